What follows belongs to an exercise in optimizing a design on an open flow for small area; a production flow would make more cautious choices. RTL that was checked went through simulation tests only; none was proved equivalent to the original. Runs are listed by start time; runs that overlapped did not see each other's results, and the first one shown may already differ from the original design. Some runs may be left out. An edit can pass the tests and still lose a function that they never use. The RTL of runs 3 and 4 was laid out without a check of its function. Power is estimated from default activity; no workload was simulated.

==> design.v <==
`timescale 1ns / 1ps
module CPU_Set(
    input CLK,
	 input reset,
	 input [15:0]camera,
	 input [15:0] move_command,
	 input [15:0] data_out,
	 output reg [23:0] memory_location,
	 output reg [15:0] memory_input,
	 output reg [127:0] display,
	 output reg write_memory
    );
    parameter [14:0] termination_line = 15'd22;
	 parameter [4:0] stall = 5'd0;
    parameter [4:0] store = 5'd1;
    parameter [4:0] add = 5'd2;
    parameter [4:0] sub = 5'd3;
    parameter [4:0] move = 5'd4;
    parameter [4:0] sll = 5'd5;
    parameter [4:0] srl = 5'd6;
    parameter [4:0] load_hi_reg = 5'd7;
    parameter [4:0] load_lo_reg = 5'd8;
    parameter [4:0] jump = 5'd9;
    parameter [4:0] set_servo = 5'd10;
    parameter [4:0] load_cam = 5'd11;
    parameter [4:0] move_buffer = 5'd12;
    parameter [4:0] bne = 5'd13;
    parameter [4:0] beq = 5'd14;
    parameter [4:0] slt = 5'd15;
    parameter [4:0] AND = 5'd16;
    parameter [4:0] OR = 5'd17;
    parameter [4:0] NOT = 5'd18;
    parameter [4:0] load = 5'd19;
    parameter [4:0] loadl = 5'd20;
    parameter [4:0] storel = 5'd21;
    parameter [1:0] phase0 = 2'b00;
    parameter [1:0] phase1 = 2'b01;
    parameter [1:0] phase2 = 2'b10;
    parameter [2:0] reg0 = 3'b000;
    parameter [2:0] reg1 = 3'b001;
    parameter [2:0] reg2 = 3'b010;
    parameter [2:0] reg3 = 3'b011;
    parameter [2:0] reg4 = 3'b100;
    parameter [2:0] reg5 = 3'b101;
    parameter [2:0] reg6 = 3'b110;    
	 reg [15:0] word;
	 reg [14:0] pc_counter;
	 reg [7:0] right_servo;  
	 reg [7:0] left_servo;
	 reg [7:0] hi_part;
	 reg [2:0] reg_to_store;
	 reg [1:0] phase;
	 reg memory_flag;
	 reg memory_ready;
	 reg load_store;  
	 reg [15:0] r0;
	 reg [15:0] r1;
	 reg [15:0] r2;
	 reg [15:0] r3;
	 reg [15:0] r4;
	 reg [15:0] r5;
	 reg [15:0] r6;
	 reg [15:0] r7;
	 reg [15:0] tempA;
	 reg [15:0] tempB;
	 reg [10:0] jump_amount;  
	 always@(posedge CLK)
	 begin 
		if(reset)
		begin
			word <= 16'b0;
			pc_counter <= 15'b0;
			right_servo <= 8'b0;
			left_servo <= 8'b0;
			hi_part <= 8'b0;
			reg_to_store <= 3'b0;
			phase <= 2'b11;
			memory_flag <= 1'b0;
			memory_ready <= 1'b0;
			write_memory <= 1'b0;
			load_store <= 1'b1;
			r0 <= 16'b0;
			r1 <= 16'b0;
			r2 <= 16'b0;
			r3 <= 16'b0;
			r4 <= 16'b0;
			r5 <= 16'b0;
			r6 <= 16'b0;
			r7 <= 16'b0;
			jump_amount <= 11'b0;
			memory_location <= 24'b0;
			memory_input <= 16'b0;
			display <= 128'b0;
		end
		else
		begin
		if(pc_counter > termination_line )
            phase <= phase0;
		else
			phase <= phase + 1'b1;	
        case(phase) 
            phase0:
            begin 
					word <= data_out;
					if(memory_flag)
					begin
					  case(reg_to_store)
							reg0: memory_input <= r0;
							reg1:	memory_input <= r1;
							reg2:	memory_input <= r2;
							reg3:	memory_input <= r3;
							reg4:	memory_input <= r4;
							reg5:	memory_input <= r5;
							reg6:	memory_input <= r6;
							default: memory_input <= r7;
					  endcase	
					  memory_ready <= 1'b1;
					end
					else if(data_out[15:11] == loadl)
					begin
						memory_location <= {16'b0, data_out[7:0]};
						memory_ready <= 1'b1;
						reg_to_store <= data_out[10:8];
						load_store <= 1'b1;
					end
					else if(data_out[15:11] == storel)
					begin
						memory_location <= {16'b0, data_out[7:0]};
						memory_ready <= 1'b1;
						load_store <= 1'b0;
						write_memory <= 1'b1;
						case(data_out[10:8])
							reg0: memory_input <= r0;
							reg1:	memory_input <= r1;
							reg2:	memory_input <= r2;
							reg3:	memory_input <= r3;
							reg4:	memory_input <= r4;
							reg5:	memory_input <= r5;
							reg6:	memory_input <= r6;
							default: memory_input <= r7;
					  endcase	
					end
            end
            phase1:
            begin
                if(memory_flag)
                begin
                  write_memory <= ~(load_store);
						memory_location <= {hi_part,word};
						hi_part <= 1'b0;
						memory_flag <= 1'b0;
                end
                else 
                begin
						case(word[15:11])  
							load:
							begin
								 memory_flag <= 1'b1;
								 load_store <= 1'b1;
								 reg_to_store <= word[10:8];
								 hi_part <= word[7:0];
							end
							store:
							begin
								 memory_flag <= 1'b1;
								 load_store <= 1'b0;
								 reg_to_store <= word[10:8];
								 hi_part <= word[7:0];
							end
							add:
							begin
								 case(word[7:5]) 
									  reg0: tempA = r0; 
									  reg1: tempA = r1; 
									  reg2: tempA = r2; 
									  reg3: tempA = r3; 
									  reg4: tempA = r4; 
									  reg5: tempA = r5; 
									  reg6: tempA = r6; 
									  default: tempA = r7;
								 endcase					
								 case(word[4:2]) 
									  reg0: tempB = r0; 
									  reg1: tempB = r1; 
									  reg2: tempB = r2; 
									  reg3: tempB = r3; 
									  reg4: tempB = r4; 
									  reg5: tempB = r5; 
									  reg6: tempB = r6; 
									  default: tempB = r7;
								 endcase					
								 case(word[10:8]) 
									  reg0: r0 <= tempA + tempB;  
									  reg1: r1 <= tempA + tempB;
									  reg2: r2 <= tempA + tempB;
									  reg3: r3 <= tempA + tempB;
									  reg4: r4 <= tempA + tempB;
									  reg5: r5 <= tempA + tempB;
									  reg6: r6 <= tempA + tempB;
									  default: r7 <= tempA + tempB;
								 endcase					
							end
							sub:
							begin
								 case(word[7:5]) 
									  reg0: tempA = r0; 
									  reg1: tempA = r1; 
									  reg2: tempA = r2; 
									  reg3: tempA = r3; 
									  reg4: tempA = r4; 
									  reg5: tempA = r5; 
									  reg6: tempA = r6; 
									  default: tempA = r7;
								 endcase					
								 case(word[4:2]) 
									  reg0: tempB= r0; 
									  reg1: tempB = r1; 
									  reg2: tempB = r2; 
									  reg3: tempB = r3; 
									  reg4: tempB = r4; 
									  reg5: tempB = r5; 
									  reg6: tempB = r6; 
									  default: tempB = r7;
								 endcase					
								 case(word[10:8]) 
									  reg0: r0 <= tempA - tempB;  
									  reg1: r1 <= tempA - tempB;
									  reg2: r2 <= tempA - tempB;
									  reg3: r3 <= tempA - tempB;
									  reg4: r4 <= tempA - tempB;
									  reg5: r5 <= tempA - tempB;
									  reg6: r6 <= tempA - tempB;
									  default: r7 <= tempA - tempB;
								 endcase
							end
							move:
							begin
								 case(word[7:5]) 
									  reg0: tempA = r0; 
									  reg1: tempA = r1; 
									  reg2: tempA = r2; 
									  reg3: tempA = r3; 
									  reg4: tempA = r4; 
									  reg5: tempA = r5; 
									  reg6: tempA = r6; 
									  default: tempA = r7;
								 endcase					
								 case(word[10:8]) 
									  reg0: r0 <= tempA;
									  reg1: r1 <= tempA;
									  reg2: r2 <= tempA;
									  reg3: r3 <= tempA;
									  reg4: r4 <= tempA;
									  reg5: r5 <= tempA;
									  reg6: r6 <= tempA;
									  default: r7 <= tempA;
								 endcase
							end
							sll:
							begin
								 case(word[7:5]) 
									  reg0: tempA = r0 << word[4:1]; 
									  reg1: tempA = r1 << word[4:1]; 
									  reg2: tempA = r2 << word[4:1]; 
									  reg3: tempA = r3 << word[4:1]; 
									  reg4: tempA = r4 << word[4:1]; 
									  reg5: tempA = r5 << word[4:1]; 
									  reg6: tempA = r6 << word[4:1]; 
									  default: tempA = r7 << word[4:1];
								 endcase					
								 case(word[10:8]) 
									  reg0: r0 <= tempA;
									  reg1: r1 <= tempA;
									  reg2: r2 <= tempA;
									  reg3: r3 <= tempA;
									  reg4: r4 <= tempA;
									  reg5: r5 <= tempA;
									  reg6: r6 <= tempA;
									  default: r7 <= tempA;
								 endcase
							end
							srl:
							begin
								 case(word[7:5]) 
									  reg0: tempA = r0 >> word[4:1]; 
									  reg1: tempA = r1 >> word[4:1]; 
									  reg2: tempA = r2 >> word[4:1]; 
									  reg3: tempA = r3 >> word[4:1]; 
									  reg4: tempA = r4 >> word[4:1]; 
									  reg5: tempA = r5 >> word[4:1]; 
									  reg6: tempA = r6 >> word[4:1]; 
									  default: tempA = r7 >> word[4:1];
								 endcase					
								 case(word[10:8]) 
									  reg0: r0 <= tempA;
									  reg1: r1 <= tempA;
									  reg2: r2 <= tempA;
									  reg3: r3 <= tempA;
									  reg4: r4 <= tempA;
									  reg5: r5 <= tempA;
									  reg6: r6 <= tempA;
									  default: r7 <= tempA;
								 endcase
							end
							load_hi_reg:
							begin
								 case(word[10:8]) 
									  reg0: r0[15:8] <= word[7:0];
									  reg1: r1[15:8] <= word[7:0];
									  reg2: r2[15:8] <= word[7:0];
									  reg3: r3[15:8] <= word[7:0];
									  reg4: r4[15:8] <= word[7:0];
									  reg5: r5[15:8] <= word[7:0];
									  reg6: r6[15:8] <= word[7:0];
									  default: r7[15:8] <= word[7:0];
								 endcase
							end
							load_lo_reg:
							begin
								 case(word[10:8]) 
									  reg0: r0[7:0] <= word[7:0];
									  reg1: r1[7:0] <= word[7:0];
									  reg2: r2[7:0] <= word[7:0];
									  reg3: r3[7:0] <= word[7:0];
									  reg4: r4[7:0] <= word[7:0];
									  reg5: r5[7:0] <= word[7:0];
									  reg6: r6[7:0] <= word[7:0];
									  default: r7[7:0] <= word[7:0];
								 endcase
							end
							jump:
							begin
								 jump_amount <= word[10:0];
							end
							set_servo:
							begin
								 case(word[10:8]) 
									  reg0:
									  begin
											right_servo <= r0[7:0];
											left_servo <= r0[15:8];
									  end
									  reg1:
									  begin
											right_servo <= r1[7:0];
											left_servo <= r1[15:8];
									  end
									  reg2:
									  begin
											right_servo <= r2[7:0];
											left_servo <= r2[15:8];
									  end
									  reg3:
									  begin
											right_servo <= r3[7:0];
											left_servo <= r3[15:8];
									  end
									  reg4:
									  begin
											right_servo <= r4[7:0];
											left_servo <= r4[15:8];
									  end
									  reg5:
									  begin
											right_servo <= r5[7:0];
											left_servo <= r5[15:8];
									  end
									  reg6:
									  begin
											right_servo <= r6[7:0];
											left_servo <= r6[15:8];
									  end
									  default:
									  begin
											right_servo <= r7[7:0];
											left_servo <= r7[15:8];
									  end
								 endcase
							end
							load_cam:
							begin
								 case(word[10:8]) 
									  reg0: r0 <= camera;
									  reg1: r1 <= camera;
									  reg2: r2 <= camera;
									  reg3: r3 <= camera;
									  reg4: r4 <= camera;
									  reg5: r5 <= camera;
									  reg6: r6 <= camera;
									  default: r7 <= camera;
								 endcase
							end
							move_buffer:
							begin
								 case(word[10:8]) 
									  reg0: r0 <= move_command;
									  reg1: r1 <= move_command;
									  reg2: r2 <= move_command;
									  reg3: r3 <= move_command;
									  reg4: r4 <= move_command;
									  reg5: r5 <= move_command;
									  reg6: r6 <= move_command;
									  default: r7 <= move_command;
								 endcase
							end
							bne:
							begin
								 case(word[10:8]) 
									  reg0: tempA = r0; 
									  reg1: tempA = r1; 
									  reg2: tempA = r2; 
									  reg3: tempA = r3; 
									  reg4: tempA = r4; 
									  reg5: tempA = r5; 
									  reg6: tempA = r6; 
									  default: tempA = r7;
								 endcase					
								 case(word[7:5]) 
									  reg0: tempB= r0; 
									  reg1: tempB = r1; 
									  reg2: tempB = r2; 
									  reg3: tempB = r3; 
									  reg4: tempB = r4; 
									  reg5: tempB = r5; 
									  reg6: tempB = r6; 
									  default: tempB = r7;
								 endcase		
								 if(tempA != tempB)
								 begin
									  jump_amount <= {6'b0, word[4:0]};
								 end
								 else
								 begin
									  jump_amount <= 11'b0;
								 end
							end
							beq:
							begin
								 case(word[10:8]) 
									  reg0: tempA = r0; 
									  reg1: tempA = r1; 
									  reg2: tempA = r2; 
									  reg3: tempA = r3; 
									  reg4: tempA = r4; 
									  reg5: tempA = r5; 
									  reg6: tempA = r6; 
									  default: tempA = r7;
								 endcase					
								 case(word[7:5]) 
									  reg0: tempB = r0; 
									  reg1: tempB = r1; 
									  reg2: tempB = r2; 
									  reg3: tempB = r3; 
									  reg4: tempB = r4; 
									  reg5: tempB = r5; 
									  reg6: tempB = r6; 
									  default: tempB = r7;
								 endcase		
								 if(tempA == tempB)
								 begin
									  jump_amount <= {6'b0 , word[4:0]};
								 end
								 else
								 begin
									  jump_amount <= 11'b0;
								 end
							end
							slt:
							begin
								 case(word[7:5]) 
									  reg0: tempA = r0; 
									  reg1: tempA = r1; 
									  reg2: tempA = r2; 
									  reg3: tempA = r3; 
									  reg4: tempA = r4; 
									  reg5: tempA = r5; 
									  reg6: tempA = r6; 
									  default: tempA = r7;
								 endcase					
								 case(word[4:2]) 
									  reg0: tempB = r0; 
									  reg1: tempB = r1; 
									  reg2: tempB = r2; 
									  reg3: tempB = r3; 
									  reg4: tempB = r4; 
									  reg5: tempB = r5; 
									  reg6: tempB = r6; 
									  default: tempB = r7;
								 endcase		
								 case(word[10:8]) 
									  reg0: r0 <= tempA < tempB;
									  reg1: r1 <= tempA < tempB;
									  reg2: r2 <= tempA < tempB;
									  reg3: r3 <= tempA < tempB;
									  reg4: r4 <= tempA < tempB;
									  reg5: r5 <= tempA < tempB;
									  reg6: r6 <= tempA < tempB;
									  default: r7 <= tempA < tempB;
								 endcase
							end
							AND:
							begin
								 case(word[7:5]) 
									  reg0: tempA = r0; 
									  reg1: tempA = r1; 
									  reg2: tempA = r2; 
									  reg3: tempA = r3; 
									  reg4: tempA = r4; 
									  reg5: tempA = r5; 
									  reg6: tempA = r6; 
									  default: tempA = r7;
								 endcase					
								 case(word[4:2]) 
									  reg0: tempB = r0; 
									  reg1: tempB = r1; 
									  reg2: tempB = r2; 
									  reg3: tempB = r3; 
									  reg4: tempB = r4; 
									  reg5: tempB = r5; 
									  reg6: tempB = r6; 
									  default: tempB = r7;
								 endcase		
								 case(word[10:8]) 
									  reg0: r0 <= tempA & tempB;
									  reg1: r1 <= tempA & tempB;
									  reg2: r2 <= tempA & tempB;
									  reg3: r3 <= tempA & tempB;
									  reg4: r4 <= tempA & tempB;
									  reg5: r5 <= tempA & tempB;
									  reg6: r6 <= tempA & tempB;
									  default: r7 <= tempA & tempB;
								 endcase
							end
							OR:
							begin
								 case(word[7:5]) 
									  reg0: tempA = r0; 
									  reg1: tempA = r1; 
									  reg2: tempA = r2; 
									  reg3: tempA = r3; 
									  reg4: tempA = r4; 
									  reg5: tempA = r5; 
									  reg6: tempA = r6; 
									  default: tempA = r7;
								 endcase					
								 case(word[4:2]) 
									  reg0: tempB = r0; 
									  reg1: tempB = r1; 
									  reg2: tempB = r2; 
									  reg3: tempB = r3; 
									  reg4: tempB = r4; 
									  reg5: tempB = r5; 
									  reg6: tempB = r6; 
									  default: tempB = r7;
								 endcase		
								 case(word[10:8]) 
									  reg0: r0 <= tempA | tempB;
									  reg1: r1 <= tempA | tempB;
									  reg2: r2 <= tempA | tempB;
									  reg3: r3 <= tempA | tempB;
									  reg4: r4 <= tempA | tempB;
									  reg5: r5 <= tempA | tempB;
									  reg6: r6 <= tempA | tempB;
									  default: r7 <= tempA | tempB;
								 endcase
							end
							NOT:
							begin
								 case(word[7:5]) 
									  reg0: tempA = r0; 
									  reg1: tempA = r1; 
									  reg2: tempA = r2; 
									  reg3: tempA = r3; 
									  reg4: tempA = r4; 
									  reg5: tempA = r5; 
									  reg6: tempA = r6; 
									  default: tempA = r7;
								 endcase
								 case(word[10:8]) 
									  reg0: r0 <= ~(tempA);
									  reg1: r1 <= ~(tempA);
									  reg2: r2 <= ~(tempA);
									  reg3: r3 <= ~(tempA);
									  reg4: r4 <= ~(tempA);
									  reg5: r5 <= ~(tempA);
									  reg6: r6 <= ~(tempA);
									  default: r7 <= ~(tempA);
								 endcase
							end
							storel:
							begin
								write_memory <= 1'b0;
							end
							default:
							begin
							end
						endcase
               end
            end
            phase2:
				begin
					write_memory <= 1'b0;
					if (memory_ready && load_store)
					begin
						memory_ready <= 1'b0;
						case(reg_to_store)
							reg0: r0 <= data_out;
							reg1:	r1 <= data_out;
							reg2:	r2 <= data_out;
							reg3:	r3 <= data_out;
							reg4:	r4 <= data_out;
							reg5:	r5 <= data_out;
							reg6:	r6 <= data_out;
							default: r7 <= data_out;
						endcase
					end
					if(jump_amount > 1'b0)
					begin
						if(jump_amount[0] == 1'b1)
						begin
							memory_location <= {9'b0,pc_counter - jump_amount[10:1]};
							pc_counter <= pc_counter - jump_amount[10:1];
						end
						else
						begin
							memory_location <= {9'b0,pc_counter + jump_amount[10:1]};
							pc_counter <= pc_counter + jump_amount[10:1];
						end
						jump_amount <= 11'b0;
					end
					else
					begin
						memory_location <= {9'b0,pc_counter + 1'b1};
						pc_counter <= pc_counter + 1'b1;
					end
				end
            default:  
            begin
					display <= {r7,r6,r5,r4,r3,r2,r1,r0};
            end				
        endcase
	 end
		end
endmodule
==> run.sh <==
#!/bin/bash
# synth_recipe.tcl (not shown) runs the flow's synth.tcl, then flattens the netlist and writes it again
# the make line also repeats each setting of config.mk as NAME=value (left out here)
make -C /OpenROAD-flow-scripts/flow DESIGN_CONFIG=/design/flow/config.mk WORK_HOME=/design/flow/orfs CLKGATE_MAP_FILE= SYNTH_SCRIPT=/design/flow/synth_recipe.tcl finish
==> config.mk <==
export PLATFORM = sky130hd
export DESIGN_NAME = CPU_Set
export DESIGN_NICKNAME = CPU_Set
export VERILOG_FILES = /design/flow/design.v
export SDC_FILE = /design/flow/constraint.sdc
export NUM_CORES = 4
export LEC_CHECK = 0
export CAP_MARGIN = 20
export CORE_MARGIN = 2
export CORE_UTILIZATION = 40
export SLEW_MARGIN = 20
==> constraint.sdc <==
create_clock -name core_clock -period 10.0 [get_ports {CLK}]
set_input_delay 2.0000 -clock core_clock [delete_from_list [all_inputs] [get_ports {CLK}]]
set_output_delay 2.0000 -clock core_clock [all_outputs]
set_load 0.01 [all_outputs]
==> impl_metrics.csv, run 1 <==
group,metric,value,unit
power_and_ir_drop,total_power,10.4,mW
place,io_buffer_count,218,
setup_path,end_kind,"register",
layout,layout_commonest_cell,"nor2_1",
global_routing,antenna_found_initial,6,
clock_tree,cts_buffers,42,
synth,synth.cell_area,0.0254,mm^2
power_and_ir_drop,ir_drop,0.160,mV
layout,largestRegisters,"display: 128 flops, memory_location: 24 flops",
place,dpl_worst_slack,4.14,ns
timing,fin_crit_sh,60.7,%
detailed_routing,drt_wl_total,121,mm
clock_tree,cts.reportedPaths.clkPinSlew,0.06,ns
synth,async_flop_share,0,%
layout,top_register,"display",
clock_tree,cts_tree,"yes",
detailed_routing,avgViaCountPerCell,6.56,
place,place.gp.congestion,0.989,
floorplanning,die_w,256,um
clock_tree,clk_latency,0.62,ns
timing,slew_headroom,23.6,%
timing,finalWorstSetupSlack,3.93,ns
place,dp.cells,3991,
power_and_ir_drop,power_density,356,mW/mm^2
synth,ys_ff_latch,355,
layout,synthToLayoutAreaGrowth,15.4,%
power_and_ir_drop,p_leak,10.3,nW
layout,largest_register_ff_count,128,
floorplanning,core,0.0630,mm^2
setup_path,r2r_slack,3.93,ns
setup_path,start_kind,"register",
hold_path,hold_end,"memory_location[19]",
power_and_ir_drop,p_clk_share,15.0,%
synth,synth_edf_count,0,
clock_tree,cts_sinks,355,
floorplanning,rows,92,
global_routing,grt_pass1_wl,174,mm
layout,layout-drive-gt1-share,9.17,%
synth,synth.net_count,3269,
hold_path,hold_path.startpoint,"memory_location[19]",
clock_tree,root_buffer,"clkbuf_16",
clock_tree,cts_max_level,2,
timing,rsz0062_at_grt,"false",
detailed_routing,vias,26700,
floorplanning,start_util,40.4,%
floorplanning,die_y,256,um
synth,avgSynthCellArea,8.07,um^2
outcome,status,"finished clean",
layout,postLayoutCoreUtil,46.6,%
timing,worstMarginPinSlew,1.14,ns
floorplanning,die_area,0.0656,mm^2
power_and_ir_drop,p_comb_share,57.3,%
detailed_routing,final_antenna_net_count,0,
place,hpwlAfterDp,88.6,mm
setup_path,r2r-start,"word[6]",
timing,fin_setup_tns,0,ns
setup_path,crit_arrival,6.54,ns
power_and_ir_drop,p_int,4.91,mW
synth,ys.flop_type,"dfxtp_1",
layout,finalNetCount,3310,
floorplanning,ios,219,
timing,min_period,6.07,ns
global_routing,overflow,0,
global_routing,grt_usage,35.2,%
clock_tree,cts_hold_buf,0,
layout,final_cell_mix,"nor2_1, dfxtp_1, mux2i_1, nand2_1, clkdlybuf4s50_1",
timing,setup_viol,0,
place,dpl_cell_area,0.0279,mm^2
timing,whs,0.448,ns
setup_path,r2r_end,"r4[14]",
global_routing,grt_max_degree,189,
detailed_routing,drtPass1Iterations,6,
synth,ys_warn_count,1,
setup_path,critPathMaxFanout,35,
detailed_routing,dr.first_iter.drc_count,3609,
setup_path,critPathKind,"register to register",
detailed_routing,drc,0,
detailed_routing,routedWlPerCell,29.7,um
power_and_ir_drop,p_switching,5.52,mW
job,cap_violations,0,
timing,drv_slew,0,
layout,finalNonFillerCells,4065,
clock_tree,cts_buffer_depth,3,
setup_path,critPathRequiredTime,10.48,ns
synth,synth.distinct_cells,115,
setup_path,rr_worst_depth,15,
layout,final_cell_area,0.0293,mm^2
global_routing,first_global_vias,25100,
timing,max_freq,0.165,GHz
timing,hold_viol,0,
timing,finalClockSkew,0.0546,ns
clock_tree,ctsResizeCount,0,
synth,syn_inst,3148,
power_and_ir_drop,p_seq_share,27.7,%
clock_tree,post_cts_buffers,0,
hold_path,hp-class,"register to register",
synth,yosysSeqAreaShare,28.0,%
hold_path,min_path_cells,2,
power_and_ir_drop,swShare,52.9,%
[area by class of cell]
type                    instances  area [um^2]
clock inverters                18          206
flip-flops and latches        355         7120
repair buffers                271         2590
multi-input cells            2420        16800
inverters                      99          375
diodes                          1         2.50
fillers                      6198        33600
well taps                     846         1060
clock buffers                  55         1180
[worst max path at each step]
stage / startpoint / cells past startpoint / slack [ns] / endpoint
6_report: word[6] / 15 / 3.93 / r4[14]
4_1_cts: word[6] / 15 / 4.09 / r4[14]
2_1_floorplan: word[2] / 17 / 5.15 / r4[14]
5_1_grt: word[6] / 15 / 3.62 / r4[14]
3_3_place_gp: word[6] / 15 / 4.35 / r4[14]
3_5_place_dp: word[6] / 15 / 4.14 / r4[14]
[critical path, stage by stage (launching register included)]
cell	delay, ns
dfxtp_2	0.68
buf_4	0.48
nand3_2	0.59
or2_2	0.57
and2_0	0.32
ha_1	0.30
inv_1	0.09
fa_1	0.24
nor2b_1	0.08
o31ai_1	0.58
a211oi_1	0.28
or3_1	0.48
a41oi_1	0.27
mux2i_1	0.61
nor2_1	0.08
a211oi_1	0.25
[logic make-up (layout without fill, tap and decap cells)]
logic type,count (synthesis),after routing,synth area share [%]
xor+xnor,53,53,1.83
mux,351,351,16.5
buf+inv,373,443,6.06
flops,355,355,28.0
compound gates,894,894,24.7
other cells,0,1,0
simple gates,1051,1051,19.4
fa+ha+maj,71,71,3.58
[power groups by stage]
| stage | Clock [mW] | Sequential (mW) | Combinational, mW |
|---|---|---|---|
| after detailed placement | 0 | 2.84 | 5.81 |
| final | 1.56 | 2.89 | 5.98 |
| after global placement | 0 | 2.83 | 5.77 |
| after floorplan | 0 | 2.22 | 4.07 |
| after CTS | 1.57 | 2.81 | 5.84 |
| after global routing | 1.63 | 2.85 | 6.36 |
[cells in the mapped netlist (all sizes together), types with 19 or more instances]
| cell | instances | area (um^2) |
|---|---|---|
| ha | 68 | 851 |
| nand2 | 223 | 837 |
| and3 | 19 | 119 |
| nand2b | 31 | 194 |
| or3 | 27 | 174 |
| dfxtp | 355 | 7110 |
| nand3 | 153 | 771 |
| buf | 103 | 523 |
| inv | 98 | 370 |
| nor3 | 61 | 327 |
| a211oi | 43 | 345 |
| o22ai | 46 | 294 |
| clkbuf | 171 | 644 |
| mux4 | 51 | 1150 |
| a31oi | 41 | 263 |
| o31ai | 30 | 273 |
| o21ai | 208 | 1040 |
| xnor2 | 40 | 350 |
| o41ai | 21 | 221 |
| nor2 | 394 | 1480 |
| a221oi | 30 | 269 |
| a21oi | 170 | 877 |
| a22oi | 42 | 315 |
| o211ai | 34 | 260 |
| o221ai | 33 | 308 |
| mux2i | 267 | 2670 |
| mux2 | 33 | 375 |
| nor2b | 33 | 206 |
[layer usage]
metal  part of all wire [%]  vias to the layer above  track usage (%)
li1                       -                    11700                -
met1                     40                    13000             45.2
met2                     45                     1559             55.8
met3                    9.2                      409             7.31
met4                    5.9                        4             18.1
met5                  0.021                        -                0
==> inputs of run 2 (changes only) <==
==> design.v (replaced) <==
`timescale 1ns / 1ps
module CPU_Set(
    input CLK,
    input reset,
    input [15:0] camera,
    input [15:0] move_command,
    input [15:0] data_out,
    output [23:0] memory_location,
    output reg [15:0] memory_input,
    output reg [127:0] display,
    output reg write_memory
    );
    localparam [4:0] OP_STORE = 5'd1,  OP_ADD = 5'd2,  OP_SUB = 5'd3,  OP_MOVE = 5'd4,
                     OP_SLL = 5'd5,    OP_SRL = 5'd6,  OP_LHI = 5'd7,  OP_LLO = 5'd8,
                     OP_JUMP = 5'd9,   OP_CAM = 5'd11, OP_MVB = 5'd12, OP_BNE = 5'd13,
                     OP_BEQ = 5'd14,   OP_SLT = 5'd15, OP_AND = 5'd16, OP_OR = 5'd17,
                     OP_NOT = 5'd18,   OP_LOAD = 5'd19, OP_LOADL = 5'd20, OP_STOREL = 5'd21;
    reg [15:0] word;
    reg [14:0] pc;
    reg [7:0]  hi;           
    reg [2:0]  rts;          
    reg [1:0]  phase;
    reg        mflag;        
    reg        mready;       
    reg        lstore;       
    reg        addr_word;    
    reg        zero;         
    reg        pload;        
    reg [15:0] P;            
    reg [1:0]  lmode;        
    wire [4:0] op  = word[15:11];
    wire [4:0] dop = data_out[15:11];
    wire ph0 = phase == 2'd0;
    wire ph1 = phase == 2'd1;
    wire ph2 = phase == 2'd2;
    wire ph3 = phase == 2'd3;
    assign memory_location[23:16] = (lmode == 2'd1) ? hi : 8'd0;
    assign memory_location[15:8]  = (lmode == 2'd1) ? word[15:8] :
                                    (lmode == 2'd0) ? {1'b0, pc[14:8]} : 8'd0;
    assign memory_location[7:0]   = (lmode == 2'd1) ? word[7:0] :
                                    (lmode == 2'd0) ? pc[7:0] : hi;
    reg [2:0] ridx;
    always @(*) begin
        case (phase)
            2'd0: ridx = mflag ? rts : data_out[10:8];
            2'd1: ridx = word[7:5];
            default: ridx = word[4:2];
        endcase
    end
    wire [15:0] rdat = display[ridx*16 +: 16];
    wire        inv = op != OP_ADD;
    wire [16:0] sum = {1'b0, P} + {1'b0, rdat ^ {16{inv}}} + {16'd0, inv};
    wire        eq  = sum[15:0] == 16'd0;
    reg [15:0] res;
    always @(*) begin
        case (op)
            OP_ADD, OP_SUB: res = sum[15:0];
            OP_SLT: res = {15'd0, ~sum[16]};
            OP_AND: res = P & rdat;
            OP_OR:  res = P | rdat;
            OP_NOT: res = ~P;
            OP_SLL: res = P << word[4:1];
            OP_SRL: res = P >> word[4:1];
            OP_LHI, OP_LLO: res = {word[7:0], word[7:0]};
            default: res = P;
        endcase
    end
    wire alu_wr = ~addr_word & (op == OP_ADD || op == OP_SUB || op == OP_MOVE || op == OP_SLL ||
                                op == OP_SRL || op == OP_LHI || op == OP_LLO || op == OP_CAM ||
                                op == OP_MVB || op == OP_SLT || op == OP_AND || op == OP_OR ||
                                op == OP_NOT);
    wire [2:0]  wdst = pload ? rts : word[10:8];
    wire [15:0] wdat = pload ? P : res;
    wire wr_hi = ph3 & (pload | (alu_wr & op != OP_LLO));
    wire wr_lo = ph3 & (pload | (alu_wr & op != OP_LHI));
    wire taken_br = ~addr_word & ((op == OP_BNE & ~zero) | (op == OP_BEQ & zero));
    wire is_jump  = ~addr_word & (op == OP_JUMP);
    wire [10:0] ja = is_jump ? word[10:0] : taken_br ? {6'd0, word[4:0]} : 11'd0;
    wire ja_zero = ja == 11'd0;
    wire [9:0] mag = {ja[10:2], ja[1] | ja_zero};
    wire [14:0] pc_next = pc + ({{5{ja[0]}}, mag ^ {10{ja[0]}}}) + {14'd0, ja[0]};
    integer i;
    always @(posedge CLK) begin
        for (i = 0; i < 8; i = i + 1) begin
            if (reset) display[i*16 +: 16] <= 16'd0;
            else begin
                if (wr_hi && wdst == i) display[i*16+8 +: 8] <= wdat[15:8];
                if (wr_lo && wdst == i) display[i*16   +: 8] <= wdat[7:0];
            end
        end
        if (reset) begin
            pc <= 15'd0;
            phase <= 2'd3;
            mflag <= 1'b0;
            mready <= 1'b0;
            lstore <= 1'b1;
            write_memory <= 1'b0;
            memory_input <= 16'd0;
            addr_word <= 1'b1;
            pload <= 1'b0;
            lmode <= 2'd0;
        end else begin
            if (pc > 15'd22) phase <= 2'd0;
            else phase <= phase + 2'd1;
            case (phase)
            2'd0: begin
                word <= data_out;
                P <= rdat;
                if (mflag) begin
                    memory_input <= rdat;
                    mready <= 1'b1;
                end else if (dop == OP_LOADL) begin
                    lmode <= 2'd2;
                    hi <= data_out[7:0];
                    mready <= 1'b1;
                    rts <= data_out[10:8];
                    lstore <= 1'b1;
                end else if (dop == OP_STOREL) begin
                    lmode <= 2'd2;
                    hi <= data_out[7:0];
                    mready <= 1'b1;
                    lstore <= 1'b0;
                    write_memory <= 1'b1;
                    memory_input <= rdat;
                end
            end
            2'd1: begin
                addr_word <= mflag;
                zero <= eq;
                P <= (op == OP_CAM) ? camera : (op == OP_MVB) ? move_command : rdat;
                if (mflag) begin
                    write_memory <= ~lstore;
                    lmode <= 2'd1;
                    mflag <= 1'b0;
                end else begin
                    if (op == OP_LOAD || op == OP_STORE) begin
                        mflag <= 1'b1;
                        lstore <= op == OP_LOAD;
                        rts <= word[10:8];
                        hi <= word[7:0];
                    end
                    if (op == OP_STOREL) write_memory <= 1'b0;
                end
            end
            2'd2: begin
                write_memory <= 1'b0;
                lmode <= 2'd0;
                pc <= pc_next;
                pload <= mready & lstore;
                if (mready & lstore) begin
                    mready <= 1'b0;
                    P <= data_out;
                end
            end
            default: ;
            endcase
        end
    end
endmodule
--- a/config.mk
+++ b/config.mk
@@ -7,5 +7,6 @@
 export LEC_CHECK = 0
+export ABC_AREA = 1
 export CAP_MARGIN = 20
 export CORE_MARGIN = 2
-export CORE_UTILIZATION = 40
+export CORE_UTILIZATION = 55
 export SLEW_MARGIN = 20
==> impl_metrics.csv, run 2 <==
group,metric,value,unit
clock_tree,cts.reportedPaths.clkPinSlew,0.06,ns
detailed_routing,routedWlPerCell,21.5,um
place,place.gp.congestion,0.965,
place,hpwlAfterDp,38.9,mm
detailed_routing,vias,15400,
setup_path,worstSetupEndpoint,"display[96]",
global_routing,overflow,0,
timing,fin_crit_sh,65.0,%
floorplanning,die_w,164,um
layout,n_antenna_cell,0,
setup_path,end_kind,"register",
setup_path,r2r_slack,4.34,ns
global_routing,grt_usage,38.6,%
power_and_ir_drop,p_int,1.97,mW
synth,synth_top_family_by_area,"compound AO/OA/AOI/OAI gates",
place,dp.cells,2423,
synth,syn_inst,1971,
floorplanning,die_y,164,um
clock_tree,root_buffer,"clkbuf_16",
setup_path,critPathRequiredTime,10.49,ns
synth,ys.flop_type,"dfxtp_1",
layout,top_register,"display",
setup_path,critPathMaxFanout,75,
synth,synth-xor-area-share,2.05,%
layout,synthToLayoutAreaGrowth,21.2,%
synth,async_flop_share,0,%
timing,max_freq,0.154,GHz
setup_path,crit_arrival,6.99,ns
floorplanning,start_util,55.9,%
global_routing,antenna_found_initial,0,
floorplanning,core,0.0251,mm^2
synth,netlist.top_cell.by_area,"dfxtp_1",
synth,ys_ff_latch,213,
timing,min_period,6.50,ns
timing,setup_viol,0,
synth,ys_warn_count,1,
global_routing,grt_max_degree,115,
layout,largest_register_ff_count,128,
power_and_ir_drop,power_density,198,mW/mm^2
clock_tree,post_cts_buffers,0,
layout,n_fill_cell,2193,
clock_tree,clk_latency,0.55,ns
floorplanning,die_area,0.0268,mm^2
setup_path,rr_worst_depth,23,
floorplanning,rows,58,
timing,hold_viol,0,
synth,synth.distinct_cells,70,
place,io_buffer_count,218,
detailed_routing,drc,0,
power_and_ir_drop,ir_drop,0.172,mV
layout,layout-drive-gt1-share,10.9,%
detailed_routing,drt_wl_total,53.0,mm
setup_path,r2r_end,"display[96]",
clock_tree,cts_tree,"yes",
power_and_ir_drop,p_switching,1.41,mW
synth,synthMuxAreaShare,0.214,%
synth,synth_edf_count,44,
layout,layout_commonest_cell,"o21ai_0",
outcome,status,"finished clean",
timing,drv_slew,0,
timing,fin_setup_tns,0,ns
clock_tree,cts_buffer_depth,3,
setup_path,start_kind,"primary input",
layout,final_cell_mix,"o21ai_0, nand2_1, nor2_1, clkdlybuf4s50_1, a21oi_1",
global_routing,grt_pass1_wl,80.7,mm
clock_tree,cts_sinks,213,
place,dpl_worst_slack,3.08,ns
hold_path,hold_path.startpoint,"write_memory",
clock_tree,cts_buffers,25,
synth,synth.cell_area,0.0140,mm^2
synth,synth-simple-area-share,20.7,%
detailed_routing,avgViaCountPerCell,6.23,
layout,finalNonFillerCells,2468,
layout,postLayoutCoreUtil,67.8,%
detailed_routing,drtPass1Iterations,6,
timing,finalClockSkew,0.0268,ns
synth,synthMostInstantiatedCell,"o21ai_0",
detailed_routing,final_antenna_net_count,0,
clock_tree,cts_hold_buf,0,
floorplanning,ios,219,
power_and_ir_drop,p_leak,6.74,nW
synth,yosys.area_share.adder,3.49,%
clock_tree,ctsResizeCount,0,
global_routing,first_global_vias,14100,
synth,ys_top_cells_by_count,"o21ai_0, nand2_1, nor2_1, a21oi_1, inv_1",
layout,finalNetCount,2208,
setup_path,startpoint,"data_out[8]",
power_and_ir_drop,total_power,3.38,mW
synth,synth.net_count,2059,
timing,slew_headroom,23.1,%
setup_path,critPathKind,"primary input to register",
detailed_routing,dr.first_iter.drc_count,2280,
setup_path,r2r-start,"word[2]",
hold_path,hp-class,"register to register",
clock_tree,cts_max_level,1,
synth,avgSynthCellArea,7.12,um^2
power_and_ir_drop,swShare,41.7,%
timing,rsz0062_at_grt,"false",
power_and_ir_drop,p_clk_share,28.5,%
power_and_ir_drop,p_seq_share,30.3,%
timing,finalWorstSetupSlack,3.50,ns
synth,netlist.area_leader.share,24.1,%
synth,synth_area_leaders,"dfxtp_1, o21ai_0, edfxtp_1",
job,cap_violations,0,
synth,yosysSeqAreaShare,33.5,%
synth,synth_compound_area_share,30.7,%
power_and_ir_drop,p_comb_share,41.3,%
timing,worstMarginPinSlew,1.15,ns
[run 2: cells by family (layout without fill, tap and decap cells)]
group | after synthesis | after routing
compound gates | 719 | 719
simple gates | 664 | 664
buf+inv | 302 | 469
mux | 3 | 3
flops | 213 | 213
fa+ha+maj | 38 | 38
xor+xnor | 32 | 32
[run 2: worst min-delay path by stage]
stage / depth (start not counted) / slack [ns] / end
global route: 2 / 0.51 / write_memory
detailed placement: 2 / 0.49 / write_memory
floorplan: 2 / 0.46 / pc[14]
global placement: 2 / 0.48 / write_memory
finish: 2 / 0.50 / write_memory
CTS: 2 / 0.49 / write_memory
[run 2: through the flow]
stage / hold WS [ns] / instance area [um^2]
finish: 0.498 / 17000
global route: 0.514 / 17000
CTS: 0.493 / 17000
detailed placement: 0.485 / 16200
global placement: 0.478 / 16200
floorplan: 0.459 / 14000
[run 2: critical path, cell delays in order]
cell	delay (ns)
clkdlybuf4s50_1	0.49
inv_1	0.07
nand2_1	0.06
nand3_1	0.10
nand2_4	0.12
nand2_4	0.39
inv_6	0.49
nor2_1	0.08
nor2_1	0.09
o21ai_1	0.07
nand3_1	0.12
nand2_2	0.11
xor2_1	0.19
fa_1	0.47
nand3_1	0.11
nand3_1	0.12
nand2_1	0.10
o211ai_1	0.13
a21oi_1	0.22
o21ai_0	0.16
a21boi_0	0.31
o211ai_1	0.15
a41oi_2	0.55
nor2_1	0.13
nor2_1	0.12
[run 2: layout make-up]
class	count	area [um^2]	area share, %
flip-flops and latches	213	4700	27.6
clock buffers	31	698	4.10
well taps	330	413	2.43
inverters	194	737	4.33
repair buffers	230	2270	13.3
multi-input cells	1456	8040	47.2
clock inverters	14	161	0.948
[run 2: metal layers]
metal / vias to the layer above / share of wire [%] / GRT usage [%]
li1: 7057 / - / -
met1: 7156 / 40 / 52.9
met2: 1020 / 45 / 61.7
met3: 138 / 10 / 4.97
met4: 0 / 4.3 / 15.9
met5: - / 0 / 0
[run 2: power by group through the flow]
stage	Clock, mW	Sequential [mW]	Combinational (mW)
after floorplan	0	1.01	0.967
after global placement	0	1.04	1.33
after detailed placement	0	1.04	1.35
after CTS	0.958	1.02	1.36
after global routing	0.990	1.03	1.51
final	0.961	1.02	1.39
==> inputs of run 3 (changes only) <==
--- a/design.v
+++ b/design.v
@@ -29,3 +29,4 @@
     reg [15:0] P;            
-    reg [1:0]  lmode;        
+    reg        loc_pc;       
+    reg        loc_hw;       
     wire [4:0] op  = word[15:11];
@@ -36,7 +37,6 @@
     wire ph3 = phase == 2'd3;
-    assign memory_location[23:16] = (lmode == 2'd1) ? hi : 8'd0;
-    assign memory_location[15:8]  = (lmode == 2'd1) ? word[15:8] :
-                                    (lmode == 2'd0) ? {1'b0, pc[14:8]} : 8'd0;
-    assign memory_location[7:0]   = (lmode == 2'd1) ? word[7:0] :
-                                    (lmode == 2'd0) ? pc[7:0] : hi;
+    wire halted = pc > 15'd22;
+    assign memory_location[23:16] = loc_hw ? hi : 8'd0;
+    assign memory_location[15:8]  = loc_hw ? word[15:8] : loc_pc ? {1'b0, pc[14:8]} : 8'd0;
+    assign memory_location[7:0]   = loc_pc ? pc[7:0] : word[7:0];
     reg [2:0] ridx;
@@ -50,2 +50,6 @@
     wire [15:0] rdat = display[ridx*16 +: 16];
+    function [15:0] rev(input [15:0] x);
+        integer k;
+        for (k = 0; k < 16; k = k + 1) rev[k] = x[15-k];
+    endfunction
     wire        inv = op != OP_ADD;
@@ -53,2 +57,3 @@
     wire        eq  = sum[15:0] == 16'd0;
+    wire [15:0] shl = P << word[4:1];
     reg [15:0] res;
@@ -61,4 +66,4 @@
             OP_NOT: res = ~P;
-            OP_SLL: res = P << word[4:1];
-            OP_SRL: res = P >> word[4:1];
+            OP_SLL: res = shl;
+            OP_SRL: res = rev(shl);
             OP_LHI, OP_LLO: res = {word[7:0], word[7:0]};
@@ -72,3 +77,3 @@
     wire [2:0]  wdst = pload ? rts : word[10:8];
-    wire [15:0] wdat = pload ? P : res;
+    wire [15:0] wdat = (pload ? P : res) & {16{~reset}};
     wire wr_hi = ph3 & (pload | (alu_wr & op != OP_LLO));
@@ -81,2 +86,6 @@
     wire [14:0] pc_next = pc + ({{5{ja[0]}}, mag ^ {10{ja[0]}}}) + {14'd0, ja[0]};
+    wire ls0    = ph0 & ~mflag & (dop == OP_LOADL || dop == OP_STOREL);
+    wire st0    = ph0 & ~mflag & (dop == OP_STOREL);
+    wire ldst1  = ph1 & ~mflag & (op == OP_LOAD || op == OP_STORE);
+    wire do_ld  = ph2 & mready & lstore;
     integer i;
@@ -84,10 +93,16 @@
         for (i = 0; i < 8; i = i + 1) begin
-            if (reset) display[i*16 +: 16] <= 16'd0;
-            else begin
-                if (wr_hi && wdst == i) display[i*16+8 +: 8] <= wdat[15:8];
-                if (wr_lo && wdst == i) display[i*16   +: 8] <= wdat[7:0];
-            end
+            if (reset | (wr_hi && wdst == i)) display[i*16+8 +: 8] <= wdat[15:8];
+            if (reset | (wr_lo && wdst == i)) display[i*16   +: 8] <= wdat[7:0];
         end
+        if (reset | ph2) pc <= pc_next & {15{~reset}};
+        if (reset | (ph0 & mflag) | st0) memory_input <= rdat & {16{~reset}};
+        if (ph0 & (~halted | ls0)) word <= data_out;
+        if (ph0 | ph1 | do_ld)
+            P <= ph2 ? data_out : (ph1 & op == OP_CAM) ? camera : (ph1 & op == OP_MVB) ? move_command :
+                 (ph1 & op == OP_SRL) ? rev(rdat) : rdat;
+        if (ldst1) hi <= word[7:0];
+        if (ldst1) rts <= word[10:8];
+        else if (ls0 & dop == OP_LOADL) rts <= data_out[10:8];
+        if (ph1) zero <= eq;
         if (reset) begin
-            pc <= 15'd0;
             phase <= 2'd3;
@@ -97,29 +112,17 @@
             write_memory <= 1'b0;
-            memory_input <= 16'd0;
             addr_word <= 1'b1;
             pload <= 1'b0;
-            lmode <= 2'd0;
+            loc_pc <= 1'b1;
+            loc_hw <= 1'b0;
         end else begin
-            if (pc > 15'd22) phase <= 2'd0;
-            else phase <= phase + 2'd1;
+            phase <= halted ? 2'd0 : phase + 2'd1;
             case (phase)
             2'd0: begin
-                word <= data_out;
-                P <= rdat;
-                if (mflag) begin
-                    memory_input <= rdat;
+                if (mflag) mready <= 1'b1;
+                else if (ls0) begin
+                    loc_pc <= 1'b0;
+                    loc_hw <= 1'b0;
                     mready <= 1'b1;
-                end else if (dop == OP_LOADL) begin
-                    lmode <= 2'd2;
-                    hi <= data_out[7:0];
-                    mready <= 1'b1;
-                    rts <= data_out[10:8];
-                    lstore <= 1'b1;
-                end else if (dop == OP_STOREL) begin
-                    lmode <= 2'd2;
-                    hi <= data_out[7:0];
-                    mready <= 1'b1;
-                    lstore <= 1'b0;
-                    write_memory <= 1'b1;
-                    memory_input <= rdat;
+                    lstore <= dop == OP_LOADL;
+                    if (st0) write_memory <= 1'b1;
                 end
@@ -128,14 +131,11 @@
                 addr_word <= mflag;
-                zero <= eq;
-                P <= (op == OP_CAM) ? camera : (op == OP_MVB) ? move_command : rdat;
                 if (mflag) begin
                     write_memory <= ~lstore;
-                    lmode <= 2'd1;
+                    loc_pc <= 1'b0;
+                    loc_hw <= 1'b1;
                     mflag <= 1'b0;
                 end else begin
-                    if (op == OP_LOAD || op == OP_STORE) begin
+                    if (ldst1) begin
                         mflag <= 1'b1;
                         lstore <= op == OP_LOAD;
-                        rts <= word[10:8];
-                        hi <= word[7:0];
                     end
@@ -146,9 +146,6 @@
                 write_memory <= 1'b0;
-                lmode <= 2'd0;
-                pc <= pc_next;
+                loc_pc <= 1'b1;
+                loc_hw <= 1'b0;
                 pload <= mready & lstore;
-                if (mready & lstore) begin
-                    mready <= 1'b0;
-                    P <= data_out;
-                end
+                if (mready & lstore) mready <= 1'b0;
             end
==> flow/run.sh (new file) <==
#!/bin/bash
# Standard ORFS layout, with two changes to what the layout inserts:
#  - ports are buffered with the smallest buffer (buf_1) instead of the
#    resizer's default pick;
#  - clock tree built from small clock buffers, without dummy loads.
set -euo pipefail
export BUFFER_PORTS_ARGS="-buffer_cell sky130_fd_sc_hd__buf_1"
export CTS_ARGS="-sink_clustering_enable -repair_clock_nets -dont_use_dummy_load -buf_list {sky130_fd_sc_hd__clkbuf_2 sky130_fd_sc_hd__clkbuf_4 sky130_fd_sc_hd__clkbuf_8}"
bash standard.sh > standard.log 2>&1
==> standard.sh (new file) <==
#!/bin/bash
# synth_recipe.tcl (not shown) runs the flow's synth.tcl, then flattens the netlist and writes it again
# the make line also repeats each setting of config.mk as NAME=value (left out here)
make -C /OpenROAD-flow-scripts/flow DESIGN_CONFIG=/design/flow/config.mk WORK_HOME=/design/flow/orfs CLKGATE_MAP_FILE= SYNTH_SCRIPT=/design/flow/synth_recipe.tcl "${@:-finish}"
removed: run.sh
==> impl_metrics.csv, run 3 <==
group,metric,value,unit
clock_tree,post_cts_buffers,0,
synth,ys_warn_count,1,
floorplanning,die_area,0.0248,mm^2
setup_path,crit_arrival,6.14,ns
synth,yosys.area_share.adder,3.79,%
timing,drv_slew,0,
outcome,status,"finished clean",
floorplanning,start_util,55.6,%
clock_tree,ctsResizeCount,0,
global_routing,overflow,0,
timing,fin_crit_sh,59.3,%
detailed_routing,dr.first_iter.drc_count,1505,
clock_tree,cts_tree,"yes",
synth,netlist.area_leader.share,47.1,%
detailed_routing,routedWlPerCell,22.4,um
floorplanning,ios,219,
clock_tree,cts_buffers,37,
clock_tree,clk_latency,0.54,ns
synth,synth.cell_area,0.0129,mm^2
floorplanning,rows,56,
place,io_buffer_count,218,
synth,synth_compound_area_share,17.9,%
detailed_routing,vias,12200,
place,place.gp.congestion,1.01,
layout,synthToLayoutAreaGrowth,11.4,%
global_routing,first_global_vias,11000,
timing,finalClockSkew,0.0615,ns
clock_tree,cts_hold_buf,0,
clock_tree,cts_buffer_depth,3,
timing,max_freq,0.169,GHz
detailed_routing,avgViaCountPerCell,6.06,
timing,min_period,5.93,ns
power_and_ir_drop,power_density,163,mW/mm^2
synth,synth-simple-area-share,20.4,%
clock_tree,cts_max_level,2,
synth,synth_edf_count,203,
layout,finalNonFillerCells,2007,
layout,largest_register_ff_count,128,
power_and_ir_drop,ir_drop,0.127,mV
synth,syn_inst,1486,
setup_path,critPathMaxFanout,79,
layout,final_cell_mix,"nand2_1, buf_1, edfxtp_1, nor2_1, inv_1",
setup_path,start_kind,"primary input",
timing,rsz0062_at_grt,"false",
layout,postLayoutCoreUtil,61.9,%
timing,finalWorstSetupSlack,4.07,ns
synth,ys_top_cells_by_count,"nand2_1, edfxtp_1, nor2_1, inv_1, o21ai_0",
timing,hold_viol,0,
floorplanning,die_w,157,um
setup_path,end_kind,"register",
synth,synthMostInstantiatedCell,"nand2_1",
layout,finalNetCount,1778,
clock_tree,cts_sinks,213,
global_routing,antenna_found_initial,0,
detailed_routing,drtPass1Iterations,6,
place,dp.cells,1970,
timing,fin_setup_tns,0,ns
layout,final_cell_area,0.0144,mm^2
power_and_ir_drop,p_leak,5.63,nW
synth,yosysSeqAreaShare,48.7,%
floorplanning,die_y,157,um
detailed_routing,drt_wl_total,45.0,mm
global_routing,grt_max_degree,80,
synth,synth-xor-area-share,1.96,%
synth,synth.distinct_cells,62,
timing,worstMarginPinSlew,1.00,ns
layout,n_antenna_cell,0,
synth,netlist.top_cell.by_area,"edfxtp_1",
synth,synth_area_leaders,"edfxtp_1, nand2_1, o21ai_0",
layout,top_register,"display",
synth,synth_top_family_by_area,"simple AND/OR/NAND/NOR gates",
synth,async_flop_share,0,%
detailed_routing,drc,0,
global_routing,grt_usage,35.5,%
global_routing,grt_pass1_wl,65.0,mm
synth,synth.net_count,1574,
place,dpl_worst_slack,3.60,ns
timing,setup_viol,0,
place,dpl_cell_area,0.0139,mm^2
floorplanning,core,0.0233,mm^2
timing,slew_headroom,33.1,%
setup_path,critPathRequiredTime,10.21,ns
clock_tree,cts.reportedPaths.clkPinSlew,0.05,ns
hold_path,hp-class,"register to register",
layout,layout-drive-gt1-share,7.41,%
layout,layout_commonest_cell,"nand2_1",
synth,ys.flop_type,"edfxtp_1",
clock_tree,root_buffer,"clkbuf_8",
detailed_routing,final_antenna_net_count,0,
synth,avgSynthCellArea,8.71,um^2
setup_path,critPathKind,"primary input to register",
synth,ys_ff_latch,213,
place,hpwlAfterDp,34.2,mm
synth,synthMuxAreaShare,0.164,%
job,cap_violations,0,
[run 3: worst max-delay path, stage by stage]
cell and delay, ns:
buf_1 0.10, nand3_1 0.14, nand3_4 0.12, nand2_4 0.55
inv_8 0.22, nor2_1 0.17, o22ai_1 0.11, o21ai_2 0.36
xor2_1 0.12, ha_1 0.36, inv_1 0.07, nor3_1 0.17
nand2_1 0.07, nand2_1 0.13, a21boi_0 0.16, o21ai_0 0.30
nand2_1 0.09, nand2_1 0.12, nand3_1 0.09, nand3_1 0.11
o2111ai_1 0.11, o211ai_1 0.21, inv_1 0.20
[run 3: path summary, 6_finish.rpt]
kind | start | endpoint | cells after the start | slack (ns)
setup / recovery | data_out[8] | display[16] | 23 | 4.07
hold / removal | mready | mready | 2 | 0.52
setup reg to reg | phase[1] | display[16] | 25 | 4.48
hold reg to reg | mready | mready | 2 | 0.52
[run 3: cell families after synthesis]
| logic type | after synthesis |
|---|---|
| AND/OR/NAND/NOR | 608 |
| multiplexers | 2 |
| XOR/XNOR | 29 |
| flip-flops | 213 |
| adder cells (fa/ha/maj) | 38 |
| AO/OA/AOI/OAI | 385 |
| buffers and inverters | 211 |
[run 3: cell type report]
| class | instances | area [um^2] |
|---|---|---|
| well taps | 319 | 399 |
| inverters | 151 | 584 |
| flip-flops and latches | 213 | 6300 |
| repair buffers | 225 | 871 |
| fillers | 2125 | 8850 |
| clock buffers | 37 | 509 |
| multi-input cells | 1062 | 5750 |
[run 3: stage by stage]
stage / total power [mW] / hold slack (ns)
after floorplan: 1.51 / 0.424
after global placement: 1.71 / 0.489
after detailed placement: 1.72 / 0.511
after CTS: 2.35 / 0.514
after global routing: 2.45 / 0.543
final: 2.36 / 0.517
[run 3: routing by layer]
layer,global-route usage [%],up-vias,part of all wire (%)
li1,-,5595,-
met2,57.8,724,46
met4,18.4,0,5.9
met1,46.6,5707,40
met5,0,-,0
met3,4.87,140,8.3
[run 3: power breakdown]
group | switching, mW | internal [mW]
clock | 0.313 | 0.326
combinational | 0.417 | 0.177
sequential | 0.0598 | 1.06
==> inputs of run 4 (changes only) <==
--- a/design.v
+++ b/design.v
@@ -77,3 +77,3 @@
     wire [2:0]  wdst = pload ? rts : word[10:8];
-    wire [15:0] wdat = (pload ? P : res) & {16{~reset}};
+    wire [15:0] wdat = P & {16{~reset}};
     wire wr_hi = ph3 & (pload | (alu_wr & op != OP_LLO));
@@ -99,4 +99,4 @@
         if (ph0 & (~halted | ls0)) word <= data_out;
-        if (ph0 | ph1 | do_ld)
-            P <= ph2 ? data_out : (ph1 & op == OP_CAM) ? camera : (ph1 & op == OP_MVB) ? move_command :
+        if (ph0 | ph1 | ph2)
+            P <= do_ld ? data_out : ph2 ? res : (ph1 & op == OP_CAM) ? camera : (ph1 & op == OP_MVB) ? move_command :
                  (ph1 & op == OP_SRL) ? rev(rdat) : rdat;
==> flow/run.sh (replaced) <==
#!/bin/bash
set -euo pipefail
here=$(pwd)

# synthesis script: synth_recipe.tcl, sourcing a copy of ORFS synth.tcl whose final abc
# call uses our ABC script
sed "s#^  log_cmd abc {\*}\$abc_args#  lset abc_args 1 $here/flow/abc.script\n  log_cmd abc {*}\$abc_args#" \
    "$FLOW_HOME/scripts/synth.tcl" > "$here/synth_own.tcl"
grep -q "flow/abc.script" "$here/synth_own.tcl"
sed "s#\$::env(SCRIPTS_DIR)/synth.tcl#$here/synth_own.tcl#" synth_recipe.tcl > "$here/own_synth.tcl"
grep -q "synth_own.tcl" "$here/own_synth.tcl"
sed "s#SYNTH_SCRIPT=[^ ]*#SYNTH_SCRIPT=$here/own_synth.tcl#" standard.sh > "$here/own_standard.sh"
grep -q "own_synth.tcl" "$here/own_standard.sh"

export BUFFER_PORTS_ARGS="-buffer_cell sky130_fd_sc_hd__buf_1"
export CTS_ARGS="-sink_clustering_enable -repair_clock_nets -dont_use_dummy_load -buf_list {sky130_fd_sc_hd__clkbuf_4} -sink_clustering_size 8 -sink_clustering_max_diameter 50"

bash "$here/own_standard.sh" synth > "$here/synth.log" 2>&1
bash "$here/own_standard.sh" > "$here/layout.log" 2>&1
==> flow/abc.script (new file) <==
strash
&get -n
&deepsyn -T 60
&put
dch
amap
strash
dch
amap
topo
==> impl_metrics.csv, run 4 <==
group,metric,value,unit
outcome,status,"finished clean",
floorplanning,rows,52,
synth,netlist.top_cell.by_area,"edfxtp_1",
synth,ys_top_cells_by_count,"nor2_1, edfxtp_1, clkinv_1, o22ai_1, o21ai_0",
synth,ys.flop_type,"edfxtp_1",
timing,setup_viol,0,
detailed_routing,drt_wl_total,41.1,mm
setup_path,cp_common_cell,"nor2_1",
global_routing,overflow,0,
synth,yosysSeqAreaShare,55.7,%
layout,layout_commonest_cell,"nor2_1",
timing,finalClockSkew,0.0604,ns
global_routing,antenna_found_initial,1,
setup_path,r2r_end,"P[15]",
setup_path,max_stage_delay,0.61,ns
global_routing,grt_pass1_wl,60.2,mm
detailed_routing,vias,10800,
synth,synth.net_count,1198,
setup_path,r2r_slack,2.44,ns
setup_path,worstSetupEndpoint,"P[15]",
power_and_ir_drop,power_density,166,mW/mm^2
detailed_routing,final_antenna_net_count,0,
setup_path,crit_arrival,8.12,ns
clock_tree,cts_tree,"yes",
detailed_routing,drc,0,
synth,synth.cell_area,0.0113,mm^2
setup_path,critPathRequiredTime,10.42,ns
layout,top_register,"display",
synth,synth_edf_count,203,
hold_path,hp-class,"register to register",
synth,synth.distinct_cells,46,
detailed_routing,drtPass1Iterations,8,
setup_path,start_kind,"primary input",
setup_path,r2r-start,"phase[1]",
clock_tree,cts_sinks,213,
synth,synth_area_leaders,"edfxtp_1, nor2_1, o22ai_1",
setup_path,critPathKind,"primary input to register",
clock_tree,root_buffer,"clkbuf_4",
floorplanning,start_util,55.9,%
setup_path,critPathTopFamily,"compound AO/OA/AOI/OAI gates",
setup_path,rr_worst_depth,39,
clock_tree,clk_latency,0.67,ns
floorplanning,core,0.0202,mm^2
synth,avgSynthCellArea,10.2,um^2
layout,layout-drive-gt1-share,4.95,%
detailed_routing,avgViaCountPerCell,6.51,
power_and_ir_drop,ir_drop,0.129,mV
clock_tree,cts_buffer_depth,3,
synth,ys_warn_count,1,
clock_tree,post_cts_buffers,0,
layout,largest_register_ff_count,128,
job,cap_violations,0,
setup_path,critPathMaxFanout,32,
synth,syn_inst,1113,
synth,synthMostInstantiatedCell,"nor2_1",
timing,worstMarginPinSlew,1.22,ns
floorplanning,ios,219,
layout,synthToLayoutAreaGrowth,14.8,%
layout,final_cell_mix,"nor2_1, buf_1, edfxtp_1, clkinv_1, o22ai_1",
floorplanning,die_w,147,um
setup_path,startpoint,"data_out[8]",
timing,max_freq,0.130,GHz
timing,hold_viol,0,
detailed_routing,dr.first_iter.drc_count,1276,
setup_path,end_kind,"register",
timing,fin_setup_tns,0,ns
synth,async_flop_share,0,%
place,place.gp.congestion,1.05,
floorplanning,die_y,147,um
clock_tree,cts.reportedPaths.clkPinSlew,0.10,ns
power_and_ir_drop,p_leak,4.42,nW
setup_path,worst_path_max_delay_cell,"a31oi_1",
floorplanning,die_area,0.0217,mm^2
synth,ys_ff_latch,213,
global_routing,first_global_vias,10100,
global_routing,grt_usage,37.0,%
clock_tree,ctsResizeCount,0,
timing,rsz0062_at_grt,"false",
setup_path,worst-path-buf-inv,5,
global_routing,grt_max_degree,55,
clock_tree,cts_hold_buf,0,
timing,fin_crit_sh,77.0,%
timing,min_period,7.70,ns
synth,netlist.area_leader.share,53.9,%
timing,slew_headroom,16.3,%
clock_tree,cts_max_level,2,
layout,finalNetCount,1481,
timing,drv_slew,0,
place,io_buffer_count,218,
detailed_routing,routedWlPerCell,24.7,um
setup_path,cp.depth,38,
clock_tree,cts_buffers,35,
power_and_ir_drop,total_power,2.15,mW
place,hpwlAfterDp,30.8,mm
## run 4: cell types whose count changed after synthesis, sizes merged, moves of 72 or more
cell	change
inv	-149
nand3	-72
o21ai	-114
nand2	-251
nor2	+82
clkinv	+104
## run 4: final cells by class
| type | instances | area (um^2) |
|---|---|---|
| multi-input combinational | 794 | 4650 |
| inverter | 106 | 398 |
| clock buffer | 35 | 263 |
| antenna | 1 | 2.50 |
| sequential | 213 | 6300 |
| fill | 1728 | 7250 |
| timing repair buffer | 246 | 1030 |
| tap | 270 | 338 |
## run 4: worst reg2reg max path: cells and delay by family (launching register included)
family	cells	cell delay, ns
AO/OA/AOI/OAI	13	3.14
AND/OR/NAND/NOR	20	2.33
buffers and inverters	4	0.77
adder cells (fa/ha/maj)	2	0.72
flip-flops	1	0.38
## run 4: where the power goes
group | total (mW) | internal (mW) | leakage, nW | switching, mW
Clock | 0.462 | 0.161 | 0.161 | 0.301
Sequential | 1.16 | 1.08 | 2.13 | 0.0730
Combinational | 0.536 | 0.174 | 2.14 | 0.362
Total | 2.15 | 1.42 | 4.42 | 0.736
## run 4: kinds of logic after synthesis
| group | count (synthesis) | share of synthesized area, % |
|---|---|---|
| AO/OA/AOI/OAI | 339 | 20.6 |
| adder cells (fa/ha/maj) | 35 | 4.01 |
| buffers and inverters | 106 | 3.52 |
| flip-flops | 213 | 55.7 |
| AND/OR/NAND/NOR | 420 | 16.2 |
## run 4: worst min-delay path by stage
stage           start  endpoint  cells past startpoint
2_1_floorplan  mready    mready                      2
6_report       mready    mready                      2
5_1_grt        mready    mready                      2
3_3_place_gp   mready    mready                      2
4_1_cts        mready    mready                      2
3_5_place_dp   mready    mready                      2
## run 4: layer usage
layer / vias to the layer above / track usage [%] / wire (um)
met5: - / 0 / 0
met4: 0 / 17.4 / 2090
met3: 154 / 11.3 / 5410
met2: 839 / 54.8 / 17700
met1: 4999 / 50.3 / 15800
li1: 4844 / - / -
## run 4: stage by stage
step                      hold slack, ns  instances  cell area [um^2]  utilization, %  setup WS, ns
after floorplan                    0.436       1113             11300               -          2.40
after global placement             0.452       1629             12700            62.8          1.97
after detailed placement           0.462       1629             12700            62.8          1.82
after CTS                          0.477       1664             13000            64.1          2.44
after global routing               0.511       1665             13000            64.1          1.82
final                              0.476       1665             13000            64.1          2.30
==> inputs of run 5 (changes only) <==
--- a/design.v
+++ b/design.v
@@ -17,5 +17,4 @@
                      OP_NOT = 5'd18,   OP_LOAD = 5'd19, OP_LOADL = 5'd20, OP_STOREL = 5'd21;
-    reg [15:0] word;
+    reg [15:0] word;         
     reg [14:0] pc;
-    reg [7:0]  hi;           
     reg [2:0]  rts;          
@@ -27,3 +26,4 @@
     reg        zero;         
-    reg        pload;        
+    reg        wr_hi;        
+    reg        wr_lo;        
     reg [15:0] P;            
@@ -38,3 +38,3 @@
     wire halted = pc > 15'd22;
-    assign memory_location[23:16] = loc_hw ? hi : 8'd0;
+    assign memory_location[23:16] = loc_hw ? P[7:0] : 8'd0;
     assign memory_location[15:8]  = loc_hw ? word[15:8] : loc_pc ? {1'b0, pc[14:8]} : 8'd0;
@@ -68,4 +68,3 @@
             OP_SRL: res = rev(shl);
-            OP_LHI, OP_LLO: res = {word[7:0], word[7:0]};
-            default: res = P;
+            default: res = P;    
         endcase
@@ -76,6 +75,2 @@
                                 op == OP_NOT);
-    wire [2:0]  wdst = pload ? rts : word[10:8];
-    wire [15:0] wdat = P & {16{~reset}};
-    wire wr_hi = ph3 & (pload | (alu_wr & op != OP_LLO));
-    wire wr_lo = ph3 & (pload | (alu_wr & op != OP_LHI));
     wire taken_br = ~addr_word & ((op == OP_BNE & ~zero) | (op == OP_BEQ & zero));
@@ -88,4 +83,6 @@
     wire st0    = ph0 & ~mflag & (dop == OP_STOREL);
-    wire ldst1  = ph1 & ~mflag & (op == OP_LOAD || op == OP_STORE);
-    wire do_ld  = ph2 & mready & lstore;
+    wire ldst   = op == OP_LOAD || op == OP_STORE;
+    wire ldst1  = ph1 & ~mflag & ldst;
+    wire do_ld  = mready & lstore;
+    wire [15:0] wdat = word & {16{~reset}};
     integer i;
@@ -93,4 +90,4 @@
         for (i = 0; i < 8; i = i + 1) begin
-            if (reset | (wr_hi && wdst == i)) display[i*16+8 +: 8] <= wdat[15:8];
-            if (reset | (wr_lo && wdst == i)) display[i*16   +: 8] <= wdat[7:0];
+            if (reset | (ph3 & wr_hi & rts == i)) display[i*16+8 +: 8] <= wdat[15:8];
+            if (reset | (ph3 & wr_lo & rts == i)) display[i*16   +: 8] <= wdat[7:0];
         end
@@ -98,8 +95,9 @@
         if (reset | (ph0 & mflag) | st0) memory_input <= rdat & {16{~reset}};
-        if (ph0 & (~halted | ls0)) word <= data_out;
-        if (ph0 | ph1 | ph2)
-            P <= do_ld ? data_out : ph2 ? res : (ph1 & op == OP_CAM) ? camera : (ph1 & op == OP_MVB) ? move_command :
-                 (ph1 & op == OP_SRL) ? rev(rdat) : rdat;
-        if (ldst1) hi <= word[7:0];
-        if (ldst1) rts <= word[10:8];
+        if ((ph0 & (~halted | ls0)) | ph2) word <= (ph2 & ~do_ld) ? res : data_out;
+        if ((ph0 | ph1) & ~mflag)
+            P <= ph0 ? rdat :
+                 (op == OP_CAM) ? camera : (op == OP_MVB) ? move_command :
+                 (op == OP_SRL) ? rev(rdat) :
+                 (ldst | op == OP_LHI | op == OP_LLO) ? {word[7:0], word[7:0]} : rdat;
+        if (ldst1 | (ph2 & ~do_ld)) rts <= word[10:8];
         else if (ls0 & dop == OP_LOADL) rts <= data_out[10:8];
@@ -112,4 +110,4 @@
             write_memory <= 1'b0;
-            addr_word <= 1'b1;
-            pload <= 1'b0;
+            wr_hi <= 1'b0;
+            wr_lo <= 1'b0;
             loc_pc <= 1'b1;
@@ -137,3 +135,3 @@
                 end else begin
-                    if (ldst1) begin
+                    if (ldst) begin
                         mflag <= 1'b1;
@@ -148,4 +146,5 @@
                 loc_hw <= 1'b0;
-                pload <= mready & lstore;
-                if (mready & lstore) mready <= 1'b0;
+                wr_hi <= do_ld | (alu_wr & op != OP_LLO);
+                wr_lo <= do_ld | (alu_wr & op != OP_LHI);
+                if (do_ld) mready <= 1'b0;
             end
--- a/flow/run.sh
+++ b/flow/run.sh
@@ -15,3 +15,3 @@
 export BUFFER_PORTS_ARGS="-buffer_cell sky130_fd_sc_hd__buf_1"
-export CTS_ARGS="-sink_clustering_enable -repair_clock_nets -dont_use_dummy_load -buf_list {sky130_fd_sc_hd__clkbuf_4} -sink_clustering_size 8 -sink_clustering_max_diameter 50"
+export CTS_ARGS="-sink_clustering_enable -repair_clock_nets -dont_use_dummy_load -buf_list {sky130_fd_sc_hd__clkbuf_4} -sink_clustering_size 6 -sink_clustering_max_diameter 40"
 
==> impl_metrics.csv, run 5 <==
group,metric,value,unit
synth,netlist.area_leader.share,53.6,%
synth,yosysSeqAreaShare,55.4,%
layout,multiInputGateArea,0.00446,mm^2
floorplanning,ios,219,
synth,synth.distinct_cells,43,
hold_path,hp-class,"register to register",
floorplanning,rows,51,
setup_path,start_kind,"primary input",
global_routing,antenna_found_initial,1,
setup_path,critPathMaxFanout,16,
timing,setup_viol,0,
timing,drv_slew,0,
timing,min_period,8.24,ns
global_routing,grt_pass1_wl,59.6,mm
setup_path,cp_common_cell,"nor2_1",
floorplanning,core,0.0195,mm^2
floorplanning,die_w,145,um
setup_path,critPathRequiredTime,10.37,ns
global_routing,first_global_vias,9940,
clock_tree,cts_sinks,206,
power_and_ir_drop,p_leak,4.37,nW
synth,avgSynthCellArea,10.3,um^2
layout,final_cell_mix,"buf_1, nor2_1, edfxtp_1, clkinv_1, o22ai_1",
detailed_routing,vias,10900,
floorplanning,start_util,56.2,%
timing,fin_crit_sh,82.4,%
job,cap_violations,0,
setup_path,worst_path_max_delay_cell,"a222oi_1",
setup_path,critPathKind,"primary input to register",
synth,synth.cell_area,0.0110,mm^2
synth,synth_edf_count,196,
synth,syn_inst,1068,
synth,ys_ff_latch,206,
layout,n_fill_cell,1677,
clock_tree,clk_latency,0.68,ns
synth,ys.flop_type,"edfxtp_1",
detailed_routing,drc,0,
detailed_routing,dr.first_iter.drc_count,1509,
setup_path,crit_arrival,8.61,ns
floorplanning,die_y,145,um
timing,hold_viol,0,
timing,slew_headroom,17.7,%
layout,synthToLayoutAreaGrowth,15.8,%
layout,layout_commonest_cell,"buf_1",
place,io_buffer_count,218,
global_routing,grt_usage,37.2,%
clock_tree,cts.reportedPaths.clkPinSlew,0.06,ns
detailed_routing,final_antenna_net_count,0,
clock_tree,cts_tree,"yes",
detailed_routing,drtPass1Iterations,7,
timing,whs,0.489,ns
clock_tree,cts_max_level,2,
place,place.gp.congestion,1.02,
synth,synthMostInstantiatedCell,"nor2_1",
outcome,status,"finished clean",
floorplanning,die_area,0.0211,mm^2
timing,finalClockSkew,0.0740,ns
detailed_routing,avgViaCountPerCell,6.68,
place,hpwlAfterDp,30.6,mm
synth,netlist.top_cell.by_area,"edfxtp_1",
timing,max_freq,0.121,GHz
clock_tree,cts_hold_buf,0,
power_and_ir_drop,ir_drop,0.131,mV
setup_path,end_kind,"register",
clock_tree,root_buffer,"clkbuf_4",
layout,top_register,"display",
power_and_ir_drop,power_density,181,mW/mm^2
clock_tree,cts_buffers,44,
synth,synth_area_leaders,"edfxtp_1, nor2_1, ha_1",
detailed_routing,routedWlPerCell,24.7,um
timing,worstMarginPinSlew,1.23,ns
layout,layout-drive-gt1-share,5.72,%
global_routing,overflow,0,
timing,finalWorstSetupSlack,1.76,ns
layout,largest_register_ff_count,128,
synth,async_flop_share,0,%
clock_tree,cts_buffer_depth,3,
layout,seq_area,0.00609,mm^2
clock_tree,ctsResizeCount,0,
layout,finalNetCount,1454,
place,dpl_worst_slack,1.33,ns
timing,rsz0062_at_grt,"false",
global_routing,grt_max_degree,56,
setup_path,max_stage_delay,0.79,ns
timing,fin_setup_tns,0,ns
clock_tree,post_cts_buffers,0,
synth,synth.net_count,1157,
synth,ys_warn_count,1,
synth,ys_top_cells_by_count,"nor2_1, edfxtp_1, clkinv_1, o22ai_1, a21oi_1",
detailed_routing,drt_wl_total,40.3,mm
==> run 5: cell types whose count changed after synthesis, sizes merged, moves of 8 or more <==
| cell | before | now |
|---|---|---|
| clkinv | 106 | 117 |
| o21ai | 68 | 50 |
| nand2 | 57 | 49 |
| a21oi | 29 | 51 |
| o22ai | 82 | 72 |
| nor3 | 48 | 38 |
| o32a | 1 | 12 |
| nor2 | 233 | 206 |
| o221ai | 24 | 35 |
| or2 | 23 | 4 |
==> run 5: final cells by class <==
class / instances / share of cell area, %
multi-input cells: 745 / 35.1
flip-flops and latches: 206 / 47.9
clock buffers: 44 / 2.60
well taps: 265 / 2.61
repair buffers: 251 / 8.38
diodes: 1 / 0.0197
inverters: 117 / 3.45
==> run 5: worst max-delay path: cells and delay by family <==
family / cells / cell delay [ns]
AO/OA/AOI/OAI: 13 / 2.95
adder cells (fa/ha/maj): 1 / 0.30
AND/OR/NAND/NOR: 17 / 2.02
buffers and inverters: 6 / 1.32
==> run 5: path summary, 6_finish.rpt <==
| kind | startpoint | to | slack, ns | cells past startpoint |
|---|---|---|---|---|
| setup reg to reg | word[2] | zero | 1.94 | 33 |
| setup / recovery | data_out[9] | word[15] | 1.76 | 37 |
| hold reg to reg | wr_lo | wr_lo | 0.49 | 1 |
| hold / removal | wr_lo | wr_lo | 0.49 | 1 |
==> run 5: per-stage QoR <==
step / utilization, % / cell area (um^2) / total power [mW] / instances
final: 65.1 / 12700 / 2.30 / 1629
after global routing: 65.1 / 12700 / 2.39 / 1629
after CTS: 65.1 / 12700 / 2.28 / 1627
after detailed placement: 63.4 / 12400 / 1.79 / 1583
after global placement: 63.4 / 12400 / 1.79 / 1583
after floorplan: - / 11000 / 1.53 / 1068
==> run 5: power breakdown <==
part / switching (mW) / leakage [nW] / total, mW / internal, mW
Clock: 0.299 / 0.202 / 0.500 / 0.201
Combinational: 0.456 / 2.10 / 0.687 / 0.231
Sequential: 0.0728 / 2.06 / 1.11 / 1.04
Total: 0.828 / 4.37 / 2.30 / 1.47
==> run 5: cell families (layout without fill, tap and decap cells) <==
family | count (synthesis) | count (layout) | share of synthesized area, %
compound gates | 348 | 348 | 22.0
fa+ha+maj | 39 | 39 | 4.58
buf+inv | 117 | 412 | 4.00
flops | 206 | 206 | 55.4
other cells | 0 | 1 | 0
simple gates | 358 | 358 | 14.0
==> run 5: layer usage <==
metal	GRT usage [%]	vias up	part of all wire, %
li1	-	4740	-
met1	54.2	5037	38
met4	15.0	0	4.3
met2	53.3	968	43
met5	0	-	0
met3	9.84	135	15
==> inputs of run 6 (changes only) <==
--- a/design.v
+++ b/design.v
@@ -29,4 +29,3 @@
     reg [15:0] P;            
-    reg        loc_pc;       
-    reg        loc_hw;       
+    reg        loc_ls;       
     wire [4:0] op  = word[15:11];
@@ -38,5 +37,6 @@
     wire halted = pc > 15'd22;
+    wire loc_hw = ph2 & addr_word;
     assign memory_location[23:16] = loc_hw ? P[7:0] : 8'd0;
-    assign memory_location[15:8]  = loc_hw ? word[15:8] : loc_pc ? {1'b0, pc[14:8]} : 8'd0;
-    assign memory_location[7:0]   = loc_pc ? pc[7:0] : word[7:0];
+    assign memory_location[15:8]  = loc_hw ? word[15:8] : loc_ls ? 8'd0 : {1'b0, pc[14:8]};
+    assign memory_location[7:0]   = (loc_hw | loc_ls) ? word[7:0] : pc[7:0];
     reg [2:0] ridx;
@@ -112,4 +112,3 @@
             wr_lo <= 1'b0;
-            loc_pc <= 1'b1;
-            loc_hw <= 1'b0;
+            loc_ls <= 1'b0;
         end else begin
@@ -120,4 +119,3 @@
                 else if (ls0) begin
-                    loc_pc <= 1'b0;
-                    loc_hw <= 1'b0;
+                    loc_ls <= 1'b1;
                     mready <= 1'b1;
@@ -131,4 +129,2 @@
                     write_memory <= ~lstore;
-                    loc_pc <= 1'b0;
-                    loc_hw <= 1'b1;
                     mflag <= 1'b0;
@@ -144,4 +140,3 @@
                 write_memory <= 1'b0;
-                loc_pc <= 1'b1;
-                loc_hw <= 1'b0;
+                loc_ls <= 1'b0;
                 wr_hi <= do_ld | (alu_wr & op != OP_LLO);
--- a/flow/run.sh
+++ b/flow/run.sh
@@ -1,10 +1,16 @@
 #!/bin/bash
+# Own layout flow: the standard ORFS flow with these changes.
+#  2. Ports are buffered with the smallest buffer (buf_1).
+#  3. The clock tree uses clkbuf_4 with small sink clusters and no dummy loads.
+# Each tool's output goes to its own log in this folder (ORFS also keeps its
+# per-step logs in orfs/logs).
 set -euo pipefail
 here=$(pwd)
+export OWN_FLOW_DIR="$here/flow"
 
-# synthesis script: synth_recipe.tcl, sourcing a copy of ORFS synth.tcl whose final abc
-# call uses our ABC script
-sed "s#^  log_cmd abc {\*}\$abc_args#  lset abc_args 1 $here/flow/abc.script\n  log_cmd abc {*}\$abc_args#" \
+# synthesis script: synth_recipe.tcl, sourcing a copy of ORFS synth.tcl whose final
+# abc call is replaced by flow/abc_multi.tcl
+sed "s#^  log_cmd abc {\*}\$abc_args#  source $here/flow/abc_multi.tcl#" \
     "$FLOW_HOME/scripts/synth.tcl" > "$here/synth_own.tcl"
-grep -q "flow/abc.script" "$here/synth_own.tcl"
+grep -q "abc_multi.tcl" "$here/synth_own.tcl"
 sed "s#\$::env(SCRIPTS_DIR)/synth.tcl#$here/synth_own.tcl#" synth_recipe.tcl > "$here/own_synth.tcl"
==> flow/abc.script (replaced) <==
strash
&get -n
&deepsyn -T 60 -S @SEED@
&put
dch -f
amap -F 4 -A 4
strash
dch -f
amap -F 4 -A 4
topo
==> flow/abc_multi.tcl (new file) <==
# Sourced by synth_own.tcl in place of ORFS's final "abc" call.
# Runs the final ABC technology mapping with flow/abc.script once per seed
# and keeps the smallest mapped netlist (by liberty cell area).  Flip-flops are
# mapped before this point and are not touched by ABC.
set own_flow_dir $::env(OWN_FLOW_DIR)
set own_seeds {0 1 2 3}
if { [info exists ::env(OWN_ABC_SEEDS)] } { set own_seeds $::env(OWN_ABC_SEEDS) }
set fh [open $own_flow_dir/abc.script r]
set own_script_text [read $fh]
close $fh
design -save own_pre_abc
set own_best_area -1
foreach own_seed $own_seeds {
  design -load own_pre_abc
  set own_sc $::env(RESULTS_DIR)/abc_seed$own_seed.script
  set fh [open $own_sc w]
  puts -nonewline $fh [string map [list @SEED@ $own_seed] $own_script_text]
  close $fh
  set own_args $abc_args
  lset own_args 1 $own_sc
  log_cmd abc {*}$own_args
  tee -q -o $::env(RESULTS_DIR)/abc_seed$own_seed.stat stat {*}$lib_args
  set fh [open $::env(RESULTS_DIR)/abc_seed$own_seed.stat r]
  set own_stat [read $fh]
  close $fh
  regexp {Chip area for module[^:]*:\s*([0-9.]+)} $own_stat -> own_area
  puts "ABC seed $own_seed: area $own_area"
  if { $own_best_area < 0 || $own_area < $own_best_area } {
    set own_best_area $own_area
    design -save own_best
  }
}
design -load own_best
puts "ABC best area $own_best_area"
--- a/config.mk
+++ b/config.mk
@@ -8,5 +8,6 @@
 export ABC_AREA = 1
-export CAP_MARGIN = 20
+export CAP_MARGIN = 5
 export CORE_MARGIN = 2
 export CORE_UTILIZATION = 55
-export SLEW_MARGIN = 20
+export GPL_TIMING_DRIVEN = 0
+export SLEW_MARGIN = 5
==> impl_metrics.csv, run 6 <==
group,metric,value,unit
timing,whs,0.453,ns
clock_tree,cts_sinks,205,
clock_tree,ctsResizeCount,0,
outcome,status,"finished clean",
global_routing,grt_usage,35.8,%
clock_tree,root_buffer,"clkbuf_4",
setup_path,end_kind,"register",
clock_tree,cts_tree,"yes",
layout,largest_register_ff_count,128,
timing,hold_viol,0,
detailed_routing,drtPass1Iterations,8,
setup_path,start_kind,"primary input",
detailed_routing,dr.first_iter.drc_count,1631,
detailed_routing,vias,10400,
hold_path,hp-class,"register to register",
power_and_ir_drop,total_power,2.48,mW
synth,synth.distinct_cells,39,
timing,drv_slew,0,
setup_path,startpoint,"data_out[8]",
layout,layout-drive-gt1-share,5.29,%
timing,setup_viol,0,
setup_path,critPathMaxFanout,24,
setup_path,r2r_slack,1.33,ns
clock_tree,cts_max_level,2,
clock_tree,cts_buffers,43,
synth,syn_inst,1039,
timing,slew_headroom,16.5,%
place,io_buffer_count,218,
synth,yosysSeqAreaShare,56.3,%
layout,final_cell_mix,"buf_1, edfxtp_1, nor2_1, clkinv_1, o22ai_1",
setup_path,critPathKind,"primary input to register",
synth,synthMostInstantiatedCell,"edfxtp_1",
place,hpwlAfterDp,27.9,mm
global_routing,overflow,0,
timing,fin_crit_sh,87.6,%
floorplanning,die_area,0.0207,mm^2
clock_tree,cts_hold_buf,0,
floorplanning,start_util,55.7,%
clock_tree,cts.reportedPaths.clkPinSlew,0.08,ns
timing,max_freq,0.114,GHz
job,cap_violations,0,
power_and_ir_drop,ir_drop,0.105,mV
power_and_ir_drop,p_leak,4.18,nW
hold_path,hold_path.startpoint,"write_memory",
timing,worstMarginPinSlew,1.25,ns
synth,ys_ff_latch,205,
setup_path,r2r-start,"word[12]",
layout,layout_commonest_cell,"buf_1",
setup_path,worstSetupEndpoint,"word[15]",
detailed_routing,drc,0,
synth,avgSynthCellArea,10.4,um^2
detailed_routing,final_antenna_net_count,0,
clock_tree,cts_buffer_depth,3,
layout,synthToLayoutAreaGrowth,15.6,%
global_routing,first_global_vias,9318,
timing,rsz0062_at_grt,"false",
synth,synth_area_leaders,"edfxtp_1, nor2_1, o22ai_1",
global_routing,antenna_found_initial,2,
synth,netlist.area_leader.share,54.6,%
synth,netlist.top_cell.by_area,"edfxtp_1",
detailed_routing,drt_wl_total,37.8,mm
floorplanning,die_w,144,um
setup_path,r2r_end,"word[15]",
floorplanning,ios,219,
floorplanning,core,0.0193,mm^2
place,place.gp.congestion,1.03,
place,dp.cells,1544,
setup_path,worst_path_max_delay_cell,"clkinv_1",
setup_path,cp_common_cell,"nor2_1",
timing,min_period,8.76,ns
setup_path,crit_arrival,9.14,ns
setup_path,rr_worst_depth,36,
detailed_routing,routedWlPerCell,23.8,um
clock_tree,post_cts_buffers,0,
synth,synth.net_count,1128,
floorplanning,die_y,144,um
global_routing,grt_max_degree,37,
power_and_ir_drop,power_density,199,mW/mm^2
floorplanning,rows,51,
synth,async_flop_share,0,%
synth,synth_edf_count,196,
timing,finalClockSkew,0.0534,ns
synth,ys_warn_count,1,
global_routing,grt_pass1_wl,54.8,mm
clock_tree,clk_latency,0.65,ns
setup_path,max_stage_delay,0.91,ns
layout,finalNetCount,1414,
layout,top_register,"display",
synth,ys_top_cells_by_count,"edfxtp_1, nor2_1, clkinv_1, o22ai_1, o21ai_0",
layout,finalNonFillerCells,1590,
synth,ys.flop_type,"edfxtp_1",
setup_path,critPathRequiredTime,10.38,ns
detailed_routing,avgViaCountPerCell,6.55,
synth,synth.cell_area,0.0108,mm^2
-- run 6: stage by stage --
step / setup slack (ns) / cell area [um^2] / util, % / TNS (ns)
after global placement: -1.31 / 11900 / 61.7 / -7.12
final: 1.24 / 12500 / 64.4 / 0
after floorplan: 2.23 / 10800 / - / 0
after global routing: 0.760 / 12500 / 64.4 / 0
after detailed placement: 0.794 / 12100 / 62.7 / 0
after CTS: 1.45 / 12400 / 64.4 / 0
-- run 6: how the worst min path moves through the flow --
stage,end,cells after the start,slack [ns]
after floorplan,write_memory,2,0.46
after global placement,write_memory,2,0.43
after detailed placement,write_memory,2,0.44
after CTS,write_memory,2,0.45
after global routing,write_memory,2,0.46
final,write_memory,2,0.45
-- run 6: layer usage --
layer,up-vias,wire length (um),track usage (%)
met3,110,4330,6.66
met5,-,0,0
met4,0,1340,12.7
met1,4900,15100,50.9
met2,751,17100,55.4
li1,4649,-,-
-- run 6: final cells by class --
type	instances	area, um^2
Inverter	125	469
Timing Repair Buffer	241	1010
Clock buffer	43	323
Fill cell	1701	6880
Tap cell	265	332
Multi-Input combinational cell	709	4250
Antenna cell	2	5.00
Sequential cell	205	6070
-- run 6: cell families after synthesis --
kind of cell	Yosys count	share of synthesized area (%)
flip-flops	205	56.3
buffers and inverters	125	4.35
AO/OA/AOI/OAI	397	24.5
adder cells (fa/ha/maj)	39	4.67
AND/OR/NAND/NOR	273	10.2
-- run 6: worst max-delay path: cells and delay by family --
family,cells,cell delay [ns]
AND/OR/NAND/NOR,21,2.43
buffers and inverters,4,1.42
adder cells (fa/ha/maj),1,0.37
AO/OA/AOI/OAI,13,2.93
-- run 6: report_power, final --
part           internal [mW]  switching [mW]
clock network          0.197           0.297
logic                  0.265           0.578
registers               1.06          0.0852
total                   1.52           0.960
==> inputs of run 7 (changes only) <==
--- a/design.v
+++ b/design.v
@@ -90,4 +90,4 @@
         for (i = 0; i < 8; i = i + 1) begin
-            if (reset | (ph3 & wr_hi & rts == i)) display[i*16+8 +: 8] <= wdat[15:8];
-            if (reset | (ph3 & wr_lo & rts == i)) display[i*16   +: 8] <= wdat[7:0];
+            if (reset | (wr_hi & rts == i)) display[i*16+8 +: 8] <= wdat[15:8];
+            if (reset | (wr_lo & rts == i)) display[i*16   +: 8] <= wdat[7:0];
         end
@@ -104,2 +104,4 @@
         if (ph1) zero <= eq;
+        wr_hi <= ~reset & ph2 & (do_ld | (alu_wr & op != OP_LLO));
+        wr_lo <= ~reset & ph2 & (do_ld | (alu_wr & op != OP_LHI));
         if (reset) begin
@@ -110,4 +112,2 @@
             write_memory <= 1'b0;
-            wr_hi <= 1'b0;
-            wr_lo <= 1'b0;
             loc_ls <= 1'b0;
@@ -141,4 +141,2 @@
                 loc_ls <= 1'b0;
-                wr_hi <= do_ld | (alu_wr & op != OP_LLO);
-                wr_lo <= do_ld | (alu_wr & op != OP_LHI);
                 if (do_ld) mready <= 1'b0;
--- a/config.mk
+++ b/config.mk
@@ -8,6 +8,6 @@
 export ABC_AREA = 1
-export CAP_MARGIN = 5
+export CAP_MARGIN = 20
 export CORE_MARGIN = 2
-export CORE_UTILIZATION = 55
+export CORE_UTILIZATION = 70
 export GPL_TIMING_DRIVEN = 0
-export SLEW_MARGIN = 5
+export SLEW_MARGIN = 20
==> impl_metrics.csv, run 7 <==
group,metric,value,unit
detailed_routing,drt_wl_total,42.0,mm
power_and_ir_drop,p_comb_share,32.9,%
setup_path,r2r_end,"zero",
outcome,status,"finished clean",
place,place.gp.congestion,1.05,
timing,hold_viol,0,
hold_path,hp-class,"register to register",
layout,finalNonFillerCells,1514,
clock_tree,cts_buffers,40,
setup_path,rr_worst_depth,36,
clock_tree,cts_buffer_depth,3,
synth,async_flop_share,0,%
power_and_ir_drop,p_clk_share,20.4,%
setup_path,r2r-start,"phase[1]",
synth,synth_edf_count,196,
detailed_routing,routedWlPerCell,27.7,um
timing,finalClockSkew,0.0745,ns
power_and_ir_drop,p_switching,0.930,mW
setup_path,critPathMaxFanout,16,
synth,synth.distinct_cells,43,
synth,ys.flop_type,"edfxtp_1",
global_routing,grt_pass1_wl,61.4,mm
synth,synthMostInstantiatedCell,"nor2_1",
layout,largest_register_ff_count,128,
layout,layout-drive-gt1-share,4.68,%
layout,final_cell_mix,"buf_1, nor2_1, edfxtp_1, clkinv_1, o22ai_1",
detailed_routing,drc,0,
power_and_ir_drop,p_int,1.47,mW
layout,top_register,"display",
hold_path,hold_path.startpoint,"write_memory",
floorplanning,die_w,128,um
global_routing,overflow,0,
synth,synth_area_leaders,"edfxtp_1, nor2_1, o22ai_1",
floorplanning,ios,219,
setup_path,worst_path_max_delay_cell,"nand3_1",
clock_tree,cts_hold_buf,0,
synth,synth.cell_area,0.0107,mm^2
synth,ys_top_cells_by_count,"nor2_1, edfxtp_1, clkinv_1, o22ai_1, o21ai_0",
place,dpl_worst_slack,1.54,ns
setup_path,cp_common_cell,"nor2_1",
floorplanning,core,0.0151,mm^2
timing,setup_viol,0,
timing,rsz0062_at_grt,"false",
timing,whs,0.513,ns
hold_path,min_path_cells,2,
detailed_routing,drtPass1Iterations,9,
layout,synthToLayoutAreaGrowth,14.1,%
synth,avgSynthCellArea,10.2,um^2
timing,min_period,8.17,ns
detailed_routing,dr.first_iter.drc_count,2479,
setup_path,critPathRequiredTime,10.40,ns
timing,drv_slew,0,
clock_tree,cts.reportedPaths.clkPinSlew,0.08,ns
power_and_ir_drop,swShare,38.8,%
layout,postLayoutCoreUtil,81.3,%
setup_path,max_stage_delay,0.77,ns
timing,worstMarginPinSlew,1.29,ns
detailed_routing,vias,11500,
global_routing,first_global_vias,10700,
synth,ys_warn_count,1,
power_and_ir_drop,power_density,195,mW/mm^2
place,dpl_cell_area,0.0119,mm^2
clock_tree,clk_latency,0.67,ns
floorplanning,rows,45,
power_and_ir_drop,p_leak,4.18,nW
synth,syn_inst,1058,
global_routing,grt_max_degree,43,
clock_tree,ctsResizeCount,0,
power_and_ir_drop,p_seq_share,46.7,%
power_and_ir_drop,ir_drop,0.203,mV
setup_path,worst-path-buf-inv,3,
layout,final_cell_area,0.0123,mm^2
place,dp.cells,1471,
hold_path,hold_end,"write_memory",
global_routing,grt_usage,50.5,%
floorplanning,start_util,71.2,%
setup_path,critPathKind,"primary input to register",
timing,slew_headroom,13.3,%
power_and_ir_drop,total_power,2.40,mW
timing,max_freq,0.122,GHz
timing,finalWorstSetupSlack,1.83,ns
timing,fin_setup_tns,0,ns
clock_tree,root_buffer,"clkbuf_4",
place,io_buffer_count,218,
clock_tree,cts_sinks,205,
floorplanning,die_area,0.0164,mm^2
synth,ys_ff_latch,205,
layout,finalNetCount,1415,
global_routing,antenna_found_initial,1,
layout,layout_commonest_cell,"buf_1",
timing,fin_crit_sh,81.7,%
place,hpwlAfterDp,29.0,mm
setup_path,end_kind,"register",
setup_path,critPathTopFamily,"simple AND/OR/NAND/NOR gates",
job,cap_violations,0,
setup_path,crit_arrival,8.57,ns
detailed_routing,avgViaCountPerCell,7.61,
synth,synth.net_count,1146,
synth,netlist.area_leader.share,54.8,%
clock_tree,cts_max_level,2,
setup_path,start_kind,"primary input",
clock_tree,cts_tree,"yes",
detailed_routing,final_antenna_net_count,0,
floorplanning,die_y,128,um
setup_path,r2r_slack,1.95,ns
synth,yosysSeqAreaShare,56.4,%
clock_tree,post_cts_buffers,0,
synth,netlist.top_cell.by_area,"edfxtp_1",
## run 7: cell types whose count changed after synthesis, moves of 3 or more
cell / before / now
o221ai_1: 28 / 21
nand2_1: 46 / 54
a32oi_1: 5 / 1
o32ai_1: 14 / 1
a31oi_1: 11 / 6
a21oi_1: 57 / 71
nand3_1: 9 / 15
o21ai_0: 86 / 81
a222oi_1: 22 / 14
nor4_1: 4 / 24
a2111oi_0: 2 / 5
a211oi_1: 26 / 22
nor2_1: 189 / 200
## run 7: worst max-delay path by stage
stage	slack, ns	startpoint	end	depth (start not counted)
2_1_floorplan	2.98	data_out[10]	word[13]	32
3_3_place_gp	1.43	data_out[10]	word[0]	31
3_5_place_dp	1.54	data_out[10]	word[0]	32
4_1_cts	2.11	data_out[10]	word[0]	32
5_1_grt	1.44	data_out[10]	word[15]	36
6_report	1.83	data_out[10]	zero	35
## run 7: final cells by class
class	count	area (um^2)
Antenna cell	1	2.50
Timing Repair Buffer	227	908
Clock buffer	40	300
Multi-Input combinational cell	730	4290
Sequential cell	205	6070
Fill cell	883	2830
Inverter	123	462
Tap cell	188	235
## run 7: routing by layer
layer  global-route usage (%)  up-vias  part of all wire [%]
met5                        0        -                     0
met4                     30.3        0                   8.2
met3                     18.8      356                    18
met2                     76.2     1450                    43
met1                     62.6     5104                    31
li1                         -     4614                     -
## run 7: kinds of logic (layout without fill, tap and decap cells)
group                      Yosys count  after routing  synth area share [%]
DFF                                205            205                  56.4
and+or+nand+nor                    320            320                  12.4
buffers and inverters              123            390                  4.30
AOI/OAI and AO/OA                  372            372                  22.3
other                                0              1                     0
adders and majority gates           38             38                  4.56
## run 7: power by group through the flow
stage               clock network, mW  logic, mW  registers [mW]
finish                          0.489      0.788            1.12
global route                    0.502      0.825            1.12
detailed placement                  0      0.721            1.13
CTS                             0.466      0.737            1.11
floorplan                           0      0.455            1.13
global placement                    0      0.688            1.13
## run 7: worst register-to-register path, delay by kind of cell, from the launching register on
| kind | cells | cell delay, ns |
|---|---|---|
| simple gates | 19 | 3.61 |
| compound gates | 12 | 2.45 |
| buf+inv | 3 | 0.68 |
| fa+ha+maj | 2 | 0.64 |
| flops | 1 | 0.42 |
==> inputs of run 8 (changes only) <==
--- a/flow/run.sh
+++ b/flow/run.sh
@@ -2,2 +2,8 @@
 # Own layout flow: the standard ORFS flow with these changes.
+#     - no extract_fa: adders are left as plain gates for ABC instead of being
+#       hard-mapped to half/full adder cells;
+#     - the final ABC technology mapping: flow/abc_multi.tcl runs flow/abc.script
+#       (area-oriented: deepsyn + amap) with a few seeds and keeps the smallest netlist.
+#     Both only touch combinational logic; the flip-flop mapping and register names
+#     are unchanged.
 #  2. Ports are buffered with the smallest buffer (buf_1).
@@ -12,5 +18,7 @@
 # abc call is replaced by flow/abc_multi.tcl
-sed "s#^  log_cmd abc {\*}\$abc_args#  source $here/flow/abc_multi.tcl#" \
+sed -e "s#^  log_cmd abc {\*}\$abc_args#  source $here/flow/abc_multi.tcl#" \
+    -e "s#^  extract_fa {\*}\[dont_use_extract_fa_args\]#  puts {extract_fa skipped by own flow}#" \
     "$FLOW_HOME/scripts/synth.tcl" > "$here/synth_own.tcl"
 grep -q "abc_multi.tcl" "$here/synth_own.tcl"
+grep -q "extract_fa skipped" "$here/synth_own.tcl"
 sed "s#\$::env(SCRIPTS_DIR)/synth.tcl#$here/synth_own.tcl#" synth_recipe.tcl > "$here/own_synth.tcl"
--- a/flow/abc_multi.tcl
+++ b/flow/abc_multi.tcl
@@ -5,3 +5,3 @@
 set own_flow_dir $::env(OWN_FLOW_DIR)
-set own_seeds {0 1 2 3}
+set own_seeds {0}
 if { [info exists ::env(OWN_ABC_SEEDS)] } { set own_seeds $::env(OWN_ABC_SEEDS) }
--- a/config.mk
+++ b/config.mk
@@ -10,4 +10,4 @@
 export CORE_MARGIN = 2
-export CORE_UTILIZATION = 70
-export GPL_TIMING_DRIVEN = 0
+export CORE_UTILIZATION = 60
+export SETUP_SLACK_MARGIN = 0.4
 export SLEW_MARGIN = 20
==> impl_metrics.csv, run 8 <==
group,metric,value,unit
layout,largest_register_ff_count,128,
synth,synth-xor-area-share,0,%
power_and_ir_drop,swShare,36.5,%
hold_path,hp-class,"register to register",
layout,synthToLayoutAreaGrowth,16.0,%
detailed_routing,avgViaCountPerCell,7.00,
clock_tree,cts_buffer_depth,3,
floorplanning,die_area,0.0184,mm^2
timing,setup_viol,0,
synth,ys_top_cells_by_count,"edfxtp_1, nor2_1, o21ai_0, clkinv_1, o22ai_1",
global_routing,first_global_vias,9700,
timing,fin_crit_sh,88.3,%
power_and_ir_drop,p_seq_share,49.0,%
synth,synth-simple-area-share,10.4,%
job,cap_violations,0,
synth,netlist.area_leader.share,56.5,%
synth,ys_warn_count,1,
layout,finalNetCount,1358,
layout,top_register,"display",
synth,netlist.top_cell.by_area,"edfxtp_1",
layout,postLayoutCoreUtil,70.6,%
timing,min_period,8.83,ns
synth,synth.cell_area,0.0104,mm^2
clock_tree,cts.reportedPaths.clkPinSlew,0.08,ns
layout,final_cell_area,0.0121,mm^2
timing,rsz0062_at_grt,"false",
synth,synth_compound_area_share,27.5,%
power_and_ir_drop,p_leak,4.10,nW
synth,ys_ff_latch,205,
global_routing,grt_use_met3,11.0,%
setup_path,worst_path_max_delay_cell,"or2_0",
floorplanning,rows,48,
synth,avgSynthCellArea,10.3,um^2
setup_path,worst-path-buf-inv,4,
setup_path,start_kind,"register",
floorplanning,ios,219,
global_routing,grt_usage,41.5,%
synth,syn_inst,1016,
floorplanning,die_w,136,um
place,io_buffer_count,218,
clock_tree,cts_buffers,42,
global_routing,grtUsageMet2,63.1,%
setup_path,critPathKind,"register to register",
detailed_routing,drtPass1Iterations,10,
power_and_ir_drop,power_density,187,mW/mm^2
global_routing,grt_max_degree,44,
setup_path,rr_worst_depth,44,
clock_tree,cts_sinks,205,
setup_path,r2r_slack,1.17,ns
place,place.gp.congestion,1.05,
setup_path,crit_arrival,9.14,ns
power_and_ir_drop,total_power,2.26,mW
timing,drv_slew,0,
clock_tree,post_cts_buffers,0,
setup_path,end_kind,"register",
setup_path,max_stage_delay,0.80,ns
timing,hold_viol,0,
setup_path,critPathRequiredTime,10.31,ns
layout,final_cell_mix,"buf_1, edfxtp_1, nor2_1, o21ai_0, clkinv_1",
setup_path,cp.depth,44,
clock_tree,cts_tree,"yes",
power_and_ir_drop,p_switching,0.826,mW
power_and_ir_drop,p_clk_share,21.5,%
place,dpl_cell_area,0.0118,mm^2
timing,fin_setup_tns,0,ns
global_routing,top_usage_layer,"met2",
setup_path,r2r-start,"phase[1]",
global_routing,overflow,0,
detailed_routing,final_antenna_net_count,0,
power_and_ir_drop,p_int,1.44,mW
synth,synth.net_count,1066,
setup_path,r2r_end,"word[14]",
setup_path,critPathMaxFanout,11,
synth,synth.distinct_cells,37,
floorplanning,start_util,60.9,%
synth,synth_edf_count,196,
timing,slew_headroom,25.1,%
synth,synth_top_family_by_area,"compound AO/OA/AOI/OAI gates",
setup_path,critPathTopFamily,"simple AND/OR/NAND/NOR gates",
detailed_routing,drt_wl_total,39.1,mm
detailed_routing,drc,0,
clock_tree,clk_latency,0.69,ns
layout,layout-drive-gt1-share,5.90,%
timing,finalClockSkew,0.134,ns
synth,synth_area_leaders,"edfxtp_1, nor2_1, o21ai_0",
clock_tree,cts_max_level,2,
place,hpwlAfterDp,28.4,mm
hold_path,min_path_cells,2,
global_routing,antenna_found_initial,1,
detailed_routing,vias,10700,
global_routing,grt_pass1_wl,56.6,mm
clock_tree,root_buffer,"clkbuf_4",
hold_path,hold_end,"mready",
power_and_ir_drop,ir_drop,0.114,mV
synth,ys.flop_type,"edfxtp_1",
timing,max_freq,0.113,GHz
timing,worstMarginPinSlew,1.12,ns
outcome,status,"finished clean",
synth,async_flop_share,0,%
setup_path,cp_common_cell,"nor2_1",
detailed_routing,dr.first_iter.drc_count,1934,
floorplanning,die_y,136,um
synth,yosys.area_share.adder,0,%
synth,yosysSeqAreaShare,58.2,%
synth,synthMuxAreaShare,0,%
synth,synthMostInstantiatedCell,"edfxtp_1",
global_routing,met1_usage,57.1,%
hold_path,hold_path.startpoint,"mready",
power_and_ir_drop,p_comb_share,29.5,%
detailed_routing,routedWlPerCell,25.5,um
layout,layout_commonest_cell,"buf_1",
floorplanning,core,0.0171,mm^2
run 8: area by class of cell:
| cell class | instances | area (um^2) |
|---|---|---|
| diodes | 1 | 2.50 |
| well taps | 225 | 282 |
| flip-flops and latches | 205 | 6070 |
| clock buffers | 42 | 315 |
| fillers | 1331 | 5030 |
| multi-input cells | 705 | 3980 |
| repair buffers | 248 | 1040 |
| inverters | 106 | 398 |
run 8: how the worst max path moves through the flow:
stage | start | slack [ns] | to
global route | data_out[8] | 0.42 | word[14]
global placement | data_out[8] | 1.20 | word[14]
floorplan | data_out[8] | 2.03 | word[14]
finish | phase[1] | 1.17 | word[14]
detailed placement | data_out[8] | 0.75 | word[14]
CTS | data_out[8] | 1.32 | word[14]
run 8: kinds of logic (layout without fill, tap and decap cells):
logic type	Yosys count	in the layout
flops	205	205
other cells	0	1
simple gates	268	268
buf+inv	106	396
compound gates	437	437
run 8: tightest hold or removal path, delay by kind of cell, from the launching register on:
family / cells / cell delay (ns)
buffers and inverters: 1 / 0.05
AO/OA/AOI/OAI: 1 / 0.06
flip-flops: 1 / 0.31
run 8: power by group through the flow:
stage	sequential (mW)	combinational (mW)	clock, mW
global route	1.11	0.708	0.513
floorplan	1.12	0.386	0
finish	1.11	0.667	0.485
global placement	1.12	0.622	0
detailed placement	1.12	0.631	0
CTS	1.10	0.636	0.481
run 8: through the flow:
| step | setup WS, ns | cells | hold WS (ns) |
|---|---|---|---|
| floorplan | 2.03 | 1016 | 0.434 |
| global placement | 1.20 | 1489 | 0.446 |
| detailed placement | 0.753 | 1489 | 0.448 |
| CTS | 1.32 | 1531 | 0.459 |
| global route | 0.419 | 1532 | 0.495 |
| finish | 1.17 | 1532 | 0.457 |
run 8: routing by layer:
| metal | routed length (um) | part of all wire, % | vias up |
|---|---|---|---|
| met5 | 0 | 0 | - |
| met4 | 1760 | 4.5 | 0 |
| met3 | 6020 | 15 | 165 |
| met2 | 17500 | 45 | 1059 |
| met1 | 13900 | 35 | 4897 |
| li1 | - | - | 4596 |
run 8: what timing repair did:
action / CTS / global route
setup endpoints to repair: 0 / 1
hold buffers: 0 / 0
resized for setup: 0 / 1
endpoints found under the hold margin: 0 / 0

separate check: timing with driven ports:
Ports are ideal in the flow. The routed layouts listed here were re-timed in OpenROAD. Step 1, drivers: a clkbuf_16 drives CLK and a buf_2 each remaining input, both assumed. Step 2, shift: input delay + t, output delay - t, t = (earliest + latest rising clock arrival at the registers) / 2. This alone moves slack from input paths to output paths. Three values: ideal, step 1, step 2; two values: the first two.
| run | t (ns) | slack for setup (ns) | worst slew at a driven data input, ns |
|---|---|---|---|
| run 1 | 0.646 | 3.932 / 3.932 / 3.932 | 0.05 |
| run 2 | 0.590 | 3.495 / 3.521 / 2.931 | 0.05 |
| run 3 | 0.557 | 4.067 / 4.092 / 3.535 | 0.03 |
| run 4 | 0.677 | 2.300 / 2.309 / 1.632 | 0.06 |
| run 5 | 0.686 | 1.762 / 1.785 / 1.099 | 0.04 |
| run 6 | 0.665 | 1.239 / 1.256 / 0.591 | 0.07 |
| run 7 | 0.675 | 1.828 / 1.847 / 1.171 | 0.06 |
| run 8 | 0.666 | 1.167 / 1.167 / 0.529 | 0.07 |
After both steps setup and hold are still met in every run listed. The setup slack of run 4, which loses most, moves by +0.009 ns with the drivers and by -0.668 ns with both steps.
